What follows belongs to an exercise in optimizing a design on an open flow for small area; a production flow would make more cautious choices. At most, simulation tests tie the RTL to the original design; equivalence was not proved. Runs are listed by start time; runs that overlapped did not see each other's results, and the first one shown may already differ from the original design. Some runs may be left out. An edit can pass the tests and still lose a function that they never use. The RTL of run 2 was laid out without a check of its function. Power and IR drop assume default switching activity.

**run.sh**
```bash
#!/bin/bash
# synth_recipe.tcl (not shown) runs the flow's synth.tcl, then flattens the netlist and writes it again
# the make line also repeats each setting of config.mk as NAME=value (left out here)
make -C /OpenROAD-flow-scripts/flow DESIGN_CONFIG=/design/flow/config.mk WORK_HOME=/design/flow/orfs CLKGATE_MAP_FILE= SYNTH_SCRIPT=/design/flow/synth_recipe.tcl finish
```
**config.mk**
```make
export PLATFORM = sky130hd
export DESIGN_NAME = top
export DESIGN_NICKNAME = top
export VERILOG_FILES = /design/flow/design.v
export SDC_FILE = /design/flow/constraint.sdc
export NUM_CORES = 4
export LEC_CHECK = 0
export CAP_MARGIN = 20
export CORE_MARGIN = 2
export CORE_UTILIZATION = 40
export SLEW_MARGIN = 20
```
**constraint.sdc**
```tcl
create_clock -name core_clock -period 10.0 [get_ports {i_wb_clk}]
set_input_delay 2.0000 -clock core_clock [delete_from_list [all_inputs] [get_ports {i_wb_clk}]]
set_output_delay 2.0000 -clock core_clock [all_outputs]
set_load 0.01 [all_outputs]
```
**design.v**
```verilog
module down_clk
(
        input wire clk,                                                  
        input wire i_wb_rst,                                             
        input wire tick,                                                 
        input wire [15:0] divisor_reg,                                   
        output wire slow_tick                                            
);
        reg [15:0] divisor_reg_sync;
        wire zero_flag = divisor_reg_sync == 0;                          
        wire one_flag = divisor_reg_sync == 1;                           
        wire enable = (!zero_flag && !one_flag);                         
        wire odd_flag = divisor_reg_sync[0];                             
        wire [14:0] divisor_reg_sync_shifted = divisor_reg_sync >> 1;    
        reg [14:0] count;                                                
        reg slow_clk_calc;                                               
        wire toggle = enable && (
                        (!odd_flag && count == divisor_reg_sync_shifted-1) ||
                        (odd_flag && (((count == divisor_reg_sync_shifted) && !slow_clk_calc) || ((count == divisor_reg_sync_shifted-1) && slow_clk_calc))));
        assign slow_tick = tick && ((zero_flag | one_flag) || (toggle && !slow_clk_calc));
        always@(posedge clk or posedge i_wb_rst)
            if(i_wb_rst)    divisor_reg_sync <= 0;
            else if(tick)   divisor_reg_sync <= divisor_reg;
        always@(posedge clk or posedge i_wb_rst)
            begin
                if(i_wb_rst)
                    begin
                        count <= 0;
                        slow_clk_calc <= 0;
                    end
                else if(tick && enable)
                    begin
                        if(toggle)
                            begin
                                count <= 0;                              
                                slow_clk_calc <= ~slow_clk_calc;         
                            end
                        else
                            count <= count + 1;                          
                    end
            end
endmodule
module main_counter
(
        input wire clk,                                  
        input wire slow_tick,                            
        input wire rst,                                  
        input wire sw_rst,                               
        input wire irq_rst,                              
        input wire counter_en,                           
        input wire mode,                                 
        input wire timer_mode,                           
        input wire [15:0] period_reg,                    
        output reg [15:0] counter                        
);
        reg [15:0] period_reg_sync;                      
        reg sw_rst_sync;
        reg irq_rst_sync;
        reg counter_en_sync;
        reg mode_sync;
        reg timer_mode_sync;
        reg mode_prev;                                   
        reg counts;                                      
        always@(posedge clk or posedge rst) begin
            if(rst) begin
                period_reg_sync <= 16'b0;
                sw_rst_sync <= 0;
                irq_rst_sync <= 0;
                counter_en_sync <= 0;
                mode_sync <= 0;
                timer_mode_sync <= 0;
            end
            else if(slow_tick) begin
                period_reg_sync <= period_reg;
                sw_rst_sync <= sw_rst;
                irq_rst_sync <= irq_rst;
                counter_en_sync <= counter_en;
                mode_sync <= mode;
                timer_mode_sync <= timer_mode;
            end
        end
        always@(posedge clk or posedge rst) begin
            if(rst) begin
                counter <= 16'b0;
                mode_prev <= 1'b0;
                counts <= 1'b0;
            end else if(slow_tick) begin
                if(sw_rst_sync) begin
                    counter <= 16'b0;
                    mode_prev <= 1'b0;
                    counts <= 1'b0;
                end else begin
                        if(!mode_sync && mode_prev)  counter <= 16'b0;
                        if(!irq_rst_sync)    counts <= 1'b0;              
                        if(counter_en_sync) begin                         
                            if(mode_sync) begin       
                                if(counter < period_reg_sync-1) begin
                                    counter <= counter + 1;
                                end else begin
                                    counter <= 16'b0;
                                end
                            end else begin       
                                if(!timer_mode_sync && counts) begin
                                    counter <= 16'b0;                
                                end else begin
                                    if(counter >= period_reg_sync) begin
                                        counts <= 1'b1;              
                                        counter <= 16'b0;
                                    end else begin
                                        counter <= counter + 1;
                                    end
                                end
                            end
                        end
                        mode_prev <= mode_sync;
                end
            end
        end
endmodule
module pwm
(
        input wire clk,                                          
        input wire tick,                                         
        input wire rst,                                          
        input wire pwm_en,                                       
        input wire DC_sel,                                       
        input wire [15:0] i_DC,                                  
        input wire [15:0] counter,                               
        input wire [15:0] period_reg,                            
        input wire [15:0] DC_reg,                                
        output wire pwm                                          
);
        reg [15:0] period_reg_sync;
        reg [15:0] DC_reg_sync;
        reg pwm_en_sync;
        reg DC_sel_sync;
        reg pwm_calc;                                            
        wire [15:0] DC;                                          
        assign DC = DC_sel_sync? i_DC : DC_reg_sync;
        assign pwm = (DC > period_reg_sync)? 1'b1 : pwm_calc;
        always@(posedge clk or posedge rst) begin
            if(rst) begin
                period_reg_sync <= 0;
                DC_reg_sync <= 0;
                pwm_en_sync <= 0;
                DC_sel_sync <= 0;
            end else if(tick) begin
                period_reg_sync <= period_reg;
                DC_reg_sync <= DC_reg;
                pwm_en_sync <= pwm_en;
                DC_sel_sync <= DC_sel;
            end
        end
        always@(posedge clk or posedge rst) begin
            if(rst) begin
                pwm_calc <= 1'b0;
            end else if(tick && pwm_en_sync) begin
                if(counter < period_reg_sync) begin
                    pwm_calc <= (counter < DC)? 1'b1 : 1'b0;
                end else begin
                    pwm_calc <= 1'b0;
                end
            end
        end
endmodule
module timer
(
        input wire clk,                                          
        input wire tick,                                         
        input wire rst,                                          
        input wire timer_en,                                     
        input wire [15:0] counter,                               
        input wire [15:0] period_reg,                            
        output reg timer,                                        
        output reg irq_flag                                      
);
        reg [15:0] period_reg_sync;
        reg timer_en_sync;
        always@(posedge clk or posedge rst) begin
            if(rst) begin
                period_reg_sync <= 0;
                timer_en_sync <= 0;
            end else if(tick) begin
                period_reg_sync <= period_reg;
                timer_en_sync <= timer_en;
            end
        end
        always@(posedge clk or posedge rst) begin
            if(rst) begin
                timer <= 0;
                irq_flag <= 0;
            end else if(tick) begin
                if(timer_en_sync) begin
                    if(counter >= period_reg_sync) begin
                        timer <= 1'b1;
                        irq_flag <= 1'b1;
                    end else begin
                        timer <= 0;
                    end
                end else begin
                    timer <= 0;
                end
            end
        end
endmodule
module wb_slave#
(
        parameter num_ch = 4,                            
        parameter mem_width = 16,                        
        parameter mem_depth = 4 * num_ch,                
        parameter adr_width = 16                         
)
(
        input wire i_wb_clk,                             
        input wire i_wb_rst,                             
        input wire i_wb_cyc,                             
        input wire i_wb_stb,                             
        input wire i_wb_we,                              
        input wire [num_ch-1:0] irq_flag,                
        input wire [adr_width-1:0] i_wb_adr,             
        input wire [mem_width-1:0] i_wb_data,            
        output reg o_wb_ack,                             
        output reg [mem_width-1:0] o_wb_data,            
        output wire [mem_depth*mem_width-1:0] regs       
);
        wire [mem_width-1:0] regfile [0:mem_depth-1];    
        wire access = i_wb_cyc && i_wb_stb && (i_wb_adr < mem_depth);
        genvar g;
        generate
            for(g=0; g<mem_depth; g=g+1) begin: word
                reg [mem_width-1:0] r;
                always@(posedge i_wb_clk or posedge i_wb_rst) begin
                    if (i_wb_rst) begin
                        r <= 0;
                    end else if(access && i_wb_we && (i_wb_adr == g)) begin
                        r <= i_wb_data;
                    end else if(((g % 4) == 0) && irq_flag[g/4]) begin
                        r[5] <= 1'b1;
                    end
                end
                assign regfile[g] = r;
                assign regs[g*mem_width +: mem_width] = r;
            end
        endgenerate
        always@(posedge i_wb_clk or posedge i_wb_rst) begin
            if (i_wb_rst) begin
                o_wb_ack <= 0;
                o_wb_data <= 0;
            end else begin
                if(access) begin
                    if(!i_wb_we) o_wb_data <= regfile[i_wb_adr[3:0]];
                    o_wb_ack <= 1;
                end else begin
                    o_wb_ack <= 0;
                end
            end
        end
endmodule
module top#
(    
        parameter num_ch = 4,                                    
        parameter mem_width = 16,                                
        parameter mem_depth = 4 * num_ch,                        
        parameter adr_width = 16                                 
)
(    
        input wire i_wb_clk,                                     
        input wire i_wb_rst,                                     
        input wire i_wb_cyc,                                     
        input wire i_wb_stb,                                     
        input wire i_wb_we,                                      
        input wire [adr_width-1:0] i_wb_adr,                     
        input wire [mem_width-1:0] i_wb_data,                    
        input wire [num_ch*mem_width-1 : 0] i_DC,                
        input wire i_extclk,                                     
        input wire [num_ch-1:0] i_DC_valid,                      
        output wire [mem_width-1:0] o_wb_data,                   
        output wire o_wb_ack,                                    
        output wire [num_ch-1:0] o_pwm                           
);
        wire [num_ch-1:0] tick;                                  
        wire [num_ch-1:0] pwm_en;
        wire [num_ch-1:0] timer_en;
        wire [num_ch-1:0] slow_tick;                             
        wire [num_ch-1:0] pwm;                                   
        wire [num_ch-1:0] timer;                                 
        wire [num_ch-1:0] irq_flag;                              
        wire [num_ch*16-1 : 0] counter;                          
        wire [num_ch*mem_width-1 : 0] valid_ext_DC;              
        wire [mem_depth*mem_width-1 : 0] regs;                   
        reg [2:0] ext_sync;
        always@(posedge i_wb_clk or posedge i_wb_rst) begin
            if(i_wb_rst)    ext_sync <= 3'b0;
            else            ext_sync <= {ext_sync[1:0], i_extclk};
        end
        wire ext_rise = ext_sync[1] & ~ext_sync[2];
        wb_slave #(.num_ch(num_ch), .mem_width(mem_width), .mem_depth(mem_depth), .adr_width(adr_width))
            wb_slave_inst (
                    .i_wb_clk(i_wb_clk),
                    .i_wb_rst(i_wb_rst),
                    .i_wb_cyc(i_wb_cyc),
                    .i_wb_stb(i_wb_stb),
                    .i_wb_we(i_wb_we),
                    .irq_flag(irq_flag),
                    .i_wb_adr(i_wb_adr),
                    .i_wb_data(i_wb_data),
                    .o_wb_ack(o_wb_ack),
                    .o_wb_data(o_wb_data),
                    .regs(regs)
            );
        genvar i;                                                
        generate
            for(i=0; i<num_ch; i=i+1) begin: ch
                wire [15:0] ctrl    = regs[(4*i + 0)*mem_width +: 16];
                wire [15:0] period  = regs[(4*i + 1)*mem_width +: 16];
                wire [15:0] divisor = regs[(4*i + 2)*mem_width +: 16];
                wire [15:0] dc      = regs[(4*i + 3)*mem_width +: 16];
                        down_clk down_clk_inst(
                                .clk(i_wb_clk),
                                .i_wb_rst(i_wb_rst),
                                .tick(tick[i]),
                                .divisor_reg(divisor),
                                .slow_tick(slow_tick[i])
                        );
                        main_counter main_counter_inst(
                                .clk(i_wb_clk),
                                .slow_tick(slow_tick[i]),
                                .rst(i_wb_rst),
                                .sw_rst(ctrl[7]),
                                .irq_rst(ctrl[5]),
                                .counter_en(ctrl[2]),
                                .mode(ctrl[1]),
                                .timer_mode(ctrl[3]),
                                .period_reg(period),
                                .counter(counter[16*(i+1)-1 : 16*i])
                        );
                        pwm pwm_inst(
                                .clk(i_wb_clk),
                                .tick(tick[i]),
                                .rst(i_wb_rst),
                                .pwm_en(pwm_en[i]),
                                .DC_sel(ctrl[6]),
                                .i_DC(valid_ext_DC[mem_width*(i+1)-1 : mem_width*i]),
                                .counter(counter[16*(i+1)-1 : 16*i]),
                                .period_reg(period),
                                .DC_reg(dc),
                                .pwm(pwm[i])
                        );
                        timer timer_inst(
                                .clk(i_wb_clk),
                                .tick(tick[i]),
                                .rst(i_wb_rst),
                                .timer_en(timer_en[i]),
                                .counter(counter[16*(i+1)-1 : 16*i]),
                                .period_reg(period),
                                .timer(timer[i]),
                                .irq_flag(irq_flag[i])
                        );
                    assign tick[i] = ctrl[0]? ext_rise : 1'b1;
                    assign timer_en[i] = ~ctrl[1] & ctrl[2];       
                    assign pwm_en[i] = ctrl[1] & ctrl[2];          
                    assign valid_ext_DC[mem_width*(i+1)-1 : i*mem_width] = i_DC_valid[i]? i_DC[mem_width*(i+1)-1 : i*mem_width] : 0;
                    assign o_pwm[i] = ctrl[7]? 1'b0 : (ctrl[1]? pwm[i] : timer[i]);
            end
        endgenerate
endmodule
```
==> qor.yml, run 1 <==
grt.overflow.total: 0
dr.pass1.iters: 6
syn_to_final_growth_pct: 12.8
startpoint_type: "primary input"
worst_slew_pin_slew_ns: 1.20
crit_path_start: "i_DC_valid[3]"
drcViolationCount: 0
num_vias: 33700
finalSetupViolations: 0
p_sw_uw: 1430
ys_async_sr_fraction_pct: 100
cts_buffer_depth: 3
clock_power_share_pct: 50.1
vias_per_cell: 5.70
pwr-share-seq_pct: 46.9
swShare_pct: 23.2
r2r_cells: 15
cap_violations: 0
worstPathArrival_ns: 5.31
hold_path.class: "flop to flop"
synth_fp_nets: 4853
leakage_uw: 0.0228
worst_slack_ns: 2.69
fmax_ghz: 0.137
power_density_nw_per_um2: 130
io_pins: 127
dr_wl_met2_mm: 60.3
end_kind: "output port"
place.gp.congestion: 0.946
r2r_start: "ch[3].main_counter_inst.period_reg_sync[0]"
row_count: 118
antenna_left: 0
die_x_um: 328
syn_area_um2: 42000
ys_seq_area_share_pct: 42.4
grt_max_degree: 167
ir_drop_mv: 0.125
cts_tree: "built"
nets: 4906
grtUsageTotal_pct: 24.9
antenna_found_initial: 14
pre_cts_ws_ns: 2.72
highest_layer: "met5"
ys_ff_latch: 712
hold_viol: 0
period_share_pct: 73.1
grt_setup_unrepaired: "false"
timing.slew.headroom_pct: 20.0
critical_path_class: "primary input to output port"
drv_slew: 0
postCtsHoldBufs: 0
dieArea_um2: 108000
period_needed_ns: 7.31
htree_levels: 3
reg2reg_slack_ns: 5.18
met3_length_mm: 8.82
clkLatencyLatePin_ns: 0.67
synth.distinct_cells: 95
root_buffer: "clkbuf_16"
hpwl_mm: 96.3
core_area_um2: 104000
initial_core_util_pct: 40.5
cts_buffers: 81
wl_per_cell_um: 22.7
postCtsSetupRepairBufs: 0
grt_pass1_wl_mm: 205
drtIter0Drc: 3088
combinationalPowerShare_pct: 3.0
cts_sinks: 712
placedCellCount: 5764
clk_pin_slew_ns: 0.06
synthFlopType: "dfrtp_1"
final_cell_mix: "dfrtp_1 (712), nand2_1 (608), ha_1 (332), inv_1 (320), o21ai_0 (276)"
endpoint: "o_pwm[3]"
wl_met1_mm: 61.1
synth_area_per_cell_um2: 9.52
timing.rr.end: "ch[3].main_counter_inst.counter[13]"
fin_cells: 5916
final_common_cell: "dfrtp_1"
synth_edf_count: 0
power_uw: 6170
drt-total-wl_mm: 134
io_buffers: 126
cts.repair.resized: 0
p_int_uw: 4740
dieHeight_um: 328
final_layout_size_suffix_gt1_share_pct: 11.1
cp_max_fo: 15
outcome: "finished clean"
synthCells: 4415
cp.required_ns: 8.00
fin_skew_ns: 0.0322
ys.warnings.count: 6
grt_pass1_vias: 32400
==> worst min-delay path by stage <==
stage | endpoint | slack (ns) | from | cells after the start
5_1_grt | ext_sync[1] | 0.36 | ext_sync[0] | 0
3_5_place_dp | ext_sync[1] | 0.34 | ext_sync[0] | 0
2_1_floorplan | ext_sync[1] | 0.33 | ext_sync[0] | 0
3_3_place_gp | ext_sync[1] | 0.33 | ext_sync[0] | 0
4_1_cts | ext_sync[1] | 0.35 | ext_sync[0] | 0
6_report | ext_sync[1] | 0.35 | ext_sync[0] | 0
==> logic make-up (layout without fill, tap and decap cells) <==
| logic type | count (synthesis) | after routing | synth area share [%] |
|---|---|---|---|
| DFF | 712 | 712 | 42.4 |
| and+or+nand+nor | 1387 | 1387 | 16.1 |
| muxes | 279 | 279 | 7.47 |
| buffers and inverters | 525 | 641 | 4.85 |
| xor gates and xnor gates | 180 | 180 | 3.75 |
| adders and majority gates | 332 | 332 | 9.89 |
| AOI/OAI and AO/OA | 1000 | 1000 | 15.6 |
| other | 0 | 5 | 0 |
==> power groups by stage <==
stage / sequential [uW] / combinational [uW] / clock (uW)
global placement: 2950 / 188 / 0
global route: 2890 / 202 / 3250
floorplan: 2940 / 86.3 / 0
CTS: 2890 / 188 / 3140
detailed placement: 2950 / 187 / 0
finish: 2890 / 187 / 3090
==> routing by layer <==
metal,vias to the layer above,global-route usage (%)
li1,15800,-
met1,16700,35.2
met2,949,38.5
met3,239,4.55
met4,18,7.58
met5,-,0
==> synth_stat cells, types with 67 or more instances <==
master	instances	area share (%)
ha_1	332	9.9
inv_1	321	2.9
nor2_1	185	1.7
xor2_1	67	1.4
nand3_1	99	1.2
o21a_1	123	2.2
nand2_1	612	5.5
mux2_2	268	7.2
nand4_1	100	1.5
clkbuf_1	160	1.4
a21oi_1	121	1.4
dfrtp_1	712	42
nor3_1	79	0.94
a22oi_1	86	1.5
xnor2_1	113	2.4
o21ai_0	276	3.3
==> state kept, by name, summed over array words and instances (netlist names), 16 cells and up <==
register                              count
ch.main_counter_inst.counter             64
wb_slave_inst.word.r                    256
ch.down_clk_inst.count                   60
ch.down_clk_inst.divisor_reg_sync        64
ch.main_counter_inst.period_reg_sync     64
ch.pwm_inst.DC_reg_sync                  64
ch.timer_inst.period_reg_sync            64
wb_slave_inst.o_wb_data                  16
==> cell type report <==
type | count | area [um^2]
Fill cell | 9943 | 56400
Multi-Input combinational cell | 3178 | 22200
Sequential cell | 712 | 17800
Clock buffer | 110 | 2300
Tap cell | 1380 | 1730
Timing Repair Buffer | 174 | 1660
Inverter | 321 | 1210
Clock inverter | 36 | 432
Antenna cell | 5 | 12.5
==> worst max-delay path: stages <==
cell	delay, ns
clkdlybuf4s50_1	0.47
and2_1	0.50
nand2_1	0.12
o21a_1	0.15
inv_1	0.06
ha_1	0.14
nor2b_1	0.15
o21a_1	0.12
o21a_1	0.11
o21a_1	0.11
o21a_1	0.11
o21a_1	0.10
o21bai_1	0.05
a2111oi_0	0.49
clkdlybuf4s50_1	0.64
==> metrics by stage <==
step	setup TNS, ns	hold slack, ns	cell area [um^2]	utilization (%)
6_report	0	0.347	47400	45.7
5_1_grt	0	0.356	47400	45.6
4_1_cts	0	0.349	47400	45.6
3_5_place_dp	0	0.336	44600	43.0
3_3_place_gp	0	0.332	44600	43.0
2_1_floorplan	-1245.88	0.331	42000	-
==> inputs of run 2 (changes only) <==
==> design.v (replaced) <==
module top
(
    input  wire        i_wb_clk,
    input  wire        i_wb_rst,
    input  wire        i_wb_cyc,
    input  wire        i_wb_stb,
    input  wire        i_wb_we,
    input  wire [15:0] i_wb_adr,
    input  wire [15:0] i_wb_data,
    input  wire [63:0] i_DC,
    input  wire        i_extclk,
    input  wire [3:0]  i_DC_valid,
    output reg  [15:0] o_wb_data,
    output reg         o_wb_ack,
    output wire [3:0]  o_pwm
);
    function lt16;
        input [15:0] a, b;
        integer i;
        reg r;
        begin
            r = 1'b0;
            for (i = 0; i < 16; i = i + 1)
                r = (~a[i] & b[i]) | (~a[i] & r) | (b[i] & r);
            lt16 = r;
        end
    endfunction
    function [16:0] inc16;
        input [15:0] a;
        integer i;
        reg cy;
        begin
            cy = 1'b1;
            for (i = 0; i < 16; i = i + 1) begin
                inc16[i] = a[i] ^ cy;
                cy = cy & a[i];
            end
            inc16[16] = cy;
        end
    endfunction
    reg [2:0] ext_sync;
    always @(posedge i_wb_clk or posedge i_wb_rst)
        if (i_wb_rst) ext_sync <= 3'b0;
        else          ext_sync <= {ext_sync[1:0], i_extclk};
    wire ext_rise = ext_sync[1] & ~ext_sync[2];
    reg live;
    always @(posedge i_wb_clk or posedge i_wb_rst)
        if (i_wb_rst) live <= 1'b0;
        else          live <= 1'b1;
    wire access = i_wb_cyc & i_wb_stb & ~|i_wb_adr[15:4];
    wire wr     = access & i_wb_we;
    wire [15:0] regs [0:15];
    wire [3:0]  irq;
    genvar c;
    generate
        for (c = 0; c < 4; c = c + 1) begin: ch
            reg [15:0] ctrl, period, divisor, dc;
            always @(posedge i_wb_clk or posedge i_wb_rst)
                if (i_wb_rst)                          ctrl <= 16'b0;
                else if (wr && i_wb_adr[3:0] == 4*c)   ctrl <= i_wb_data;
                else if (irq[c])                       ctrl[5] <= 1'b1;
            always @(posedge i_wb_clk or posedge i_wb_rst)
                if (i_wb_rst)                          period <= 16'b0;
                else if (wr && i_wb_adr[3:0] == 4*c+1) period <= i_wb_data;
            always @(posedge i_wb_clk or posedge i_wb_rst)
                if (i_wb_rst)                          divisor <= 16'b0;
                else if (wr && i_wb_adr[3:0] == 4*c+2) divisor <= i_wb_data;
            always @(posedge i_wb_clk or posedge i_wb_rst)
                if (i_wb_rst)                          dc <= 16'b0;
                else if (wr && i_wb_adr[3:0] == 4*c+3) dc <= i_wb_data;
            assign regs[4*c]   = ctrl;
            assign regs[4*c+1] = period;
            assign regs[4*c+2] = divisor;
            assign regs[4*c+3] = dc;
            wire tick = ~ctrl[0] | ext_rise;
            reg [15:0] dsync;
            reg [14:0] count;
            reg        slow;
            always @(posedge i_wb_clk)
                if (tick) dsync <= divisor;
            wire        den    = live & |dsync[15:1];
            wire        cinc   = ~dsync[0] | slow;
            wire [16:0] cnt1x  = inc16({1'b0, count});
            wire [14:0] cnt1   = cnt1x[14:0];
            wire        toggle = den & ((cinc ? cnt1 : count) == dsync[15:1]);
            wire        st     = tick & (~den | (toggle & ~slow));
            always @(posedge i_wb_clk or posedge i_wb_rst)
                if (i_wb_rst) begin
                    count <= 15'b0;
                    slow  <= 1'b0;
                end else if (tick & den) begin
                    if (toggle) begin
                        count <= 15'b0;
                        slow  <= ~slow;
                    end else
                        count <= cnt1;
                end
            reg [15:0] pmc;
            reg sw_s, irq_s, en_s, mode_s, tm_s;
            reg [15:0] counter;
            reg mode_prev, counts;
            always @(posedge i_wb_clk or posedge i_wb_rst)
                if (i_wb_rst) begin
                    en_s <= 1'b0; mode_s <= 1'b0;
                end else if (st) begin
                    en_s <= ctrl[2]; mode_s <= ctrl[1];
                end
            always @(posedge i_wb_clk)
                if (st) begin
                    pmc <= period; sw_s <= ctrl[7]; irq_s <= ctrl[5]; tm_s <= ctrl[3];
                end
            wire [16:0] incx = inc16(counter);
            wire [15:0] inc  = incx[15:0];
            wire        lt   = lt16(counter, pmc - {15'b0, mode_s});
            wire        stop = ~tm_s & counts;
            always @(posedge i_wb_clk or posedge i_wb_rst)
                if (i_wb_rst) begin
                    counter <= 16'b0; mode_prev <= 1'b0; counts <= 1'b0;
                end else if (st) begin
                    if (sw_s) begin
                        counter <= 16'b0; mode_prev <= 1'b0; counts <= 1'b0;
                    end else begin
                        mode_prev <= mode_s;
                        if (en_s & ~mode_s & ~stop & ~lt) counts <= 1'b1;
                        else if (~irq_s)                  counts <= 1'b0;
                        if (en_s) begin
                            if (lt & (mode_s | ~stop)) counter <= inc;
                            else                       counter <= 16'b0;
                        end else if (~mode_s & mode_prev)
                            counter <= 16'b0;
                    end
                end
            reg [15:0] psync, dcs;
            reg pm_s, pe_s, dsel_s;
            reg pwm_calc, timer, irq_flag;
            always @(posedge i_wb_clk or posedge i_wb_rst)
                if (i_wb_rst)  pe_s <= 1'b0;
                else if (tick) pe_s <= ctrl[2];
            always @(posedge i_wb_clk)
                if (tick) begin
                    psync <= period; dcs <= dc; pm_s <= ctrl[1]; dsel_s <= ctrl[6];
                end
            wire [15:0] dcx  = dsel_s ? (i_DC_valid[c] ? i_DC[16*c +: 16] : 16'b0) : dcs;
            wire        gt   = lt16(psync, dcx);
            wire        ltb  = lt16(counter, (pm_s & ~gt) ? dcx : psync);
            always @(posedge i_wb_clk or posedge i_wb_rst)
                if (i_wb_rst) begin
                    pwm_calc <= 1'b0; timer <= 1'b0; irq_flag <= 1'b0;
                end else if (tick) begin
                    if (pm_s & pe_s) pwm_calc <= ltb;
                    timer <= ~pm_s & pe_s & ~ltb;
                    if (~pm_s & pe_s & ~ltb) irq_flag <= 1'b1;
                end
            assign irq[c] = irq_flag;
            assign o_pwm[c] = ~ctrl[7] & (ctrl[1] ? (gt | pwm_calc) : timer);
        end
    endgenerate
    always @(posedge i_wb_clk or posedge i_wb_rst)
        if (i_wb_rst) begin
            o_wb_ack  <= 1'b0;
            o_wb_data <= 16'b0;
        end else begin
            o_wb_ack <= access;
            if (access & ~i_wb_we) o_wb_data <= regs[i_wb_adr[3:0]];
        end
endmodule
==> flow/run.sh (new file) <==
#!/bin/bash
# The standard ORFS layout with these changes:
#  - synthesis: the standard flow's synthesis script unchanged up to technology mapping;
#    ABC maps the logic with an area-oriented script (flow/abc_area.script)
#    instead of ORFS's delay-oriented one. Registers are mapped before ABC,
#    exactly as in the standard synthesis.
#  - port buffers use the smallest buffer cell;
#  - the clock tree uses small clock buffers and no dummy loads.
set -euo pipefail
WORK=$PWD
export MY_ABC_SCRIPT=$WORK/flow/abc_area.script

# synthesis core: ORFS's synth.tcl with only the ABC call's script replaced
# (and its delay target dropped, as the area script ignores it)
python3 - "$FLOW_HOME/scripts/synth.tcl" "$WORK/synth_core.tcl" <<'PY'
import sys
s = open(sys.argv[1]).read()
old = "  log_cmd abc {*}$abc_args\n"
assert s.count(old) == 1
new = """  set abc_args [lreplace $abc_args 1 1 $::env(MY_ABC_SCRIPT)]
  set i [lsearch -exact $abc_args -D]
  if { $i >= 0 } { set abc_args [lreplace $abc_args $i [expr {$i + 1}]] }
  log_cmd abc {*}$abc_args
"""
open(sys.argv[2], "w").write(s.replace(old, new))
PY
# The standard flow's synthesis wrapper, sourcing the core above instead of ORFS's synth.tcl
python3 - "$WORK/synth_recipe.tcl" "$WORK/my_synth.tcl" "$WORK/synth_core.tcl" <<'PY'
import sys
s = open(sys.argv[1]).read()
old = "source $::env(SCRIPTS_DIR)/synth.tcl"
assert s.count(old) == 1
open(sys.argv[2], "w").write(s.replace(old, "source " + sys.argv[3]))
PY

export BUFFER_PORTS_ARGS="-buffer_cell sky130_fd_sc_hd__buf_1"
export CTS_ARGS="-sink_clustering_enable -repair_clock_nets -sink_clustering_size 14 -sink_clustering_max_diameter 40 -buf_list {sky130_fd_sc_hd__clkbuf_8} -dont_use_dummy_load"
bash standard.sh SYNTH_SCRIPT=$WORK/my_synth.tcl finish > standard_flow.log 2>&1
==> flow/abc_area.script (new file) <==
strash
&get -n
&st
&dc2
&syn2
&dch -f
&nf -R 1000
&put
strash
&get -n
&st
&dch -f
&nf -R 1000
&put
topo
==> standard.sh (new file) <==
#!/bin/bash
# synth_recipe.tcl (not shown) runs the flow's synth.tcl, then flattens the netlist and writes it again
# the make line also repeats each setting of config.mk as NAME=value (left out here)
make -C /OpenROAD-flow-scripts/flow DESIGN_CONFIG=/design/flow/config.mk WORK_HOME=/design/flow/orfs CLKGATE_MAP_FILE= SYNTH_SCRIPT=/design/flow/synth_recipe.tcl "${@:-finish}"
--- a/config.mk
+++ b/config.mk
@@ -7,5 +7,6 @@
 export LEC_CHECK = 0
 export CAP_MARGIN = 20
 export CORE_MARGIN = 2
-export CORE_UTILIZATION = 40
+export CORE_UTILIZATION = 65
+export PLACE_DENSITY = 0.75
 export SLEW_MARGIN = 20
removed: run.sh
==> qor.yml, run 2 <==
hold_path.class: "flop to flop"  # unchanged
cts_tree: "built"  # unchanged
nets: 2992  # was 4906
synthCells: 2502  # was 4415
timing.slew.headroom_pct: 15.3  # was 20.0%
synthDominantCellAreaShare_pct: 33.6  # was 42.4%
drt-total-wl_mm: 91.6  # was 134 mm
startpoint_type: "primary input"  # unchanged
max_stage_delay_ns: 0.72  # was 0.64 ns
syn_to_final_growth_pct: 9.67  # was 12.8%
worst_slew_pin_slew_ns: 1.27  # was 1.20 ns
cts.repair.resized: 0  # unchanged
hold_path_depth: 0  # unchanged
r2r_cells: 35  # was 15
io_buffers: 126  # unchanged
period_share_pct: 82.7  # was 73.1%
postCtsSetupRepairBufs: 0  # unchanged
initial_core_util_pct: 65.5  # was 40.5%
synth_area_per_cell_um2: 13.0  # was 9.52 um^2
grt.overflow.total: 0  # unchanged
cp_max_fo: 28  # was 15
ys_async_sr_fraction_pct: 61.3  # was 100%
syn_area_um2: 32600  # was 42000 um^2
cap_violations: 0  # unchanged
grt_pass1_wl_mm: 140  # was 205 mm
cts_buffers: 98  # was 81
ys.warnings.count: 1  # was 6
synth_fp_nets: 2724  # was 4853
drtIter0Drc: 2653  # was 3088
worstPathArrival_ns: 8.79  # was 5.31 ns
drv_slew: 0  # unchanged
ir_drop_mv: 0.113  # was 0.125 mV
num_vias: 23500  # was 33700
grt_setup_unrepaired: "false"  # unchanged
ys_ff_latch: 713  # was 712
synthTopCellsByArea: "dfrtp_1 (34%), edfxtp_1 (25%), mux2_1 (9.1%)"  # was dfrtp_1 (42%), ha_1 (9.9%), mux2_2 (7.2%)
clock_power_share_pct: 37.2  # was 50.1%
hpwl_mm: 64.4  # was 96.3 mm
finalSetupViolations: 0  # unchanged
dr.pass1.iters: 8  # was 6
grt_max_degree: 159  # was 167
leakage_uw: 0.0166  # was 0.0228 uW
hold_start: "ext_sync[0]"  # unchanged
fin_skew_ns: 0.0721  # was 0.0322 ns
row_count: 82  # was 118
fin_setup_tns_ns: 0  # unchanged
period_needed_ns: 8.27  # was 7.31 ns
end_kind: "flop"  # was output port
pwr-share-seq_pct: 60.3  # was 46.9%
yosysMostFrequentCell: "dfrtp_1"  # unchanged
outcome: "finished clean"  # unchanged
grtUsageTotal_pct: 35.6  # was 24.9%
antenna_found_initial: 2  # was 14
io_pins: 127  # unchanged
synth_edf_count: 276  # was 0
critical_path_class: "primary input to flop"  # was primary input to output port
postCtsHoldBufs: 0  # unchanged
clk_pin_slew_ns: 0.06  # about the same
cts_buffer_depth: 3  # unchanged
p_sw_uw: 1110  # was 1430 uW
holdPathEnd: "ext_sync[1]"  # unchanged
r2r_start: "ch[2].dsel_s"  # was ch[3].main_counter_inst.period_reg_sync[0]
p_int_uw: 3910  # was 4740 uW
hold_viol: 0  # unchanged
cp.required_ns: 10.52  # was 8.00 ns
ys_seq_area_share_pct: 59.0  # was 42.4%
synth_commonest_cells: "dfrtp_1 (437), edfxtp_1 (276), mux2_1 (263)"  # was dfrtp_1 (712), nand2_1 (612), ha_1 (332)
place.gp.congestion: 0.980  # was 0.946
synth.distinct_cells: 47  # was 95
cpMostUsedCell: "a21oi_1"  # was o21a_1
yosysTopAreaCell: "dfrtp_1"  # unchanged
fmax_ghz: 0.121  # was 0.137 GHz
dieHeight_um: 228  # was 328 um
cp_slowest_cell: "and2_0"  # was clkdlybuf4s50_1
cts_sinks: 713  # was 712
antenna_left: 0  # unchanged
pre_cts_ws_ns: 1.25  # was 2.72 ns
htree_levels: 3  # unchanged
synthFlopType: "dfrtp_1"  # unchanged
swShare_pct: 22.1  # was 23.2%
final_common_cell: "dfrtp_1"  # unchanged
core_area_um2: 49800  # was 104000 um^2
reg2reg_slack_ns: 2.23  # was 5.18 ns
worst_slack_ns: 1.73  # was 2.69 ns
combinationalPowerShare_pct: 2.5  # was 3.0%
grt_pass1_vias: 23400  # was 32400
final_layout_size_suffix_gt1_share_pct: 5.82  # was 11.1%
timing.rr.end: "ch[2].irq_flag"  # was ch[3].main_counter_inst.counter[13]
dieArea_um2: 51900  # was 108000 um^2
die_x_um: 228  # was 328 um
vias_per_cell: 6.83  # was 5.70
root_buffer: "clkbuf_8"  # was clkbuf_16
clkLatencyLatePin_ns: 0.71  # was 0.67 ns
final_cell_mix: "dfrtp_1 (437), edfxtp_1 (276), mux2_1 (263), a21oi_1 (181), nand2_1 (142)"  # was dfrtp_1 (712), nand2_1 (608), ha_1 (332), inv_1 (320), o21ai_0 (276)
power_density_nw_per_um2: 141  # was 130 nW/um^2
wl_per_cell_um: 26.6  # was 22.7 um
drcViolationCount: 0  # unchanged
[run 2: cell types whose count changed in the layout (fill, tap and decap cells not counted), moves of 165 or more]
cell | before | now
nand2_1 | 608 | 142
inv_1 | 320 | 0
edfxtp_1 | 0 | 276
dfrtp_1 | 712 | 437
mux2_2 | 268 | 0
mux2_1 | 8 | 263
ha_1 | 332 | 116
o21ai_0 | 276 | 111
[run 2: per-layer routing]
layer	global-route usage (%)	vias up	part of all wire (%)	wire length, um
met5	0	-	0.012	11
met4	14.5	2	4.2	3820
met3	9.36	238	10	9520
met2	54.6	1258	46	42000
met1	48.7	11800	40	36300
li1	-	10300	-	-
[run 2: worst max-delay path by stage]
stage / startpoint / to / slack [ns] / cells past startpoint
global route: i_DC_valid[0] / ch[0].timer / 1.19 / 33
global placement: i_DC_valid[0] / ch[0].timer / 1.45 / 33
floorplan: i_DC_valid[0] / ch[0].timer / 1.59 / 31
CTS: i_DC_valid[2] / ch[2].irq_flag / 1.89 / 36
detailed placement: i_DC_valid[2] / ch[2].timer / 1.25 / 36
finish: i_DC_valid[2] / ch[2].irq_flag / 1.73 / 36
[run 2: cells by family after synthesis]
family	synth area share (%)
AND/OR/NAND/NOR	7.51
flip-flops	59.0
other	0.0115
XOR/XNOR	2.69
AO/OA/AOI/OAI	14.5
buffers and inverters	0.334
adder cells (fa/ha/maj)	5.35
multiplexers	10.6
[run 2: stage by stage]
| stage | instances | util (%) | instance area, um^2 | hold slack [ns] | total power [uW] |
|---|---|---|---|---|---|
| after floorplan | 2502 | - | 32600 | 0.331 | 3130 |
| after global placement | 3339 | 68.9 | 34300 | 0.344 | 3200 |
| after detailed placement | 3341 | 69.0 | 34300 | 0.345 | 3210 |
| after CTS | 3439 | 71.7 | 35700 | 0.355 | 5020 |
| after global routing | 3440 | 71.8 | 35700 | 0.373 | 5150 |
| final | 3443 | 71.8 | 35700 | 0.353 | 5020 |
[run 2: critical path: cells and delay by family]
family	cells	cell delay (ns)
AO/OA/AOI/OAI	22	3.02
adder cells (fa/ha/maj)	6	2.09
AND/OR/NAND/NOR	6	1.31
buffers and inverters	2	0.35
[run 2: cell type report]
class | instances | area [um^2]
multi-input combinational | 1760 | 13400
fill | 3490 | 14000
antenna | 3 | 7.51
clock buffer | 98 | 1350
timing repair buffer | 168 | 820
tap | 672 | 841
sequential | 713 | 19200
inverter | 29 | 125
[run 2: power groups by stage]
stage,clock (uW),combinational [uW],sequential (uW)
global route,1990,135,3030
CTS,1870,123,3030
global placement,0,119,3090
detailed placement,0,122,3090
floorplan,0,46.4,3080
finish,1870,127,3030
==> inputs of run 3 (changes only) <==
--- a/design.v
+++ b/design.v
@@ -84,8 +84,8 @@
             wire [14:0] cnt1   = cnt1x[14:0];
             wire        toggle = den & ((cinc ? cnt1 : count) == dsync[15:1]);
             wire        st     = tick & (~den | (toggle & ~slow));
-            always @(posedge i_wb_clk or posedge i_wb_rst)
-                if (i_wb_rst) begin
+            always @(posedge i_wb_clk)
+                if (~live) begin
                     count <= 15'b0;
                     slow  <= 1'b0;
                 end else if (tick & den) begin
@@ -99,22 +99,17 @@
             reg sw_s, irq_s, en_s, mode_s, tm_s;
             reg [15:0] counter;
             reg mode_prev, counts;
-            always @(posedge i_wb_clk or posedge i_wb_rst)
-                if (i_wb_rst) begin
-                    en_s <= 1'b0; mode_s <= 1'b0;
-                end else if (st) begin
-                    en_s <= ctrl[2]; mode_s <= ctrl[1];
-                end
             always @(posedge i_wb_clk)
                 if (st) begin
                     pmc <= period; sw_s <= ctrl[7]; irq_s <= ctrl[5]; tm_s <= ctrl[3];
+                    en_s <= ctrl[2]; mode_s <= ctrl[1];
                 end
             wire [16:0] incx = inc16(counter);
             wire [15:0] inc  = incx[15:0];
             wire        lt   = lt16(counter, pmc - {15'b0, mode_s});
             wire        stop = ~tm_s & counts;
-            always @(posedge i_wb_clk or posedge i_wb_rst)
-                if (i_wb_rst) begin
+            always @(posedge i_wb_clk)
+                if (~live) begin
                     counter <= 16'b0; mode_prev <= 1'b0; counts <= 1'b0;
                 end else if (st) begin
                     if (sw_s) begin
==> qor.yml, run 3 <==
clock_power_share_pct: 36.3  # was 37.2%
nets: 3041  # was 2992
synth_xor_area_share_pct: 2.67  # was 2.69%
end_kind: "flop"  # unchanged
cts_sinks: 713  # unchanged
p_int_uw: 3870  # was 3910 uW
synth_area_per_cell_um2: 12.6  # was 13.0 um^2
drt-total-wl_mm: 93.2  # was 91.6 mm
io_buffers: 126  # unchanged
synth_top_family_by_area: "compound AO/OA/AOI/OAI gates"  # unchanged
fillCellCount: 3474  # was 3490
wl_per_cell_um: 26.7  # was 26.6 um
hold_path.class: "flop to flop"  # unchanged
leakage_uw: 0.0158  # was 0.0166 uW
grtUsageTotal_pct: 36.7  # was 35.6%
grt_pass1_wl_mm: 139  # was 140 mm
clkLatencyLatePin_ns: 0.70  # was 0.71 ns
ir_drop_mv: 0.115  # was 0.113 mV
synthTopCellsByArea: "edfxtp_1 (27%), dfrtp_1 (23%), mux2_1 (9.0%)"  # was dfrtp_1 (34%), edfxtp_1 (25%), mux2_1 (9.1%)
cap_violations: 0  # unchanged
outcome: "finished clean"  # unchanged
root_buffer: "clkbuf_8"  # unchanged
startpoint_type: "primary input"  # unchanged
synth_commonest_cells: "dfrtp_1 (293), edfxtp_1 (284), mux2_1 (258)"  # was dfrtp_1 (437), edfxtp_1 (276), mux2_1 (263)
fin_skew_ns: 0.0701  # was 0.0721 ns
dieHeight_um: 226  # was 228 um
io_pins: 127  # unchanged
syn_area_um2: 32100  # was 32600 um^2
critPathBufInv: 1  # was 2
place.gp.congestion: 1.01  # was 0.980
syn_to_final_growth_pct: 9.43  # was 9.67%
synth_fa_ha_area_share_pct: 5.30  # was 5.35%
yosys.area_share.simple_pct: 8.28  # was 7.51%
antenna_found_initial: 9  # was 2
ys_ff_latch: 713  # unchanged
cts.repair.resized: 0  # unchanged
synth_edf_count: 284  # was 276
p_sw_uw: 1080  # was 1110 uW
fin_hold_ws_ns: 0.364  # was 0.353 ns
initial_core_util_pct: 65.8  # was 65.5%
cp_slowest_cell: "and2_0"  # unchanged
timing.slew.headroom_pct: 16.4  # was 15.3%
ys_seq_area_share_pct: 57.8  # was 59.0%
synth_compound_area_share_pct: 14.9  # was 14.5%
grt_setup_unrepaired: "false"  # unchanged
grt.overflow.total: 0  # unchanged
pre_cts_ws_ns: 1.10  # was 1.25 ns
grt_max_degree: 189  # was 159
worst_slack_ns: 1.74  # was 1.73 ns
synth_fp_nets: 2779  # was 2724
swShare_pct: 21.7  # was 22.1%
drcViolationCount: 0  # unchanged
cp_top_family: "compound AO/OA/AOI/OAI gates"  # unchanged
drtIter0Drc: 2663  # was 2653
ys_async_sr_fraction_pct: 41.1  # was 61.3%
dr.pass1.iters: 8  # unchanged
yosysTopAreaCell: "edfxtp_1"  # was dfrtp_1
cp.required_ns: 10.56  # was 10.52 ns
antenna_left: 0  # unchanged
synth.distinct_cells: 54  # was 47
critical_path_class: "primary input to flop"  # unchanged
worst_slew_pin_slew_ns: 1.25  # was 1.27 ns
final_layout_size_suffix_gt1_share_pct: 5.61  # was 5.82%
dieArea_um2: 51200  # was 51900 um^2
core_area_um2: 48800  # was 49800 um^2
clk_pin_slew_ns: 0.07  # was 0.06 ns
yosysMostFrequentCell: "dfrtp_1"  # unchanged
period_needed_ns: 8.26  # was 8.27 ns
cp_max_fo: 16  # was 28
fmax_ghz: 0.121  # about the same
pwr-share-seq_pct: 61.1  # was 60.3%
postCtsSetupRepairBufs: 0  # unchanged
hpwl_mm: 65.9  # was 64.4 mm
fin_util_pct: 72.0  # was 71.8%
drv_slew: 0  # unchanged
ys.warnings.count: 1  # unchanged
num_vias: 24000  # was 23500
row_count: 81  # was 82
cts_buffers: 94  # was 98
synthFlopType: "dfrtp_1"  # unchanged
vias_per_cell: 6.88  # was 6.83
period_share_pct: 82.6  # was 82.7%
finalSetupViolations: 0  # unchanged
grt_pass1_vias: 23100  # was 23400
synthCells: 2557  # was 2502
max_stage_delay_ns: 0.65  # was 0.72 ns
cpMostUsedCell: "maj3_1"  # was a21oi_1
final_common_cell: "dfrtp_1"  # unchanged
cts_buffer_depth: 3  # unchanged
synthMuxAreaShare_pct: 10.7  # was 10.6%
die_x_um: 226  # was 228 um
hold_viol: 0  # unchanged
fin_setup_tns_ns: 0  # unchanged
power_density_nw_per_um2: 141  # about the same
combinationalPowerShare_pct: 2.6  # was 2.5%
final_cell_mix: "dfrtp_1 (293), edfxtp_1 (284), mux2_1 (258), a21oi_1 (212), nor2_1 (158)"  # was dfrtp_1 (437), edfxtp_1 (276), mux2_1 (263), a21oi_1 (181), nand2_1 (142)
cts_tree: "built"  # unchanged
postCtsHoldBufs: 0  # unchanged
worstPathArrival_ns: 8.82  # was 8.79 ns
htree_levels: 3  # unchanged
synthDominantCellAreaShare_pct: 26.5  # was 33.6%
-- run 3: cell types whose count changed in the layout (fill, tap and decap cells not counted), moves of 7 or more --
| cell | delta |
|---|---|
| dfxtp_1 | +136 |
| a22oi_1 | +41 |
| o21ai_0 | -18 |
| dfrtp_1 | -144 |
| nor2_1 | +41 |
| and2_0 | +10 |
| or3_1 | +7 |
| a21oi_1 | +31 |
| nand3_1 | +11 |
| a22o_1 | -56 |
| nand2_1 | -27 |
| edfxtp_1 | +8 |
-- run 3: kinds of logic after synthesis --
| family | count (synthesis) |
|---|---|
| other | 1 |
| buffers and inverters | 27 |
| DFF | 713 |
| muxes | 310 |
| and+or+nand+nor | 547 |
| adders and majority gates | 141 |
| AOI/OAI and AO/OA | 720 |
| xor gates and xnor gates | 98 |
-- run 3: final timing paths --
path / startpoint / slack, ns / end / cells after the start
max: i_DC_valid[2] / 1.74 / ch[2].timer / 35
min: ext_sync[0] / 0.36 / ext_sync[1] / 0
max reg2reg: ch[2].dsel_s / 2.27 / ch[2].timer / 34
min reg2reg: ext_sync[0] / 0.36 / ext_sync[1] / 0
max in group asynchronous: i_wb_rst / 7.03 / o_wb_data[2] / 3
min in group asynchronous: i_wb_rst / 1.43 / ch[3].period[3] / 2
-- run 3: per-layer routing --
metal	global-route usage, %	up-vias	wire (um)
li1	-	10500	-
met2	56.1	1322	41900
met1	49.5	11900	36800
met3	10.2	303	9850
met5	0	-	57
met4	16.3	8	4570
-- run 3: power by group through the flow --
| stage | sequential [uW] | clock [uW] | combinational, uW |
|---|---|---|---|
| CTS | 3020 | 1810 | 121 |
| finish | 3020 | 1800 | 127 |
| global placement | 3080 | 0 | 118 |
| floorplan | 3080 | 0 | 43.9 |
| global route | 3020 | 1920 | 132 |
| detailed placement | 3080 | 0 | 120 |
-- run 3: metrics by stage --
step	instance area (um^2)	cells	power [uW]
finish	35200	3485	4950
global route	35200	3485	5080
CTS	35100	3480	4950
detailed placement	33800	3386	3200
global placement	33800	3386	3200
floorplan	32100	2557	3130
-- run 3: layout make-up --
cell class / instances / area (um^2) / share of cell area [%]
tap: 664 / 831 / 2.36
antenna: 4 / 10.0 / 0.0285
sequential: 713 / 18600 / 52.8
timing repair buffer: 166 / 795 / 2.26
multi-input combinational: 1817 / 13500 / 38.5
inverter: 27 / 109 / 0.310
clock buffer: 94 / 1290 / 3.68
==> inputs of run 4 (changes only) <==
--- a/flow/run.sh
+++ b/flow/run.sh
@@ -34,5 +34,5 @@
 PY
 
 export BUFFER_PORTS_ARGS="-buffer_cell sky130_fd_sc_hd__buf_1"
-export CTS_ARGS="-sink_clustering_enable -repair_clock_nets -sink_clustering_size 14 -sink_clustering_max_diameter 40 -buf_list {sky130_fd_sc_hd__clkbuf_8} -dont_use_dummy_load"
+export CTS_ARGS="-sink_clustering_enable -repair_clock_nets -sink_clustering_size 16 -sink_clustering_max_diameter 55 -buf_list {sky130_fd_sc_hd__clkbuf_8} -dont_use_dummy_load"
 bash standard.sh SYNTH_SCRIPT=$WORK/my_synth.tcl finish > standard_flow.log 2>&1
==> qor.yml, run 4 <==
clock_power_share_pct: 30.7  # was 36.3%
p_int_uw: 3540  # was 3870 uW
synthTopCellsByArea: "edfxtp_1 (27%), dfrtp_1 (23%), mux2_1 (9.0%)"  # unchanged
cp.required_ns: 10.57  # was 10.56 ns
cts_buffers: 56  # was 94
fin_skew_ns: 0.0566  # was 0.0701 ns
htree_levels: 2  # was 3
drt-total-wl_mm: 92.4  # was 93.2 mm
synthCells: 2557  # unchanged
r2r_cells: 34  # unchanged
postCtsHoldBufs: 0  # unchanged
ys.warnings.count: 1  # unchanged
syn_area_um2: 32100  # unchanged
grt_pass1_vias: 22800  # was 23100
fin_setup_tns_ns: 0  # unchanged
grtUsageTotal_pct: 36.4  # was 36.7%
fillCellCount: 3535  # was 3474
cts_buffer_depth: 3  # unchanged
clkLatencyLatePin_ns: 0.71  # was 0.70 ns
combinationalPowerShare_pct: 2.8  # was 2.6%
fmax_ghz: 0.122  # was 0.121 GHz
startpoint_type: "primary input"  # unchanged
dr.pass1.iters: 9  # was 8
synth_edf_count: 284  # unchanged
row_count: 81  # unchanged
num_vias: 23700  # was 24000
period_needed_ns: 8.22  # was 8.26 ns
grt_setup_unrepaired: "false"  # unchanged
pwr-share-seq_pct: 66.5  # was 61.1%
leakage_uw: 0.0156  # was 0.0158 uW
io_pins: 127  # unchanged
die_x_um: 226  # unchanged
cts_tree: "built"  # unchanged
place.gp.congestion: 1.01  # unchanged
synth.distinct_cells: 54  # unchanged
initial_core_util_pct: 65.8  # unchanged
ys_async_sr_fraction_pct: 41.1  # unchanged
wl_per_cell_um: 26.8  # was 26.7 um
swShare_pct: 22.0  # was 21.7%
outcome: "finished clean"  # unchanged
antenna_left: 0  # unchanged
drv_slew: 0  # unchanged
finalSetupViolations: 0  # unchanged
synthFlopType: "dfrtp_1"  # unchanged
synthDominantCellAreaShare_pct: 26.5  # unchanged
ys_seq_area_share_pct: 57.8  # unchanged
cp_top_family: "compound AO/OA/AOI/OAI gates"  # unchanged
end_kind: "flop"  # unchanged
drcViolationCount: 0  # unchanged
yosysTopAreaCell: "edfxtp_1"  # unchanged
hold_path_depth: 0  # unchanged
critical_path_class: "primary input to flop"  # unchanged
fin_cells: 3448  # was 3485
grt.overflow.total: 0  # unchanged
core_area_um2: 48800  # unchanged
p_sw_uw: 1000  # was 1080 uW
fin_hold_ws_ns: 0.374  # was 0.364 ns
final_common_cell: "dfrtp_1"  # unchanged
path_depth: 35  # unchanged
hpwl_mm: 65.9  # unchanged
grt_pass1_wl_mm: 138  # was 139 mm
synth_area_per_cell_um2: 12.6  # unchanged
timing.slew.headroom_pct: 13.1  # was 16.4%
period_share_pct: 82.2  # was 82.6%
syn_to_final_growth_pct: 7.81  # was 9.43%
place_area_um2: 33800  # unchanged
critPathBufInv: 1  # unchanged
synth_commonest_cells: "dfrtp_1 (293), edfxtp_1 (284), mux2_1 (258)"  # unchanged
yosysMostFrequentCell: "dfrtp_1"  # unchanged
nets: 3003  # was 3041
worstPathArrival_ns: 8.79  # was 8.82 ns
root_buffer: "clkbuf_8"  # unchanged
ys_ff_latch: 713  # unchanged
placedCellCount: 3386  # unchanged
cap_violations: 0  # unchanged
drtIter0Drc: 2567  # was 2663
cts.repair.resized: 0  # unchanged
worst_slew_pin_slew_ns: 1.30  # was 1.25 ns
synth_fp_nets: 2779  # unchanged
cp_slowest_cell: "and2_0"  # unchanged
vias_per_cell: 6.88  # about the same
clk_pin_slew_ns: 0.10  # was 0.07 ns
hold_path.class: "flop to flop"  # unchanged
postCtsSetupRepairBufs: 0  # unchanged
cts_sinks: 713  # unchanged
dieArea_um2: 51200  # unchanged
cp_max_fo: 16  # unchanged
final_area_um2: 34600  # was 35200 um^2
max_stage_delay_ns: 0.65  # about the same
ir_drop_mv: 0.132  # was 0.115 mV
cpMostUsedCell: "maj3_1"  # unchanged
final_cell_mix: "dfrtp_1 (293), edfxtp_1 (284), mux2_1 (258), a21oi_1 (212), nor2_1 (158)"  # unchanged
grt_max_degree: 189  # unchanged
antenna_found_initial: 5  # was 9
final_layout_size_suffix_gt1_share_pct: 4.28  # was 5.61%
io_buffers: 126  # unchanged
power_density_nw_per_um2: 131  # was 141 nW/um^2
dieHeight_um: 226  # unchanged
hold_viol: 0  # unchanged
==> run 4: cell count changes in the layout (fill, tap and decap cells not counted), sizes merged <==
cell    previous run  this run
buf              163       164
clkbuf            97        58
diode              4         5
==> run 4: kinds of logic after synthesis <==
group | synth area share, %
AO/OA/AOI/OAI | 14.9
flip-flops | 57.8
AND/OR/NAND/NOR | 8.28
multiplexers | 10.7
adder cells (fa/ha/maj) | 5.30
XOR/XNOR | 2.67
buffers and inverters | 0.315
other | 0.0117
==> run 4: power groups by stage <==
stage	Sequential, uW	Clock, uW	Combinational, uW
after global routing	3020	1500	132
after CTS	3020	1400	121
after global placement	3080	0	118
after floorplan	3080	0	43.9
after detailed placement	3080	0	120
final	3020	1400	126
==> run 4: per-stage QoR <==
stage / setup WS, ns / power, uW / util, %
2_1_floorplan: 1.48 / 3130 / -
3_3_place_gp: 1.14 / 3200 / 69.2
3_5_place_dp: 1.10 / 3200 / 69.2
4_1_cts: 1.85 / 4540 / 70.8
5_1_grt: 1.11 / 4650 / 70.9
6_report: 1.78 / 4540 / 70.9
==> run 4: path summary, 6_finish.rpt <==
check	start	slack [ns]	to
setup / recovery	i_DC_valid[2]	1.78	ch[2].timer
hold / removal	ext_sync[0]	0.37	ext_sync[1]
setup reg to reg	ch[2].dsel_s	2.31	ch[2].timer
hold reg to reg	ext_sync[0]	0.37	ext_sync[1]
max in group asynchronous	i_wb_rst	7.07	ch[0].pwm_calc
min in group asynchronous	i_wb_rst	1.40	ch[3].period[3]
==> run 4: layer usage <==
layer | GRT usage [%] | share of wire (%)
met2 | 55.9 | 45
met1 | 49.3 | 40
met3 | 9.34 | 10
met5 | 0 | 0.023
met4 | 16.2 | 4.6
==> run 4: cell type report <==
class / count / area (um^2) / share of cell area [%]
clock buffers: 56 / 771 / 2.22
inverters: 27 / 109 / 0.314
well taps: 664 / 831 / 2.40
repair buffers: 166 / 793 / 2.29
flip-flops and latches: 713 / 18600 / 53.6
multi-input cells: 1817 / 13500 / 39.1
diodes: 5 / 12.5 / 0.0361
==> inputs of run 5 (changes only) <==
--- a/flow/run.sh
+++ b/flow/run.sh
@@ -34,5 +34,5 @@
 PY
 
 export BUFFER_PORTS_ARGS="-buffer_cell sky130_fd_sc_hd__buf_1"
-export CTS_ARGS="-sink_clustering_enable -repair_clock_nets -sink_clustering_size 16 -sink_clustering_max_diameter 55 -buf_list {sky130_fd_sc_hd__clkbuf_8} -dont_use_dummy_load"
+export CTS_ARGS="-sink_clustering_enable -repair_clock_nets -sink_clustering_size 32 -sink_clustering_max_diameter 80 -buf_list {sky130_fd_sc_hd__clkbuf_16} -dont_use_dummy_load"
 bash standard.sh SYNTH_SCRIPT=$WORK/my_synth.tcl finish > standard_flow.log 2>&1
==> qor.yml, run 5 <==
power_uw: 4690  # was 4540 uW
ir_drop_mv: 0.147  # was 0.132 mV
core_area_um2: 48800  # unchanged
fmax_ghz: 0.121  # was 0.122 GHz
postCtsHoldBufs: 0  # unchanged
cpMostUsedCell: "maj3_1"  # unchanged
drcViolationCount: 0  # unchanged
hpwl_mm: 65.9  # unchanged
cts_sinks: 713  # unchanged
clk_pin_slew_ns: 0.08  # was 0.10 ns
num_vias: 23600  # was 23700
drtIter0Drc: 2804  # was 2567
worst_slew_pin_slew_ns: 1.28  # was 1.30 ns
fin_skew_ns: 0.0571  # was 0.0566 ns
cts_tree: "built"  # unchanged
synthCells: 2557  # unchanged
grt_max_degree: 189  # unchanged
synthFlopType: "dfrtp_1"  # unchanged
cap_violations: 0  # unchanged
synth_area_per_cell_um2: 12.6  # unchanged
synthDominantCellAreaShare_pct: 26.5  # unchanged
grtUsageTotal_pct: 36.3  # was 36.4%
fin_setup_tns_ns: 0  # unchanged
dieArea_um2: 51200  # unchanged
r2r_start: "ch[2].dsel_s"  # unchanged
ys_async_sr_fraction_pct: 41.1  # unchanged
dieHeight_um: 226  # unchanged
place_area_um2: 33800  # unchanged
initial_core_util_pct: 65.8  # unchanged
synthTopCellsByArea: "edfxtp_1 (27%), dfrtp_1 (23%), mux2_1 (9.0%)"  # unchanged
period_needed_ns: 8.30  # was 8.22 ns
io_pins: 127  # unchanged
synth_edf_count: 284  # unchanged
syn_to_final_growth_pct: 8.20  # was 7.81%
fin_util_pct: 71.2  # was 70.9%
antenna_left: 0  # unchanged
power_density_nw_per_um2: 135  # was 131 nW/um^2
yosysTopAreaCell: "edfxtp_1"  # unchanged
grt.overflow.total: 0  # unchanged
reg2reg_slack_ns: 2.32  # was 2.31 ns
cts_buffers: 36  # was 56
cp_max_fo: 16  # unchanged
startpoint_type: "primary input"  # unchanged
outcome: "finished clean"  # unchanged
final_layout_size_suffix_gt1_share_pct: 3.62  # was 4.28%
row_count: 81  # unchanged
synth_fp_nets: 2779  # unchanged
grt_setup_unrepaired: "false"  # unchanged
final_area_um2: 34800  # was 34600 um^2
hold_viol: 0  # unchanged
clkLatencyLatePin_ns: 0.61  # was 0.71 ns
leakage_uw: 0.0156  # about the same
place.gp.congestion: 1.01  # unchanged
finalSetupViolations: 0  # unchanged
yosysMostFrequentCell: "dfrtp_1"  # unchanged
nets: 2983  # was 3003
antenna_found_initial: 7  # was 5
worstPathArrival_ns: 8.75  # was 8.79 ns
crit_path_start: "i_DC_valid[2]"  # unchanged
vias_per_cell: 6.89  # was 6.88
hold_path.class: "flop to flop"  # unchanged
final_cell_mix: "dfrtp_1 (293), edfxtp_1 (284), mux2_1 (258), a21oi_1 (212), nor2_1 (158)"  # unchanged
max_stage_delay_ns: 0.64  # was 0.65 ns
endpoint: "ch[2].timer"  # unchanged
postCtsSetupRepairBufs: 0  # unchanged
ys.warnings.count: 1  # unchanged
end_kind: "flop"  # unchanged
die_x_um: 226  # unchanged
cts_buffer_depth: 3  # unchanged
cp.required_ns: 10.45  # was 10.57 ns
critical_path_class: "primary input to flop"  # unchanged
ys_seq_area_share_pct: 57.8  # unchanged
timing.rr.end: "ch[2].timer"  # unchanged
cp_slowest_cell: "and2_0"  # unchanged
grt_pass1_wl_mm: 137  # was 138 mm
cts.repair.resized: 0  # unchanged
synth.distinct_cells: 54  # unchanged
synth_commonest_cells: "dfrtp_1 (293), edfxtp_1 (284), mux2_1 (258)"  # unchanged
worst_slack_ns: 1.70  # was 1.78 ns
period_share_pct: 83.0  # was 82.2%
wl_per_cell_um: 26.9  # was 26.8 um
io_buffers: 126  # unchanged
drv_slew: 0  # unchanged
htree_levels: 2  # unchanged
syn_area_um2: 32100  # unchanged
root_buffer: "clkbuf_16"  # was clkbuf_8
drt-total-wl_mm: 92.2  # was 92.4 mm
ys_ff_latch: 713  # unchanged
timing.slew.headroom_pct: 14.6  # was 13.1%
pre_cts_ws_ns: 1.10  # unchanged
r2r_cells: 34  # unchanged
grt_pass1_vias: 22600  # was 22800
final_common_cell: "dfrtp_1"  # unchanged
dr.pass1.iters: 9  # unchanged
-- run 5: worst min-delay path by stage --
stage               slack, ns  depth (start not counted)         from           to
finish                   0.36                          0  ext_sync[0]  ext_sync[1]
global placement         0.33                          0  ext_sync[0]  ext_sync[1]
detailed placement       0.34                          0  ext_sync[0]  ext_sync[1]
CTS                      0.37                          0  ext_sync[0]  ext_sync[1]
global route             0.38                          0  ext_sync[0]  ext_sync[1]
floorplan                0.33                          0  ext_sync[0]  ext_sync[1]
-- run 5: worst max-delay path, delay by kind of cell --
family | cells | cell delay [ns]
adder cells (fa/ha/maj) | 7 | 2.42
multiplexers | 1 | 0.22
AND/OR/NAND/NOR | 6 | 1.23
buffers and inverters | 1 | 0.06
AO/OA/AOI/OAI | 20 | 2.82
-- run 5: cell type report --
class	count	area (um^2)
Multi-Input combinational cell	1817	13500
Sequential cell	713	18600
Inverter	27	109
Tap cell	664	831
Clock buffer	36	901
Antenna cell	2	5.00
Timing Repair Buffer	166	793
Fill cell	3498	14100
-- run 5: power breakdown --
part / internal (uW) / switching, uW
logic: 24.6 / 101
clock network: 648 / 893
registers: 3020 / 2.66
total: 3690 / 997
-- run 5: logic make-up (layout without fill, tap and decap cells) --
family,after synthesis,after routing,synth area share (%)
compound gates,720,720,14.9
flops,713,713,57.8
simple gates,547,547,8.28
mux,310,310,10.7
fa+ha+maj,141,141,5.30
xor+xnor,98,98,2.67
buf+inv,27,229,0.315
other cells,1,3,0.0117
-- run 5: per-stage QoR --
step,cells,hold slack (ns)
floorplan,2557,0.331
global placement,3386,0.335
detailed placement,3386,0.345
CTS,3422,0.365
global route,3424,0.378
finish,3425,0.365
-- run 5: layer usage --
layer  part of all wire, %  track usage, %  routed length, um  vias to the layer above
li1                      -               -                  -                    10400
met1                    40            49.8              36800                    11700
met2                    46            56.3              42000                     1228
met3                    10            9.10               9350                      266
met4                   4.4            14.1               4050                        6
met5                 0.048               0                 44                        -
==> inputs of run 6 (changes only) <==
--- a/flow/run.sh
+++ b/flow/run.sh
@@ -34,5 +34,5 @@
 PY
 
 export BUFFER_PORTS_ARGS="-buffer_cell sky130_fd_sc_hd__buf_1"
-export CTS_ARGS="-sink_clustering_enable -repair_clock_nets -sink_clustering_size 32 -sink_clustering_max_diameter 80 -buf_list {sky130_fd_sc_hd__clkbuf_16} -dont_use_dummy_load"
+export CTS_ARGS="-sink_clustering_enable -repair_clock_nets -sink_clustering_size 16 -sink_clustering_max_diameter 55 -buf_list {sky130_fd_sc_hd__clkbuf_8} -dont_use_dummy_load"
 bash standard.sh SYNTH_SCRIPT=$WORK/my_synth.tcl finish > standard_flow.log 2>&1
==> flow/abc_area.script (replaced) <==
strash
&get -n
&st
&dc2
&syn2
&dch -f
&nf -R 2000 -C 32 -E 30
&put
topo
==> qor.yml, run 6 <==
clock_power_share_pct: 30.9  # was 32.9%
critical_path_class: "primary input to flop"  # unchanged
synthDominantCellAreaShare_pct: 26.7  # was 26.5%
seqCellArea_um2: 18600  # unchanged
cts.repair.resized: 0  # unchanged
syn_area_um2: 32000  # was 32100 um^2
cp_slowest_cell: "o21ai_0"  # was and2_0
ys_seq_area_share_pct: 58.1  # was 57.8%
drtIter0Drc: 2827  # was 2804
fin_util_pct: 70.8  # was 71.2%
ys_ff_latch: 713  # unchanged
cts_tree: "built"  # unchanged
swShare_pct: 22.2  # was 21.3%
initial_core_util_pct: 65.6  # was 65.8%
cts_sinks: 713  # unchanged
grt_pass1_vias: 22300  # was 22600
htree_levels: 2  # unchanged
fillCellCount: 3461  # was 3498
combinationalPowerShare_pct: 2.8  # was 2.7%
core_area_um2: 48700  # was 48800 um^2
power_density_nw_per_um2: 132  # was 135 nW/um^2
fin_skew_ns: 0.0596  # was 0.0571 ns
timing.slew.headroom_pct: 16.1  # was 14.6%
grt.overflow.total: 0  # unchanged
cp.required_ns: 10.55  # was 10.45 ns
outcome: "finished clean"  # unchanged
synth_edf_count: 284  # unchanged
clk_pin_slew_ns: 0.09  # was 0.08 ns
fin_setup_tns_ns: 0  # unchanged
antenna_left: 0  # unchanged
dieHeight_um: 226  # about the same
io_buffers: 126  # unchanged
cts_buffers: 56  # was 36
period_share_pct: 84.1  # was 83.0%
p_sw_uw: 1010  # was 997 uW
ir_drop_mv: 0.144  # was 0.147 mV
end_kind: "flop"  # unchanged
root_buffer: "clkbuf_8"  # was clkbuf_16
antenna_found_initial: 2  # was 7
wl_per_cell_um: 26.8  # was 26.9 um
grt_setup_unrepaired: "false"  # unchanged
synthCells: 2531  # was 2557
nets: 2979  # was 2983
place.gp.congestion: 0.972  # was 1.01
ys_async_sr_fraction_pct: 41.1  # unchanged
row_count: 81  # unchanged
synth_commonest_cells: "dfrtp_1 (293), edfxtp_1 (284), mux2_1 (256)"  # was dfrtp_1 (293), edfxtp_1 (284), mux2_1 (258)
cts_buffer_depth: 3  # unchanged
hold_path.class: "flop to flop"  # unchanged
multi_input_area_um2: 13300  # was 13500 um^2
cap_violations: 0  # unchanged
dr.pass1.iters: 6  # was 9
final_cell_mix: "dfrtp_1 (293), edfxtp_1 (284), mux2_1 (256), nor2_1 (224), a22oi_1 (213)"  # was dfrtp_1 (293), edfxtp_1 (284), mux2_1 (258), a21oi_1 (212), nor2_1 (158)
synth.distinct_cells: 56  # was 54
hold_viol: 0  # unchanged
final_layout_size_suffix_gt1_share_pct: 4.25  # was 3.62%
worst_slew_pin_slew_ns: 1.26  # was 1.28 ns
synth_area_per_cell_um2: 12.6  # about the same
cp_max_fo: 15  # was 16
synth_fp_nets: 2753  # was 2779
drt-total-wl_mm: 91.7  # was 92.2 mm
fmax_ghz: 0.119  # was 0.121 GHz
pwr-share-seq_pct: 66.3  # was 64.4%
p_int_uw: 3540  # was 3690 uW
final_common_cell: "dfrtp_1"  # unchanged
die_x_um: 226  # about the same
finalSetupViolations: 0  # unchanged
synthTopCellsByArea: "edfxtp_1 (27%), dfrtp_1 (23%), mux2_1 (9.0%)"  # unchanged
grt_max_degree: 162  # was 189
postCtsSetupRepairBufs: 0  # unchanged
num_vias: 23600  # about the same
worstPathArrival_ns: 8.96  # was 8.75 ns
io_pins: 127  # unchanged
yosysTopAreaCell: "edfxtp_1"  # unchanged
period_needed_ns: 8.41  # was 8.30 ns
postCtsHoldBufs: 0  # unchanged
yosysMostFrequentCell: "dfrtp_1"  # unchanged
clkLatencyLatePin_ns: 0.71  # was 0.61 ns
grtUsageTotal_pct: 36.1  # was 36.3%
cpMostUsedCell: "maj3_1"  # unchanged
startpoint_type: "primary input"  # unchanged
syn_to_final_growth_pct: 7.90  # was 8.20%
max_stage_delay_ns: 0.42  # was 0.64 ns
vias_per_cell: 6.90  # was 6.89
ys.warnings.count: 1  # unchanged
hpwl_mm: 65.5  # was 65.9 mm
drv_slew: 0  # unchanged
drcViolationCount: 0  # unchanged
leakage_uw: 0.0151  # was 0.0156 uW
grt_pass1_wl_mm: 137  # about the same
dieArea_um2: 51000  # was 51200 um^2
synthFlopType: "dfrtp_1"  # unchanged
==> run 6: metrics by stage <==
step	hold WS, ns	std cells	instance area (um^2)	total power [uW]	setup WS [ns]
after floorplan	0.331	2531	32000	3130	0.741
after global placement	0.341	3360	33600	3200	1.03
after detailed placement	0.346	3361	33700	3200	0.968
after CTS	0.377	3417	34400	4550	1.63
after global routing	0.392	3419	34500	4660	0.882
final	0.373	3423	34500	4550	1.59
==> run 6: routing by layer <==
metal / up-vias / track usage (%) / share of wire, %
met5: - / 0 / 0.0087
met4: 2 / 14.9 / 4.4
met3: 223 / 6.70 / 9.3
met2: 1194 / 55.2 / 45
met1: 11900 / 51.3 / 41
li1: 10300 / - / -
==> run 6: cell families (layout without fill, tap and decap cells) <==
| group | count (synthesis) | after routing | synth area share (%) |
|---|---|---|---|
| fa+ha+maj | 151 | 151 | 5.64 |
| xor+xnor | 96 | 96 | 2.63 |
| flops | 713 | 713 | 58.1 |
| simple gates | 544 | 544 | 7.77 |
| compound gates | 675 | 675 | 14.7 |
| other cells | 1 | 5 | 0.0117 |
| buf+inv | 44 | 268 | 0.517 |
| mux | 307 | 307 | 10.6 |
==> run 6: final timing paths <==
path	start	slack (ns)	end	depth (start not counted)
worst max register to register	ch[2].dsel_s	2.44	ch[2].timer	32
worst min-delay path	ext_sync[0]	0.37	ext_sync[1]	0
max in group asynchronous	i_wb_rst	7.10	ch[0].period[12]	3
min in group asynchronous	i_wb_rst	1.47	ch[1].period[2]	2
worst min register to register	ext_sync[0]	0.37	ext_sync[1]	0
worst max-delay path	i_DC_valid[2]	1.59	ch[2].timer	33
==> run 6: worst max-delay path, delay by kind of cell <==
kind	cells	cell delay (ns)
fa+ha+maj	9	2.97
compound gates	18	2.77
simple gates	4	0.91
buf+inv	2	0.31
==> run 6: power by group through the flow <==
stage	Clock, uW	Combinational, uW	Sequential, uW
floorplan	0	45.6	3080
global route	1510	135	3020
finish	1410	128	3020
CTS	1410	124	3020
detailed placement	0	123	3080
global placement	0	121	3080
==> run 6: final cells by class <==
class | instances | area share [%]
timing repair buffer | 168 | 2.35
sequential | 713 | 53.9
multi-input combinational | 1774 | 38.6
antenna | 4 | 0.0290
clock buffer | 56 | 2.23
inverter | 44 | 0.501
tap | 664 | 2.41
==> inputs of run 7 (changes only) <==
--- a/config.mk
+++ b/config.mk
@@ -5,8 +5,8 @@
 export SDC_FILE = /design/flow/constraint.sdc
 export NUM_CORES = 4
 export LEC_CHECK = 0
-export CAP_MARGIN = 20
+export CAP_MARGIN = 0
 export CORE_MARGIN = 2
 export CORE_UTILIZATION = 65
 export PLACE_DENSITY = 0.75
-export SLEW_MARGIN = 20
+export SLEW_MARGIN = 0
==> qor.yml, run 7 <==
finalSetupViolations: 0  # unchanged
r2r_cells: 32  # unchanged
drt-total-wl_mm: 91.9  # was 91.7 mm
grt_pass1_vias: 22300  # about the same
fillCellCount: 3457  # was 3461
yosysTopAreaCell: "edfxtp_1"  # unchanged
fin_cells: 3419  # was 3423
antenna_left: 0  # unchanged
synthTopCellsByArea: "edfxtp_1 (27%), dfrtp_1 (23%), mux2_1 (9.0%)"  # unchanged
outcome: "finished clean"  # unchanged
end_kind: "flop"  # unchanged
vias_per_cell: 6.89  # was 6.90
dieHeight_um: 226  # unchanged
antenna_found_initial: 3  # was 2
fin_skew_ns: 0.0653  # was 0.0596 ns
final_cell_mix: "dfrtp_1 (293), edfxtp_1 (284), mux2_1 (256), nor2_1 (225), a22oi_1 (213)"  # was dfrtp_1 (293), edfxtp_1 (284), mux2_1 (256), nor2_1 (224), a22oi_1 (213)
max_stage_delay_ns: 0.36  # was 0.42 ns
synth_edf_count: 284  # unchanged
cts_sinks: 713  # unchanged
syn_area_um2: 32000  # unchanged
ys_ff_latch: 713  # unchanged
startpoint_type: "primary input"  # unchanged
ys_seq_area_share_pct: 58.1  # unchanged
final_common_cell: "dfrtp_1"  # unchanged
synth_area_per_cell_um2: 12.6  # unchanged
synthFlopType: "dfrtp_1"  # unchanged
htree_levels: 2  # unchanged
yosysMostFrequentCell: "dfrtp_1"  # unchanged
fmax_ghz: 0.119  # about the same
fin_setup_tns_ns: 0  # unchanged
final_layout_size_suffix_gt1_share_pct: 4.03  # was 4.25%
grt_setup_unrepaired: "false"  # unchanged
die_x_um: 226  # unchanged
initial_core_util_pct: 65.6  # unchanged
nets: 2976  # was 2979
grt_max_degree: 162  # unchanged
period_needed_ns: 8.41  # about the same
ys.warnings.count: 1  # unchanged
period_share_pct: 84.1  # about the same
leakage_uw: 0.0151  # about the same
cp_max_fo: 16  # was 15
worstPathArrival_ns: 8.95  # was 8.96 ns
drtIter0Drc: 2619  # was 2827
cts.repair.resized: 0  # unchanged
cap_violations: 0  # unchanged
clkLatencyLatePin_ns: 0.71  # about the same
synthDominantCellAreaShare_pct: 26.7  # unchanged
grt.overflow.total: 0  # unchanged
grt_pass1_wl_mm: 138  # was 137 mm
row_count: 81  # unchanged
drv_slew: 0  # unchanged
worst_slew_pin_slew_ns: 1.32  # was 1.26 ns
synth_commonest_cells: "dfrtp_1 (293), edfxtp_1 (284), mux2_1 (256)"  # unchanged
hold_start: "ext_sync[0]"  # unchanged
seqCellArea_um2: 18600  # unchanged
cp_slowest_cell: "maj3_1"  # was o21ai_0
hpwl_mm: 65.5  # about the same
critical_path_class: "primary input to flop"  # unchanged
power_density_nw_per_um2: 132  # about the same
hold_path_depth: 0  # unchanged
syn_to_final_growth_pct: 7.69  # was 7.90%
multi_input_area_um2: 13300  # about the same
timing.slew.headroom_pct: 11.4  # was 16.1%
io_buffers: 126  # unchanged
wl_per_cell_um: 26.9  # was 26.8 um
dieArea_um2: 51000  # unchanged
core_area_um2: 48700  # unchanged
hold_path.class: "flop to flop"  # unchanged
cpMostUsedCell: "maj3_1"  # unchanged
io_pins: 127  # unchanged
cts_tree: "built"  # unchanged
ir_drop_mv: 0.156  # was 0.144 mV
worst_slack_ns: 1.59  # about the same
synth_fp_nets: 2753  # unchanged
ys_async_sr_fraction_pct: 41.1  # unchanged
grtUsageTotal_pct: 36.5  # was 36.1%
num_vias: 23600  # about the same
crit_path_start: "i_DC_valid[3]"  # was i_DC_valid[2]
endpoint: "ch[3].timer"  # was ch[2].timer
pre_cts_ws_ns: 0.926  # was 0.968 ns
reg2reg_slack_ns: 2.44  # about the same
clk_pin_slew_ns: 0.09  # about the same
cts_buffer_depth: 3  # unchanged
synth.distinct_cells: 56  # unchanged
r2r_start: "ch[2].dsel_s"  # unchanged
place.gp.congestion: 0.972  # unchanged
dr.pass1.iters: 7  # was 6
hold_viol: 0  # unchanged
root_buffer: "clkbuf_8"  # unchanged
timing.rr.end: "ch[2].timer"  # unchanged
postCtsSetupRepairBufs: 0  # unchanged
postCtsHoldBufs: 0  # unchanged
synthCells: 2531  # unchanged
cts_buffers: 56  # unchanged
drcViolationCount: 0  # unchanged
cp.required_ns: 10.54  # was 10.55 ns
placedCellCount: 3360  # was 3361
-- run 7: cell count changes in the layout (fill, tap and decap cells not counted), sizes merged --
cell   change
diode      -1
buf        -3
-- run 7: worst min-delay path by stage --
stage                             end  slack (ns)
after global routing      ext_sync[1]        0.39
after global placement    ext_sync[1]        0.34
after floorplan           ext_sync[1]        0.33
final                     ext_sync[1]        0.37
after detailed placement  ext_sync[1]        0.35
after CTS                 ext_sync[1]        0.38
-- run 7: layer usage --
layer | vias to the layer above | wire length [um] | part of all wire [%] | track usage, %
met3 | 232 | 8540 | 9.3 | 6.79
met1 | 11800 | 37800 | 41 | 51.8
li1 | 10300 | - | - | -
met5 | - | 0 | 0 | 0
met2 | 1154 | 41500 | 45 | 55.7
met4 | 0 | 4030 | 4.4 | 15.1
-- run 7: layout make-up --
| cell class | count | area share, % |
|---|---|---|
| Sequential cell | 713 | 54.0 |
| Timing Repair Buffer | 165 | 2.26 |
| Antenna cell | 3 | 0.0218 |
| Tap cell | 664 | 2.41 |
| Inverter | 44 | 0.502 |
| Clock buffer | 56 | 2.24 |
| Multi-Input combinational cell | 1774 | 38.6 |
-- run 7: where the power goes --
group          switching, uW  internal [uW]  total, uW
Combinational            102           24.7        126
Sequential              2.47           3010       3020
Clock                    909            499       1410
-- run 7: worst max-delay path, delay by kind of cell --
kind	cells	cell delay, ns
adders and majority gates	9	3.15
buffers and inverters	2	0.27
and+or+nand+nor	5	0.65
AOI/OAI and AO/OA	19	2.66
muxes	1	0.22
-- run 7: cell families (layout without fill, tap and decap cells) --
family                   Yosys count  count (layout)  synth area share (%)
AND/OR/NAND/NOR                  544             544                  7.77
adder cells (fa/ha/maj)          151             151                  5.64
AO/OA/AOI/OAI                    675             675                  14.7
XOR/XNOR                          96              96                  2.63
flip-flops                       713             713                  58.1
other                              1               4                0.0117
multiplexers                     307             307                  10.6
buffers and inverters             44             265                 0.517
-- run 7: per-stage QoR --
stage               instance area, um^2  hold slack [ns]  util, %  power, uW
finish                            34400            0.375     70.6       4550
global route                      34400            0.392     70.6       4660
CTS                               34400            0.377     70.6       4560
detailed placement                33600            0.346     69.0       3200
global placement                  33600            0.341     69.0       3200
floorplan                         32000            0.331        -       3130
==> inputs of run 8 (changes only) <==
--- a/flow/run.sh
+++ b/flow/run.sh
@@ -34,5 +34,5 @@
 PY
 
 export BUFFER_PORTS_ARGS="-buffer_cell sky130_fd_sc_hd__buf_1"
-export CTS_ARGS="-sink_clustering_enable -repair_clock_nets -sink_clustering_size 16 -sink_clustering_max_diameter 55 -buf_list {sky130_fd_sc_hd__clkbuf_8} -dont_use_dummy_load"
+export CTS_ARGS="-sink_clustering_enable -repair_clock_nets -sink_clustering_size 18 -sink_clustering_max_diameter 45 -buf_list {sky130_fd_sc_hd__clkbuf_8} -dont_use_dummy_load"
 bash standard.sh SYNTH_SCRIPT=$WORK/my_synth.tcl finish > standard_flow.log 2>&1
==> config.mk (replaced) <==
export PLATFORM = sky130hd
export DESIGN_NAME = top
export DESIGN_NICKNAME = top
export VERILOG_FILES = /design/flow/design.v
export SDC_FILE = /design/flow/constraint.sdc
export NUM_CORES = 4
export LEC_CHECK = 0
export CAP_MARGIN = 20
export CORE_MARGIN = 2
export CORE_UTILIZATION = 80
export PLACE_DENSITY = 0.88
export SLEW_MARGIN = 20
==> qor.yml, run 8 <==
die_x_um: 204  # was 226 um
startpoint_type: "primary input"  # unchanged
final_area_um2: 34400  # about the same
final_common_cell: "dfrtp_1"  # unchanged
cp_max_fo: 20  # was 16
row_count: 73  # was 81
cap_violations: 0  # unchanged
cts.repair.resized: 0  # unchanged
postCtsSetupRepairBufs: 0  # unchanged
power_density_nw_per_um2: 134  # was 132 nW/um^2
final_layout_size_suffix_gt1_share_pct: 4.51  # was 4.03%
grt_pass1_wl_mm: 146  # was 138 mm
fillCellCount: 1850  # was 3457
grt_pass1_vias: 24900  # was 22300
cts_buffer_depth: 3  # unchanged
synth_edf_count: 284  # unchanged
placedCellCount: 3214  # was 3360
fin_cells: 3286  # was 3419
fin_hold_ws_ns: 0.382  # was 0.375 ns
synthDominantCellAreaShare_pct: 26.7  # unchanged
antenna_found_initial: 9  # was 3
vias_per_cell: 7.67  # was 6.89
cts_sinks: 713  # unchanged
leakage_uw: 0.0151  # about the same
root_buffer: "clkbuf_8"  # unchanged
clk_pin_slew_ns: 0.09  # about the same
worst_slew_pin_slew_ns: 1.39  # was 1.32 ns
ys_ff_latch: 713  # unchanged
final_cell_mix: "dfrtp_1 (293), edfxtp_1 (284), mux2_1 (256), nor2_1 (222), a22oi_1 (213)"  # was dfrtp_1 (293), edfxtp_1 (284), mux2_1 (256), nor2_1 (225), a22oi_1 (213)
synthFlopType: "dfrtp_1"  # unchanged
core_area_um2: 39500  # was 48700 um^2
ys_seq_area_share_pct: 58.1  # unchanged
synth_commonest_cells: "dfrtp_1 (293), edfxtp_1 (284), mux2_1 (256)"  # unchanged
synthTopCellsByArea: "edfxtp_1 (27%), dfrtp_1 (23%), mux2_1 (9.0%)"  # unchanged
cp_slowest_cell: "and2_0"  # was maj3_1
critical_path_class: "primary input to flop"  # unchanged
reg2reg_slack_ns: 2.26  # was 2.44 ns
hold_viol: 0  # unchanged
syn_area_um2: 32000  # unchanged
postCtsHoldBufs: 0  # unchanged
outcome: "finished clean"  # unchanged
synth_area_per_cell_um2: 12.6  # unchanged
synth.distinct_cells: 56  # unchanged
cpMostUsedCell: "maj3_1"  # unchanged
drtIter0Drc: 3880  # was 2619
num_vias: 25200  # was 23600
ys.warnings.count: 1  # unchanged
htree_levels: 2  # unchanged
dr.pass1.iters: 14  # was 7
worstPathArrival_ns: 9.24  # was 8.95 ns
yosysMostFrequentCell: "dfrtp_1"  # unchanged
finalSetupViolations: 0  # unchanged
cts_tree: "built"  # unchanged
io_buffers: 126  # unchanged
period_needed_ns: 8.74  # was 8.41 ns
fin_setup_tns_ns: 0  # unchanged
synth_fp_nets: 2753  # unchanged
grt.overflow.total: 0  # unchanged
hold_path.class: "flop to flop"  # unchanged
initial_core_util_pct: 80.8  # was 65.6%
yosysTopAreaCell: "edfxtp_1"  # unchanged
cp.required_ns: 10.50  # was 10.54 ns
grt_setup_unrepaired: "false"  # unchanged
hpwl_mm: 67.6  # was 65.5 mm
drcViolationCount: 0  # unchanged
cts_buffers: 60  # was 56
nets: 2976  # unchanged
syn_to_final_growth_pct: 7.52  # was 7.69%
timing.slew.headroom_pct: 7.33  # was 11.4%
io_pins: 127  # unchanged
max_stage_delay_ns: 0.67  # was 0.36 ns
drt-total-wl_mm: 97.9  # was 91.9 mm
fin_util_pct: 86.9  # was 70.6%
period_share_pct: 87.4  # was 84.1%
place.gp.congestion: 1.01  # was 0.972
drv_slew: 0  # unchanged
wl_per_cell_um: 29.8  # was 26.9 um
ir_drop_mv: 0.154  # was 0.156 mV
fin_skew_ns: 0.0769  # was 0.0653 ns
grt_max_degree: 196  # was 162
ys_async_sr_fraction_pct: 41.1  # unchanged
antenna_left: 0  # unchanged
grtUsageTotal_pct: 47.6  # was 36.5%
clkLatencyLatePin_ns: 0.73  # was 0.71 ns
place_area_um2: 33400  # was 33600 um^2
fmax_ghz: 0.114  # was 0.119 GHz
dieHeight_um: 204  # was 226 um
dieArea_um2: 41600  # was 51000 um^2
end_kind: "flop"  # unchanged
synthCells: 2531  # unchanged
run 8: cell counts after synthesis:
Identical to the previous run, type by type.
run 8: power breakdown:
| group | switching [uW] | total (uW) | internal, uW |
|---|---|---|---|
| sequential | 2.77 | 3020 | 3020 |
| clock | 923 | 1460 | 532 |
| combinational | 107 | 133 | 25.7 |
run 8: per-stage QoR:
step	setup WS, ns	power [uW]
floorplan	0.741	3130
global placement	0.751	3190
detailed placement	0.673	3200
CTS	1.31	4560
global route	0.744	4680
finish	1.26	4610
run 8: cells by family after synthesis:
logic type / after synthesis / synth area share (%)
AOI/OAI and AO/OA: 675 / 14.7
xor gates and xnor gates: 96 / 2.63
adders and majority gates: 151 / 5.64
buffers and inverters: 44 / 0.517
DFF: 713 / 58.1
muxes: 307 / 10.6
other: 1 / 0.0117
and+or+nand+nor: 544 / 7.77
run 8: final timing paths:
| check | from | endpoint | cells after the start |
|---|---|---|---|
| min reg2reg | ext_sync[0] | ext_sync[1] | 0 |
| min in group asynchronous | i_wb_rst | ext_sync[0] | 2 |
| min | ext_sync[0] | ext_sync[1] | 0 |
| max in group asynchronous | i_wb_rst | ch[2].timer | 4 |
| max reg2reg | ch[2].dsel_s | ch[2].timer | 31 |
| max | i_DC_valid[2] | ch[2].timer | 32 |
run 8: cell type report:
class | instances | area, um^2 | area share [%]
multi-input combinational | 1774 | 13300 | 38.8
inverter | 44 | 173 | 0.502
sequential | 713 | 18600 | 54.1
timing repair buffer | 161 | 782 | 2.28
antenna | 9 | 22.5 | 0.0655
clock buffer | 60 | 826 | 2.40
tap | 525 | 657 | 1.91
run 8: worst max-delay path, delay by kind of cell:
| family | cells | cell delay, ns |
|---|---|---|
| buffers and inverters | 2 | 0.35 |
| AND/OR/NAND/NOR | 4 | 1.22 |
| AO/OA/AOI/OAI | 18 | 2.82 |
| adder cells (fa/ha/maj) | 8 | 2.87 |
run 8: layer usage:
metal	share of wire, %	wire length (um)	GRT usage, %	vias up
met5	0.11	112	1.67	-
met4	7.9	7690	31.0	8
met3	14	13300	15.1	602
met2	45	44000	72.8	2106
met1	34	32900	58.9	12200
li1	-	-	-	10300
==> inputs of run 9 (changes only) <==
--- a/design.v
+++ b/design.v
@@ -48,36 +48,38 @@
         if (i_wb_rst) live <= 1'b0;
         else          live <= 1'b1;
     wire access = i_wb_cyc & i_wb_stb & ~|i_wb_adr[15:4];
-    wire wr     = access & i_wb_we;
+    wire wr     = access & i_wb_we & ~i_wb_rst;
+    wire rd     = access & ~i_wb_we;
     wire [15:0] regs [0:15];
     wire [3:0]  irq;
     genvar c;
     generate
         for (c = 0; c < 4; c = c + 1) begin: ch
             reg [15:0] ctrl, period, divisor, dc;
-            always @(posedge i_wb_clk or posedge i_wb_rst)
-                if (i_wb_rst)                          ctrl <= 16'b0;
-                else if (wr && i_wb_adr[3:0] == 4*c)   ctrl <= i_wb_data;
-                else if (irq[c])                       ctrl[5] <= 1'b1;
-            always @(posedge i_wb_clk or posedge i_wb_rst)
-                if (i_wb_rst)                          period <= 16'b0;
-                else if (wr && i_wb_adr[3:0] == 4*c+1) period <= i_wb_data;
-            always @(posedge i_wb_clk or posedge i_wb_rst)
-                if (i_wb_rst)                          divisor <= 16'b0;
-                else if (wr && i_wb_adr[3:0] == 4*c+2) divisor <= i_wb_data;
-            always @(posedge i_wb_clk or posedge i_wb_rst)
-                if (i_wb_rst)                          dc <= 16'b0;
-                else if (wr && i_wb_adr[3:0] == 4*c+3) dc <= i_wb_data;
+            wire [3:0] wsel, wkeep;
+            genvar k;
+            for (k = 0; k < 4; k = k + 1) begin: w
+                assign wsel[k]  = wr & (i_wb_adr[3:0] == 4*c+k);
+                assign wkeep[k] = live & ~wsel[k];
+            end
+            wire [15:0] ctrl_keep = ctrl | {10'b0, irq[c], 5'b0};
+            always @(posedge i_wb_clk) begin
+                ctrl    <= ({16{wsel[0]}} & i_wb_data) | ({16{wkeep[0]}} & ctrl_keep);
+                period  <= ({16{wsel[1]}} & i_wb_data) | ({16{wkeep[1]}} & period);
+                divisor <= ({16{wsel[2]}} & i_wb_data) | ({16{wkeep[2]}} & divisor);
+                dc      <= ({16{wsel[3]}} & i_wb_data) | ({16{wkeep[3]}} & dc);
+            end
             assign regs[4*c]   = ctrl;
             assign regs[4*c+1] = period;
             assign regs[4*c+2] = divisor;
             assign regs[4*c+3] = dc;
-            wire tick = ~ctrl[0] | ext_rise;
+            wire tick  = ~(ctrl[0] & live) | ext_rise;
+            wire tload = tick & live;
             reg [15:0] dsync;
             reg [14:0] count;
             reg        slow;
             always @(posedge i_wb_clk)
-                if (tick) dsync <= divisor;
+                dsync <= ({16{tload}} & divisor) | ({16{~tick}} & dsync);
             wire        den    = live & |dsync[15:1];
             wire        cinc   = ~dsync[0] | slow;
             wire [16:0] cnt1x  = inc16({1'b0, count});
@@ -99,11 +101,15 @@
             reg sw_s, irq_s, en_s, mode_s, tm_s;
             reg [15:0] counter;
             reg mode_prev, counts;
-            always @(posedge i_wb_clk)
-                if (st) begin
-                    pmc <= period; sw_s <= ctrl[7]; irq_s <= ctrl[5]; tm_s <= ctrl[3];
-                    en_s <= ctrl[2]; mode_s <= ctrl[1];
-                end
+            wire sload = st & live;
+            always @(posedge i_wb_clk) begin
+                pmc    <= ({16{sload}} & period) | ({16{~st}} & pmc);
+                sw_s   <= (sload & ctrl[7]) | (~st & sw_s);
+                irq_s  <= (sload & ctrl[5]) | (~st & irq_s);
+                tm_s   <= (sload & ctrl[3]) | (~st & tm_s);
+                en_s   <= (sload & ctrl[2]) | (~st & en_s);
+                mode_s <= (sload & ctrl[1]) | (~st & mode_s);
+            end
             wire [16:0] incx = inc16(counter);
             wire [15:0] inc  = incx[15:0];
             wire        lt   = lt16(counter, pmc - {15'b0, mode_s});
@@ -129,12 +135,14 @@
             reg pm_s, pe_s, dsel_s;
             reg pwm_calc, timer, irq_flag;
             always @(posedge i_wb_clk or posedge i_wb_rst)
-                if (i_wb_rst)  pe_s <= 1'b0;
-                else if (tick) pe_s <= ctrl[2];
-            always @(posedge i_wb_clk)
-                if (tick) begin
-                    psync <= period; dcs <= dc; pm_s <= ctrl[1]; dsel_s <= ctrl[6];
-                end
+                if (i_wb_rst) pe_s <= 1'b0;
+                else          pe_s <= (tload & ctrl[2]) | (~tick & pe_s);
+            always @(posedge i_wb_clk) begin
+                psync  <= ({16{tload}} & period) | ({16{~tick}} & psync);
+                dcs    <= ({16{tload}} & dc)     | ({16{~tick}} & dcs);
+                pm_s   <= (tload & ctrl[1]) | (~tick & pm_s);
+                dsel_s <= (tload & ctrl[6]) | (~tick & dsel_s);
+            end
             wire [15:0] dcx  = dsel_s ? (i_DC_valid[c] ? i_DC[16*c +: 16] : 16'b0) : dcs;
             wire        gt   = lt16(psync, dcx);
             wire        ltb  = lt16(counter, (pm_s & ~gt) ? dcx : psync);
@@ -147,7 +155,7 @@
                     if (~pm_s & pe_s & ~ltb) irq_flag <= 1'b1;
                 end
             assign irq[c] = irq_flag;
-            assign o_pwm[c] = ~ctrl[7] & (ctrl[1] ? (gt | pwm_calc) : timer);
+            assign o_pwm[c] = live & ~ctrl[7] & (ctrl[1] ? (gt | pwm_calc) : timer);
         end
     endgenerate
     always @(posedge i_wb_clk or posedge i_wb_rst)
@@ -156,6 +164,6 @@
             o_wb_data <= 16'b0;
         end else begin
             o_wb_ack <= access;
-            if (access & ~i_wb_we) o_wb_data <= regs[i_wb_adr[3:0]];
+            o_wb_data <= ({16{rd & live}} & regs[i_wb_adr[3:0]]) | ({16{~rd}} & o_wb_data);
         end
 endmodule
--- a/flow/run.sh
+++ b/flow/run.sh
@@ -34,5 +34,5 @@
 PY
 
 export BUFFER_PORTS_ARGS="-buffer_cell sky130_fd_sc_hd__buf_1"
-export CTS_ARGS="-sink_clustering_enable -repair_clock_nets -sink_clustering_size 18 -sink_clustering_max_diameter 45 -buf_list {sky130_fd_sc_hd__clkbuf_8} -dont_use_dummy_load"
+export CTS_ARGS="-sink_clustering_enable -repair_clock_nets -sink_clustering_size 16 -sink_clustering_max_diameter 55 -buf_list {sky130_fd_sc_hd__clkbuf_8} -dont_use_dummy_load"
 bash standard.sh SYNTH_SCRIPT=$WORK/my_synth.tcl finish > standard_flow.log 2>&1
==> config.mk (replaced) <==
export PLATFORM = sky130hd
export DESIGN_NAME = top
export DESIGN_NICKNAME = top
export VERILOG_FILES = /design/flow/design.v
export SDC_FILE = /design/flow/constraint.sdc
export NUM_CORES = 4
export LEC_CHECK = 0
export CAP_MARGIN = 0
export CORE_MARGIN = 2
export CORE_UTILIZATION = 65
export PLACE_DENSITY = 0.75
export SLEW_MARGIN = 0
==> qor.yml, run 9 <==
outcome: "finished clean"  # unchanged
dieArea_um2: 48900  # was 41600 um^2
num_vias: 29300  # was 25200
fin_skew_ns: 0.0788  # was 0.0769 ns
cts_buffer_depth: 3  # unchanged
final_common_cell: "dfxtp_1"  # was dfrtp_1
highest_layer: "met4"  # was met5
synthCells: 3519  # was 2531
drv_slew: 0  # unchanged
cap_violations: 0  # unchanged
drtIter0Drc: 4193  # was 3880
antenna_found_initial: 1  # was 9
synth_fp_nets: 3741  # was 2753
grt_setup_unrepaired: "false"  # unchanged
fin_cells: 4364  # was 3286
cts_buffers: 56  # was 60
nets: 3980  # was 2976
ys_ff_latch: 713  # unchanged
max_stage_delay_ns: 0.62  # was 0.67 ns
hold_path.class: "flop to flop"  # unchanged
wl_per_cell_um: 24.0  # was 29.8 um
die_x_um: 221  # was 204 um
synthDominantCellAreaShare_pct: 44.2  # was 26.7%
postCtsSetupRepairBufs: 0  # unchanged
cp_max_fo: 22  # was 20
period_share_pct: 86.3  # was 87.4%
clkLatencyLatePin_ns: 0.71  # was 0.73 ns
wl_met1_mm: 40.6  # was 32.9 mm
fmax_ghz: 0.116  # was 0.114 GHz
reg2reg_slack_ns: 2.31  # was 2.26 ns
antenna_left: 0  # unchanged
ys_seq_area_share_pct: 47.2  # was 58.1%
hold_viol: 0  # unchanged
multi_input_area_um2: 16100  # was 13300 um^2
dr.pass1.iters: 12  # was 14
met3_length_mm: 12.6  # was 13.3 mm
synth.distinct_cells: 53  # was 56
postCtsHoldBufs: 0  # unchanged
synth_area_per_cell_um2: 8.70  # was 12.6 um^2
grt_pass1_vias: 27100  # was 24900
syn_to_final_growth_pct: 8.28  # was 7.52%
yosysTopAreaCell: "dfxtp_1"  # was edfxtp_1
power_uw: 4430  # was 4610 uW
place.gp.congestion: 1.01  # about the same
clk_pin_slew_ns: 0.09  # about the same
final_cell_mix: "dfxtp_1 (676), nor2_1 (594), a21oi_1 (571), nand2_1 (426), a22oi_1 (193)"  # was dfrtp_1 (293), edfxtp_1 (284), mux2_1 (256), nor2_1 (222), a22oi_1 (213)
grt_max_degree: 108  # was 196
core_area_um2: 46600  # was 39500 um^2
htree_levels: 2  # unchanged
cp.required_ns: 10.58  # was 10.50 ns
dr_wl_met2_mm: 45.5  # was 44.0 mm
period_needed_ns: 8.63  # was 8.74 ns
synth_commonest_cells: "dfxtp_1 (676), nor2_1 (597), a21oi_1 (571)"  # was dfrtp_1 (293), edfxtp_1 (284), mux2_1 (256)
ys.warnings.count: 1  # unchanged
finalSetupViolations: 0  # unchanged
grt_pass1_wl_mm: 158  # was 146 mm
worst_slew_pin_slew_ns: 1.20  # was 1.39 ns
timing.slew.headroom_pct: 20.1  # was 7.33%
synthFlopType: "dfxtp_1"  # was dfrtp_1
initial_core_util_pct: 65.8  # was 80.8%
grtUsageTotal_pct: 41.5  # was 47.6%
root_buffer: "clkbuf_8"  # unchanged
syn_area_um2: 30600  # was 32000 um^2
fin_hold_ws_ns: 0.354  # was 0.382 ns
worstPathArrival_ns: 9.21  # was 9.24 ns
startpoint_type: "primary input"  # unchanged
placedCellCount: 4307  # was 3214
row_count: 79  # was 73
dieHeight_um: 221  # was 204 um
io_pins: 127  # unchanged
synth_edf_count: 0  # was 284
final_layout_size_suffix_gt1_share_pct: 3.54  # was 4.51%
drt-total-wl_mm: 105  # was 97.9 mm
cts.repair.resized: 0  # unchanged
fin_setup_tns_ns: 0  # unchanged
grt.overflow.total: 0  # unchanged
vias_per_cell: 6.71  # was 7.67
drcViolationCount: 0  # unchanged
end_kind: "flop"  # unchanged
hpwl_mm: 74.7  # was 67.6 mm
leakage_uw: 0.0134  # was 0.0151 uW
fin_util_pct: 71.2  # was 86.9%
yosysMostFrequentCell: "dfxtp_1"  # was dfrtp_1
power_density_nw_per_um2: 134  # about the same
cpMostUsedCell: "maj3_1"  # unchanged
synthTopCellsByArea: "dfxtp_1 (44%), a21oi_1 (9.3%), nor2_1 (7.3%)"  # was edfxtp_1 (27%), dfrtp_1 (23%), mux2_1 (9.0%)
cts_sinks: 713  # unchanged
critical_path_class: "primary input to flop"  # unchanged
io_buffers: 126  # unchanged
ys_async_sr_fraction_pct: 5.19  # was 41.1%
ir_drop_mv: 0.139  # was 0.154 mV
seqCellArea_um2: 14500  # was 18600 um^2
fillCellCount: 3638  # was 1850
cts_tree: "built"  # unchanged
cp_slowest_cell: "and2_0"  # unchanged
run 9: cell types whose count changed in the layout (fill, tap and decap cells not counted), moves of 13 or more:
cell / change
nand2_1: +290
a22oi_1: -20
dfxtp_1: +540
a21oi_1: +422
maj3_1: +13
nor2_1: +372
buf_4: +24
dfrtp_1: -257
a22o_1: +59
o21ai_0: +65
edfxtp_1: -284
mux2_1: -256
nand3_1: +31
run 9: per-stage QoR:
stage               instance area [um^2]  setup WS [ns]
floorplan                          30600           1.19
global placement                   32400          0.726
detailed placement                 32400          0.765
CTS                                33100           1.46
global route                       33100          0.845
finish                             33100           1.37
run 9: final cells by class:
class | instances | area share (%)
multi-input combinational | 2763 | 48.6
sequential | 713 | 43.6
timing repair buffer | 181 | 2.68
clock buffer | 56 | 2.33
tap | 607 | 2.29
inverter | 43 | 0.487
antenna | 1 | 0.00755
run 9: critical path, delay by kind of cell:
kind / cells / cell delay [ns]
adders and majority gates: 7 / 2.53
and+or+nand+nor: 6 / 1.49
AOI/OAI and AO/OA: 16 / 2.87
buffers and inverters: 2 / 0.33
run 9: path summary, 6_finish.rpt:
check | startpoint | end | depth (start not counted)
min in group asynchronous | i_wb_rst | o_wb_ack | 2
max reg2reg | ch[2].dsel_s | ch[2].irq_flag | 30
max | i_DC_valid[2] | ch[2].irq_flag | 31
max in group asynchronous | i_wb_rst | live | 2
min | ext_sync[0] | ext_sync[1] | 0
min reg2reg | ext_sync[0] | ext_sync[1] | 0
run 9: power by group:
part / internal (uW) / switching, uW
sequential: 2850 / 10.8
combinational: 34.8 / 122
clock: 499 / 912
total: 3380 / 1050
run 9: cells by family after synthesis:
logic type	after synthesis	share of synthesized area [%]
compound gates	1203	24.6
fa+ha+maj	164	6.31
flops	713	47.2
buf+inv	43	0.527
mux	49	1.60
other cells	1	0.0122
simple gates	1244	16.8
xor+xnor	102	2.92
run 9: layer usage:
layer	GRT usage [%]	vias to the layer above
li1	-	13500
met1	55.5	13800
met2	63.3	1728
met3	9.69	360
met4	20.3	0
met5	0	-
==> inputs of run 10 (changes only) <==
--- a/config.mk
+++ b/config.mk
@@ -8,5 +8,6 @@
 export CAP_MARGIN = 0
 export CORE_MARGIN = 2
 export CORE_UTILIZATION = 65
+export GPL_TIMING_DRIVEN = 0
 export PLACE_DENSITY = 0.75
 export SLEW_MARGIN = 0
==> qor.yml, run 10 <==
hold_path.class: "flop to flop"  # unchanged
timing.rr.end: "ch[3].irq_flag"  # was ch[2].irq_flag
clk_pin_slew_ns: 0.10  # was 0.09 ns
place_area_um2: 32400  # about the same
synth.distinct_cells: 53  # unchanged
period_share_pct: 94.5  # was 86.3%
final_area_um2: 33200  # was 33100 um^2
cts_sinks: 713  # unchanged
hold_viol: 0  # unchanged
ir_drop_mv: 0.124  # was 0.139 mV
grt_pass1_wl_mm: 154  # was 158 mm
crit_path_start: "i_DC_valid[3]"  # was i_DC_valid[2]
grt_max_degree: 94  # was 108
fin_setup_tns_ns: 0  # unchanged
synthFlopType: "dfxtp_1"  # unchanged
holdPathEnd: "ext_sync[1]"  # unchanged
period_needed_ns: 9.45  # was 8.63 ns
max_stage_delay_ns: 0.74  # was 0.62 ns
nets: 3953  # was 3980
htree_levels: 2  # unchanged
hold_path_depth: 0  # unchanged
multi_input_area_um2: 16100  # about the same
critical_path_class: "primary input to flop"  # unchanged
timing.slew.headroom_pct: -9.67  # was 20.1%
vias_per_cell: 6.68  # was 6.71
final_common_cell: "dfxtp_1"  # unchanged
cap_violations: 6  # was 0
cp_max_fo: 28  # was 22
syn_to_final_growth_pct: 8.53  # was 8.28%
cts_buffer_depth: 3  # unchanged
synth_commonest_cells: "dfxtp_1 (676), nor2_1 (597), a21oi_1 (571)"  # unchanged
postCtsSetupRepairBufs: 0  # unchanged
reg2reg_slack_ns: 1.42  # was 2.31 ns
num_vias: 29000  # was 29300
leakage_uw: 0.0134  # about the same
power_density_nw_per_um2: 134  # about the same
check.faults: "max-capacitance violations, max-slew violations"
yosysMostFrequentCell: "dfxtp_1"  # unchanged
grt_pass1_vias: 26700  # was 27100
antenna_left: 0  # unchanged
r2r_start: "ch[3].dsel_s"  # was ch[2].dsel_s
place.gp.congestion: 0.964  # was 1.01
synth_fp_nets: 3741  # unchanged
hpwl_mm: 73.3  # was 74.7 mm
cts_buffers: 57  # was 56
dr.pass1.iters: 10  # was 12
grtUsageTotal_pct: 40.3  # was 41.5%
r2r_cells: 33  # was 30
fin_skew_ns: 0.0877  # was 0.0788 ns
final_layout_size_suffix_gt1_share_pct: 3.16  # was 3.54%
cpMostUsedCell: "maj3_1"  # unchanged
dieArea_um2: 48900  # unchanged
synthDominantCellAreaShare_pct: 44.2  # unchanged
row_count: 79  # unchanged
antenna_found_initial: 5  # was 1
worst_slew_pin_slew_ns: 1.65  # was 1.20 ns
fmax_ghz: 0.106  # was 0.116 GHz
syn_area_um2: 30600  # unchanged
die_x_um: 221  # unchanged
drv_slew: 71  # was 0
synthCells: 3519  # unchanged
clkLatencyLatePin_ns: 0.73  # was 0.71 ns
ys_async_sr_fraction_pct: 5.19  # unchanged
startpoint_type: "primary input"  # unchanged
final_cell_mix: "dfxtp_1 (676), nor2_1 (588), a21oi_1 (571), nand2_1 (424), a22oi_1 (193)"  # was dfxtp_1 (676), nor2_1 (594), a21oi_1 (571), nand2_1 (426), a22oi_1 (193)
synth_edf_count: 0  # unchanged
cp_slowest_cell: "and2_0"  # unchanged
root_buffer: "clkbuf_8"  # unchanged
io_pins: 127  # unchanged
worstPathArrival_ns: 10.05  # was 9.21 ns
drcViolationCount: 0  # unchanged
drt-total-wl_mm: 102  # was 105 mm
initial_core_util_pct: 65.8  # unchanged
synthTopCellsByArea: "dfxtp_1 (44%), a21oi_1 (9.3%), nor2_1 (7.3%)"  # unchanged
grt_setup_unrepaired: "false"  # unchanged
hold_start: "ext_sync[0]"  # unchanged
io_buffers: 126  # unchanged
synth_area_per_cell_um2: 8.70  # unchanged
yosysTopAreaCell: "dfxtp_1"  # unchanged
dieHeight_um: 221  # unchanged
outcome: "failed layout checks"  # was finished clean
seqCellArea_um2: 14500  # unchanged
cts_tree: "built"  # unchanged
cp.required_ns: 10.59  # was 10.58 ns
core_area_um2: 46600  # unchanged
drtIter0Drc: 3879  # was 4193
ys_seq_area_share_pct: 47.2  # unchanged
wl_per_cell_um: 23.5  # was 24.0 um
end_kind: "flop"  # unchanged
ys.warnings.count: 1  # unchanged
grt.overflow.total: 0  # unchanged
finalSetupViolations: 0  # unchanged
ys_ff_latch: 713  # unchanged
fillCellCount: 3730  # was 3638
fin_util_pct: 71.4  # was 71.2%
run 10: what timing repair did:
| item | in CTS | in global routing |
|---|---|---|
| endpoints found under the setup margin | 0 | 5 |
| resized for setup | 0 | 3 |
| hold buffers | 0 | 0 |
run 10: cell families (layout without fill, tap and decap cells):
family / Yosys count / in the layout / share of synthesized area, %
compound gates: 1203 / 1203 / 24.6
xor+xnor: 102 / 102 / 2.92
fa+ha+maj: 164 / 164 / 6.31
buf+inv: 43 / 253 / 0.527
flops: 713 / 713 / 47.2
mux: 49 / 49 / 1.60
other cells: 1 / 4 / 0.0122
simple gates: 1244 / 1244 / 16.8
run 10: routing by layer:
| metal | wire, um | global-route usage [%] | part of all wire, % |
|---|---|---|---|
| met1 | 40300 | 52.8 | 39 |
| met2 | 45000 | 62.4 | 44 |
| met3 | 10400 | 7.91 | 10 |
| met4 | 6240 | 22.7 | 6.1 |
| met5 | 122 | 1.27 | 0.12 |
run 10: worst max-delay path by stage:
stage,end,cells past startpoint
after floorplan,ch[3].counter[0],9
after global placement,ch[3].counter[15],9
after detailed placement,ch[3].irq_flag,35
after CTS,ch[3].irq_flag,35
after global routing,ch[2].irq_flag,32
final,ch[3].irq_flag,34
run 10: final cells by class:
| class | instances | area share [%] |
|---|---|---|
| Multi-Input combinational cell | 2763 | 48.5 |
| Sequential cell | 713 | 43.5 |
| Timing Repair Buffer | 153 | 2.79 |
| Clock buffer | 57 | 2.36 |
| Tap cell | 607 | 2.29 |
| Inverter | 43 | 0.493 |
| Antenna cell | 3 | 0.0226 |
run 10: worst max-delay path, delay by kind of cell:
family	cells	cell delay, ns
adders and majority gates	9	3.35
AOI/OAI and AO/OA	18	3.01
buffers and inverters	1	0.06
and+or+nand+nor	6	1.61
run 10: per-stage QoR:
stage               power [uW]  hold WS, ns  worst slack (ns)  cells
finish                    4450        0.360             0.546   4339
detailed placement        3070        0.342            -0.321   4279
global placement          3050        0.338             -3.70   4252
global route              4550        0.369             0.114   4337
CTS                       4430        0.365             0.387   4336
floorplan                 2970        0.331              1.19   3519
run 10: report_power, final:
part | switching, uW | total, uW | internal [uW]
clock network | 931 | 1440 | 507
logic | 119 | 155 | 35.6
registers | 9.64 | 2860 | 2850
total | 1060 | 4450 | 3390
==> inputs of run 11 (changes only) <==
==> flow/abc_area.script (replaced) <==
strash
&get -n
&st
&dch -x
&nf -R 2000 -C 32 -E 30
&put
strash
&get -n
&st
&dch -x
&nf -R 2000 -C 32 -E 30
&put
strash
&get -n
&st
&dch -x
&nf -R 2000 -C 32 -E 30
&put
strash
&get -n
&st
&dch -x
&nf -R 2000 -C 32 -E 30
&put
strash
&get -n
&st
&dch -x
&nf -R 2000 -C 32 -E 30
&put
strash
&get -n
&st
&dch -x
&nf -R 2000 -C 32 -E 30
&put
strash
&get -n
&st
&dch -x
&nf -R 2000 -C 32 -E 30
&put
strash
&get -n
&st
&dch -x
&nf -R 2000 -C 32 -E 30
&put
strash
&get -n
&st
&dch -x
&nf -R 2000 -C 32 -E 30
&put
strash
&get -n
&st
&dch -x
&nf -R 2000 -C 32 -E 30
&put
strash
&get -n
&st
&dch -x
&nf -R 2000 -C 32 -E 30
&put
strash
&get -n
&st
&dch -x
&nf -R 2000 -C 32 -E 30
&put
strash
&get -n
&st
&dch -x
&nf -R 2000 -C 32 -E 30
&put
strash
&get -n
&st
&dch -x
&nf -R 2000 -C 32 -E 30
&put
strash
&get -n
&st
&dch -x
&nf -R 2000 -C 32 -E 30
&put
topo
--- a/config.mk
+++ b/config.mk
@@ -8,6 +8,5 @@
 export CAP_MARGIN = 0
 export CORE_MARGIN = 2
 export CORE_UTILIZATION = 65
-export GPL_TIMING_DRIVEN = 0
 export PLACE_DENSITY = 0.75
 export SLEW_MARGIN = 0
==> qor.yml, run 11 <==
cts_tree: "built"  # unchanged
period_share_pct: 75.3  # was 94.5%
final_layout_size_suffix_gt1_share_pct: 4.61  # was 3.16%
fin_cells: 3656  # was 4339
ys_ff_latch: 713  # unchanged
dr.pass1.iters: 10  # unchanged
wl_per_cell_um: 25.8  # was 23.5 um
root_buffer: "clkbuf_8"  # unchanged
end_kind: "output port"  # was flop
hpwl_mm: 66.4  # was 73.3 mm
timing.slew.headroom_pct: 9.49  # was -9.67%
num_vias: 26600  # was 29000
critical_path_class: "primary input to output port"  # was primary input to flop
hold_viol: 0  # unchanged
io_pins: 127  # unchanged
yosysTopAreaCell: "dfxtp_1"  # unchanged
ys_seq_area_share_pct: 48.9  # was 47.2%
synth_top_family_by_area: "compound AO/OA/AOI/OAI gates"  # unchanged
grt_pass1_wl_mm: 146  # was 154 mm
final_common_cell: "dfxtp_1"  # unchanged
fin_skew_ns: 0.0667  # was 0.0877 ns
antenna_found_initial: 1  # was 5
row_count: 78  # was 79
grt_max_degree: 57  # was 94
synthTopCellsByArea: "dfxtp_1 (46%), a22o_1 (16%), a22oi_1 (5.6%)"  # was dfxtp_1 (44%), a21oi_1 (9.3%), nor2_1 (7.3%)
nets: 3280  # was 3953
cp_slowest_cell: "and2_0"  # unchanged
cts_buffer_depth: 3  # unchanged
drt-total-wl_mm: 94.3  # was 102 mm
postCtsSetupRepairBufs: 0  # unchanged
htree_levels: 2  # unchanged
synth.distinct_cells: 50  # was 53
synthFlopType: "dfxtp_1"  # unchanged
finalSetupViolations: 0  # unchanged
antenna_left: 0  # unchanged
hold_path.class: "flop to flop"  # unchanged
yosysMostFrequentCell: "dfxtp_1"  # unchanged
clkLatencyLatePin_ns: 0.71  # was 0.73 ns
initial_core_util_pct: 65.5  # was 65.8%
grt_setup_unrepaired: "false"  # unchanged
placedCellCount: 3599  # was 4279
cp_top_family: "compound AO/OA/AOI/OAI gates"  # was adder cells
worst_slack_ns: 2.47  # was 0.546 ns
ir_drop_mv: 0.120  # was 0.124 mV
ys.warnings.count: 1  # unchanged
ys_async_sr_fraction_pct: 5.19  # unchanged
grt_pass1_vias: 25300  # was 26700
cap_violations: 0  # was 6
vias_per_cell: 7.29  # was 6.68
startpoint_type: "primary input"  # unchanged
synth_xor_area_share_pct: 2.58  # was 2.92%
leakage_uw: 0.0124  # was 0.0134 uW
period_needed_ns: 7.53  # was 9.45 ns
synth_area_per_cell_um2: 10.5  # was 8.70 um^2
cp.required_ns: 8.00  # was 10.59 ns
grtUsageTotal_pct: 39.3  # was 40.3%
max_stage_delay_ns: 0.64  # was 0.74 ns
worstPathArrival_ns: 5.53  # was 10.05 ns
critPathBufInv: 2  # was 1
core_area_um2: 45200  # was 46600 um^2
final_cell_mix: "dfxtp_1 (676), a22o_1 (537), nor2_1 (272), a22oi_1 (222), a21oi_1 (129)"  # was dfxtp_1 (676), nor2_1 (588), a21oi_1 (571), nand2_1 (424), a22oi_1 (193)
cts_sinks: 713  # unchanged
worst_slew_pin_slew_ns: 1.36  # was 1.65 ns
fin_hold_ws_ns: 0.372  # was 0.360 ns
fin_util_pct: 71.1  # was 71.4%
die_x_um: 217  # was 221 um
cpMostUsedCell: "o21ai_0"  # was maj3_1
io_buffers: 126  # unchanged
synthDominantCellAreaShare_pct: 45.8  # was 44.2%
fin_setup_tns_ns: 0  # unchanged
place.gp.congestion: 1.02  # was 0.964
cts_buffers: 56  # was 57
cp_cell_sequence: "buf_1 -> and2_0 -> a22oi_1 -> a22oi_1 -> a21oi_1 -> a221oi_1 -> o21ai_0 -> o221ai_1 -> a21oi_1 -> a221oi_1 -> o21ai_0 -> a222oi_1 -> o21ai_0 -> nand2_1 -> nor2_1 -> nor3_1 -> buf_1"
power_density_nw_per_um2: 137  # was 134 nW/um^2
cts.repair.resized: 0  # unchanged
insertedDiodeCount: 0  # was 3
synthMuxAreaShare_pct: 1.94  # was 1.60%
synth_commonest_cells: "dfxtp_1 (676), a22o_1 (537), nor2_1 (277)"  # was dfxtp_1 (676), nor2_1 (597), a21oi_1 (571)
syn_area_um2: 29600  # was 30600 um^2
grt.overflow.total: 0  # unchanged
cp_max_fo: 16  # was 28
drtIter0Drc: 3707  # was 3879
postCtsHoldBufs: 0  # unchanged
drcViolationCount: 0  # unchanged
yosys.area_share.simple_pct: 8.60  # was 16.8%
synth_fa_ha_area_share_pct: 5.18  # was 6.31%
syn_to_final_growth_pct: 8.60  # was 8.53%
synth_edf_count: 0  # unchanged
synth_compound_area_share_pct: 32.5  # was 24.6%
pre_cts_ws_ns: 2.12  # was -0.321 ns
fmax_ghz: 0.133  # was 0.106 GHz
synth_fp_nets: 3043  # was 3741
dieHeight_um: 217  # was 221 um
dieArea_um2: 47200  # was 48900 um^2
synthCells: 2821  # was 3519
clk_pin_slew_ns: 0.10  # about the same
outcome: "finished clean"  # was failed layout checks
drv_slew: 0  # was 71
run 11: cell count changes in the layout (fill, tap and decap cells not counted), sizes merged, moves of 29 or more:
cell and change:
a22oi +29, nand3 -31, a22o +418, o21ai -32
nand2 -313, a222oi +40, a21oi -442, nor2 -320
maj3 -40
run 11: worst paths after layout:
| kind | from | to | slack (ns) | depth (start not counted) |
|---|---|---|---|---|
| setup / recovery | i_DC_valid[1] | o_pwm[1] | 2.47 | 17 |
| hold / removal | ext_sync[0] | ext_sync[1] | 0.37 | 0 |
| setup reg to reg | ch[2].count[0] | ch[2].counter[0] | 3.46 | 27 |
| hold reg to reg | ext_sync[0] | ext_sync[1] | 0.37 | 0 |
| max in group asynchronous | i_wb_rst | ch[3].timer | 8.10 | 3 |
| min in group asynchronous | i_wb_rst | o_wb_data[9] | 1.41 | 3 |
run 11: final cells by class:
type                    instances  area (um^2)
inverters                      21         81.3
well taps                     600          751
clock buffers                  56          771
flip-flops and latches        713        14500
repair buffers                179          871
fillers                      3469        13100
multi-input cells            2087        15200
run 11: metrics by stage:
step / area, um^2 / total power, uW
detailed placement: 31300 / 3040
CTS: 32100 / 4390
floorplan: 29600 / 2960
finish: 32100 / 4390
global placement: 31300 / 3040
global route: 32100 / 4500
run 11: logic make-up after synthesis:
group,count (synthesis)
buffers and inverters,21
multiplexers,57
XOR/XNOR,87
other,1
adder cells (fa/ha/maj),124
AO/OA/AOI/OAI,1242
flip-flops,713
AND/OR/NAND/NOR,576
run 11: report_power, final:
group | leakage (uW) | internal, uW | switching, uW
logic | 0.00610 | 25.0 | 115
registers | 0.00593 | 2840 | 1.70
clock network | 0.000403 | 499 | 909
run 11: routing by layer:
metal  GRT usage, %  part of all wire (%)
met1           52.8                    40
met2           59.8                    43
met3           9.08                    11
met4           19.5                   5.5
met5              0                 0.012
==> inputs of run 12 (changes only) <==
--- a/flow/run.sh
+++ b/flow/run.sh
@@ -34,5 +34,5 @@
 PY
 
 export BUFFER_PORTS_ARGS="-buffer_cell sky130_fd_sc_hd__buf_1"
-export CTS_ARGS="-sink_clustering_enable -repair_clock_nets -sink_clustering_size 16 -sink_clustering_max_diameter 55 -buf_list {sky130_fd_sc_hd__clkbuf_8} -dont_use_dummy_load"
+export CTS_ARGS="-sink_clustering_enable -repair_clock_nets -sink_clustering_size 18 -sink_clustering_max_diameter 65 -buf_list {sky130_fd_sc_hd__clkbuf_8} -dont_use_dummy_load"
 bash standard.sh SYNTH_SCRIPT=$WORK/my_synth.tcl finish > standard_flow.log 2>&1
==> qor.yml, run 12 <==
outcome: "finished clean"  # unchanged
max_stage_delay_ns: 0.64  # about the same
yosysMostFrequentCell: "dfxtp_1"  # unchanged
drt-total-wl_mm: 93.9  # was 94.3 mm
syn_to_final_growth_pct: 8.23  # was 8.60%
num_vias: 26500  # was 26600
cpMostUsedCell: "o21ai_0"  # unchanged
leakage_uw: 0.0124  # about the same
synth_edf_count: 0  # unchanged
io_buffers: 126  # unchanged
place.gp.congestion: 1.02  # unchanged
drv_slew: 0  # unchanged
hold_path.class: "flop to flop"  # unchanged
cp_max_fo: 16  # unchanged
synthTopCellsByArea: "dfxtp_1 (46%), a22o_1 (16%), a22oi_1 (5.6%)"  # unchanged
cp_cell_sequence: "buf_1 -> and2_0 -> a22oi_1 -> a22oi_1 -> a21oi_1 -> a221oi_1 -> o21ai_0 -> o221ai_1 -> a21oi_1 -> a221oi_1 -> o21ai_0 -> a222oi_1 -> o21ai_0 -> nand2_1 -> nor2_1 -> nor3_1 -> buf_1"  # unchanged
finalSetupViolations: 0  # unchanged
power_uw: 4300  # was 4390 uW
yosysTopAreaCell: "dfxtp_1"  # unchanged
final_layout_size_suffix_gt1_share_pct: 4.36  # was 4.61%
synthCells: 2821  # unchanged
ys_seq_area_share_pct: 48.9  # unchanged
dr.pass1.iters: 10  # unchanged
dieHeight_um: 217  # unchanged
cp_slowest_cell: "and2_0"  # unchanged
postCtsSetupRepairBufs: 0  # unchanged
cts_buffers: 48  # was 56
drcViolationCount: 0  # unchanged
insertedDiodeCount: 0  # unchanged
end_kind: "output port"  # unchanged
worstPathArrival_ns: 5.47  # was 5.53 ns
grt_pass1_vias: 25100  # was 25300
ys_async_sr_fraction_pct: 5.19  # unchanged
cts_buffer_depth: 3  # unchanged
ys_ff_latch: 713  # unchanged
cts_tree: "built"  # unchanged
hold_viol: 0  # unchanged
grt_setup_unrepaired: "false"  # unchanged
pre_cts_ws_ns: 2.12  # unchanged
ir_drop_mv: 0.133  # was 0.120 mV
wl_per_cell_um: 25.8  # about the same
cp.required_ns: 8.00  # about the same
root_buffer: "clkbuf_8"  # unchanged
critical_path_class: "primary input to output port"  # unchanged
reg2reg_slack_ns: 3.40  # was 3.46 ns
startpoint_type: "primary input"  # unchanged
synth_area_per_cell_um2: 10.5  # unchanged
synth_fp_nets: 3043  # unchanged
die_x_um: 217  # unchanged
cts.repair.resized: 0  # unchanged
nets: 3272  # was 3280
final_cell_mix: "dfxtp_1 (676), a22o_1 (537), nor2_1 (272), a22oi_1 (222), a21oi_1 (129)"  # unchanged
timing.slew.headroom_pct: 9.73  # was 9.49%
synth_commonest_cells: "dfxtp_1 (676), a22o_1 (537), nor2_1 (277)"  # unchanged
grt.overflow.total: 0  # unchanged
dieArea_um2: 47200  # unchanged
final_area_um2: 32000  # was 32100 um^2
cap_violations: 0  # unchanged
fmax_ghz: 0.134  # was 0.133 GHz
r2r_start: "ch[2].count[0]"  # unchanged
power_density_nw_per_um2: 134  # was 137 nW/um^2
core_area_um2: 45200  # unchanged
ys.warnings.count: 1  # unchanged
period_share_pct: 74.7  # was 75.3%
fin_skew_ns: 0.0530  # was 0.0667 ns
grt_max_degree: 57  # unchanged
worst_slack_ns: 2.53  # was 2.47 ns
row_count: 78  # unchanged
fin_util_pct: 70.8  # was 71.1%
path_depth: 17  # unchanged
synthDominantCellAreaShare_pct: 45.8  # unchanged
clkLatencyLatePin_ns: 0.70  # was 0.71 ns
postCtsHoldBufs: 0  # unchanged
critPathBufInv: 2  # unchanged
vias_per_cell: 7.26  # was 7.29
hpwl_mm: 66.4  # unchanged
synthFlopType: "dfxtp_1"  # unchanged
fin_setup_tns_ns: 0  # unchanged
drtIter0Drc: 3932  # was 3707
antenna_left: 0  # unchanged
worst_slew_pin_slew_ns: 1.35  # was 1.36 ns
htree_levels: 2  # unchanged
initial_core_util_pct: 65.5  # unchanged
cp_top_family: "compound AO/OA/AOI/OAI gates"  # unchanged
endpoint: "o_pwm[1]"  # unchanged
grt_pass1_wl_mm: 145  # was 146 mm
r2r_cells: 27  # unchanged
cts_sinks: 713  # unchanged
period_needed_ns: 7.47  # was 7.53 ns
grtUsageTotal_pct: 39.2  # was 39.3%
antenna_found_initial: 0  # was 1
place_area_um2: 31300  # unchanged
io_pins: 127  # unchanged
timing.rr.end: "ch[2].counter[10]"  # was ch[2].counter[0]
clk_pin_slew_ns: 0.11  # was 0.10 ns
synth.distinct_cells: 50  # unchanged
syn_area_um2: 29600  # unchanged
final_common_cell: "dfxtp_1"  # unchanged
crit_path_start: "i_DC_valid[1]"  # unchanged
## run 12: cell counts after synthesis
Identical to the previous run, type by type.
## run 12: stage by stage
| step | instances | hold WS [ns] |
|---|---|---|
| floorplan | 2821 | 0.331 |
| global placement | 3599 | 0.341 |
| detailed placement | 3599 | 0.349 |
| CTS | 3647 | 0.373 |
| global route | 3648 | 0.400 |
| finish | 3648 | 0.377 |
## run 12: final cells by class
cell class | count | area (um^2)
multi-input combinational | 2087 | 15200
sequential | 713 | 14500
fill | 3510 | 13200
timing repair buffer | 179 | 871
tap | 600 | 751
clock buffer | 48 | 661
inverter | 21 | 81.3
## run 12: power breakdown
part	total, uW	switching, uW	leakage (uW)	internal (uW)
clock	1320	885	0.000345	432
sequential	2840	1.70	0.00593	2840
combinational	140	115	0.00610	25.0
## run 12: worst min path at each step
stage / cells after the start / start / end
6_report: 0 / ext_sync[0] / ext_sync[1]
5_1_grt: 0 / ext_sync[0] / ext_sync[1]
4_1_cts: 0 / ext_sync[0] / ext_sync[1]
3_5_place_dp: 0 / ext_sync[0] / ext_sync[1]
3_3_place_gp: 0 / ext_sync[0] / ext_sync[1]
2_1_floorplan: 0 / ext_sync[0] / ext_sync[1]
## run 12: logic make-up after synthesis
kind of cell,share of synthesized area [%]
AOI/OAI and AO/OA,32.5
xor gates and xnor gates,2.58
adders and majority gates,5.18
buffers and inverters,0.267
DFF,48.9
muxes,1.94
other,0.0127
and+or+nand+nor,8.60
## run 12: routing by layer
metal  share of wire (%)  vias up  global-route usage (%)
met1                  40    12700                    52.9
li1                    -    11900                       -
met5                   0        -                       0
met4                 5.9        0                    20.3
met3                  11      335                    8.25
met2                  43     1594                    59.3
==> inputs of run 13 (changes only) <==
--- a/config.mk
+++ b/config.mk
@@ -7,6 +7,6 @@
 export LEC_CHECK = 0
 export CAP_MARGIN = 0
 export CORE_MARGIN = 2
-export CORE_UTILIZATION = 65
-export PLACE_DENSITY = 0.75
+export CORE_UTILIZATION = 55
+export PLACE_DENSITY = 0.65
 export SLEW_MARGIN = 0
==> qor.yml, run 13 <==
grt_pass1_wl_mm: 149  # was 145 mm
root_buffer: "clkbuf_8"  # unchanged
drtIter0Drc: 3032  # was 3932
ys.warnings.count: 1  # unchanged
grt_pass1_vias: 24500  # was 25100
grt_setup_unrepaired: "false"  # unchanged
ys_async_sr_fraction_pct: 5.19  # unchanged
outcome: "finished clean"  # unchanged
place.gp.congestion: 0.980  # was 1.02
cts.repair.resized: 0  # unchanged
fin_setup_tns_ns: 0  # unchanged
antenna_found_initial: 1  # was 0
hold_path.class: "flop to flop"  # unchanged
row_count: 84  # was 78
synth_commonest_cells: "dfxtp_1 (676), a22o_1 (537), nor2_1 (277)"  # unchanged
worstPathArrival_ns: 5.45  # was 5.47 ns
final_common_cell: "dfxtp_1"  # unchanged
synth_fp_nets: 3043  # unchanged
postCtsHoldBufs: 0  # unchanged
nets: 3281  # was 3272
leakage_uw: 0.0124  # about the same
grt_max_degree: 55  # was 57
cts_buffer_depth: 3  # unchanged
synth_edf_count: 0  # unchanged
cp.required_ns: 8.00  # about the same
postCtsSetupRepairBufs: 0  # unchanged
fin_skew_ns: 0.0695  # was 0.0530 ns
syn_to_final_growth_pct: 8.94  # was 8.23%
fin_util_pct: 61.0  # was 70.8%
yosys.area_share.simple_pct: 8.60  # unchanged
reg2reg_slack_ns: 3.37  # was 3.40 ns
ir_drop_mv: 0.0993  # was 0.133 mV
dieArea_um2: 55600  # was 47200 um^2
cts_tree: "built"  # unchanged
final_cell_mix: "dfxtp_1 (676), a22o_1 (537), nor2_1 (271), a22oi_1 (222), a21oi_1 (129)"  # was dfxtp_1 (676), a22o_1 (537), nor2_1 (272), a22oi_1 (222), a21oi_1 (129)
clkLatencyLatePin_ns: 0.70  # about the same
yosysMostFrequentCell: "dfxtp_1"  # unchanged
grtUsageTotal_pct: 34.1  # was 39.2%
cap_violations: 0  # unchanged
hpwl_mm: 68.8  # was 66.4 mm
placedCellCount: 3693  # was 3599
synthCells: 2821  # unchanged
htree_levels: 2  # unchanged
antenna_left: 0  # unchanged
core_area_um2: 52900  # was 45200 um^2
syn_area_um2: 29600  # unchanged
drv_slew: 0  # unchanged
synth_compound_area_share_pct: 32.5  # unchanged
startpoint_type: "primary input"  # unchanged
synthDominantCellAreaShare_pct: 45.8  # unchanged
synth_area_per_cell_um2: 10.5  # unchanged
finalSetupViolations: 0  # unchanged
dr.pass1.iters: 10  # unchanged
crit_path_start: "i_DC_valid[1]"  # unchanged
critical_path_class: "primary input to output port"  # unchanged
num_vias: 26200  # was 26500
io_buffers: 126  # unchanged
power_density_nw_per_um2: 135  # was 134 nW/um^2
drt-total-wl_mm: 97.7  # was 93.9 mm
vias_per_cell: 6.98  # was 7.26
hold_start: "ext_sync[0]"  # unchanged
final_layout_size_suffix_gt1_share_pct: 4.71  # was 4.36%
period_needed_ns: 7.45  # was 7.47 ns
synth.distinct_cells: 50  # unchanged
yosysTopAreaCell: "dfxtp_1"  # unchanged
synth_fa_ha_area_share_pct: 5.18  # unchanged
ys_ff_latch: 713  # unchanged
cp_max_fo: 16  # unchanged
synth_top_family_by_area: "compound AO/OA/AOI/OAI gates"  # unchanged
cts_buffers: 52  # was 48
synthFlopType: "dfxtp_1"  # unchanged
end_kind: "output port"  # unchanged
period_share_pct: 74.5  # was 74.7%
synthMuxAreaShare_pct: 1.94  # unchanged
synthTopCellsByArea: "dfxtp_1 (46%), a22o_1 (16%), a22oi_1 (5.6%)"  # unchanged
wl_per_cell_um: 26.1  # was 25.8 um
fin_cells: 3746  # was 3648
clk_pin_slew_ns: 0.11  # about the same
die_x_um: 236  # was 217 um
worst_slew_pin_slew_ns: 1.42  # was 1.35 ns
timing.slew.headroom_pct: 5.33  # was 9.73%
initial_core_util_pct: 56.0  # was 65.5%
synth_xor_area_share_pct: 2.58  # unchanged
hold_viol: 0  # unchanged
io_pins: 127  # unchanged
r2r_start: "ch[2].count[0]"  # unchanged
cts_sinks: 713  # unchanged
fmax_ghz: 0.134  # about the same
ys_seq_area_share_pct: 48.9  # unchanged
grt.overflow.total: 0  # unchanged
dieHeight_um: 236  # was 217 um
drcViolationCount: 0  # unchanged
==> run 13: routing by layer <==
metal  vias to the layer above  track usage, %  share of wire, %  wire length, um
li1                      11900               -                 -                -
met2                      1304            52.6                44            42700
met1                     12700            47.2                43            41600
met3                       233            6.76               9.6             9340
met4                         2            13.3               4.1             4050
met5                         -               0             0.010               10
==> run 13: cells by family (layout without fill, tap and decap cells) <==
logic type | after synthesis | after routing
AO/OA/AOI/OAI | 1242 | 1242
XOR/XNOR | 87 | 87
adder cells (fa/ha/maj) | 124 | 124
buffers and inverters | 21 | 257
flip-flops | 713 | 713
multiplexers | 57 | 57
other | 1 | 2
AND/OR/NAND/NOR | 576 | 576
==> run 13: where the power goes <==
group | total [uW] | internal [uW] | switching (uW) | leakage, uW
Combinational | 144 | 26.0 | 118 | 0.00612
Sequential | 2840 | 2840 | 1.50 | 0.00593
Clock | 1380 | 465 | 913 | 0.000374
Total | 4370 | 3330 | 1030 | 0.0124
==> run 13: worst max-delay path: stages <==
cell and delay [ns]:
buf_1 0.10, and2_0 0.66, a22oi_1 0.25, a22oi_1 0.24, a21oi_1 0.10, a221oi_1 0.21
o21ai_0 0.13, o221ai_1 0.09, a21oi_1 0.09, a221oi_1 0.20, o21ai_0 0.13, a222oi_1 0.32
o21ai_0 0.28, nand2_1 0.14, nor2_1 0.05, nor3_1 0.26, buf_1 0.19
==> run 13: final timing paths <==
kind	to	cells after the start
max reg2reg	ch[2].pmc[11]	26
min reg2reg	ext_sync[1]	0
max in group asynchronous	ch[3].irq_flag	3
min in group asynchronous	o_wb_ack	3
min	ext_sync[1]	0
max	o_pwm[1]	17
==> run 13: final cells by class <==
type	count	area, um^2
diodes	1	2.50
multi-input cells	2087	15200
clock buffers	52	716
inverters	21	81.3
well taps	688	861
flip-flops and latches	713	14500
fillers	4431	20600
repair buffers	184	908
==> run 13: through the flow <==
step / cell area (um^2) / total power [uW] / setup WS, ns / hold WS, ns
CTS: 32200 / 4380 / 2.61 / 0.363
global placement: 31500 / 3040 / 2.35 / 0.333
floorplan: 29600 / 2960 / 3.12 / 0.331
finish: 32200 / 4370 / 2.55 / 0.360
detailed placement: 31500 / 3050 / 2.23 / 0.338
global route: 32200 / 4480 / 2.20 / 0.365

port drivers added, routing unchanged:
How much do the figures lean on ideal ports? The routed layouts below were timed once more, with nothing changed but the port constraints.
Step 1 (the two cells are an assumption about what drives the block):
set clk [get_ports {i_wb_clk}]
set_driving_cell -lib_cell sky130_fd_sc_hd__clkbuf_16 $clk
set_driving_cell -lib_cell sky130_fd_sc_hd__buf_2 [delete_from_list [all_inputs] $clk]
Step 2 times the ports against the registers' clock, not the clock port: input delays grow and output delays shrink by t, the midpoint of the rising clock arrivals with the driver on.
Three values: ideal, step 1, step 2; two values: the first two.
run | t, ns | setup slack, ns | slew at the worst register clock pin (ns) | worst slew at a driven data input, ns | cell pins on the clock port's net
run 1 | 0.725 | 2.687 / 2.664 / 2.664 | 0.07 / 0.07 | 0.15 | 1
run 2 | 0.738 | 1.734 / 1.770 / 1.032 | 0.09 / 0.09 | 0.06 | 1
run 3 | 0.733 | 1.736 / 1.771 / 1.038 | 0.09 / 0.09 | 0.08 | 1
run 4 | 0.749 | 1.784 / 1.818 / 1.069 | 0.11 / 0.11 | 0.08 | 1
run 5 | 0.640 | 1.704 / 1.738 / 1.098 | 0.12 / 0.12 | 0.09 | 1
run 6 | 0.739 | 1.591 / 1.627 / 0.888 | 0.11 / 0.11 | 0.10 | 1
run 7 | 0.736 | 1.594 / 1.627 / 0.891 | 0.11 / 0.11 | 0.12 | 1
run 8 | 0.752 | 1.262 / 1.291 / 0.539 | 0.12 / 0.12 | 0.09 | 1
run 9 | 0.736 | 1.368 / 1.408 / 0.672 | 0.11 / 0.11 | 0.07 | 1
run 10 | 0.756 | 0.546 / 0.577 / -0.179 | 0.11 / 0.11 | 0.08 | 1
run 11 | 0.745 | 2.471 / 2.441 / 2.024 | 0.11 / 0.11 | 0.07 | 1
run 12 | 0.731 | 2.525 / 2.495 / 2.044 | 0.12 / 0.12 | 0.07 | 1
run 13 | 0.730 | 2.549 / 2.526 / 2.142 | 0.12 / 0.12 | 0.08 | 1
For run 10, which loses most, drivers alone change the setup slack by +0.031 ns; drivers and shift together by -0.725 ns.
